What follows belongs to an exercise in optimizing a design on an open flow for small area; a production flow would make more cautious choices. In this exercise RTL edits were held to simulation tests only and were not proved equivalent to the original. Order is by start time. A run may have started before the one above it ended, and the first run may already hold edits. The series may have gaps, and a smaller design here may also do less where the tests do not look. No activity file was given, so power comes from the tool's default toggle rates.

--- design/flow/config.mk ---
export PLATFORM = sky130hd
export DESIGN_NAME = router_top_module
export DESIGN_NICKNAME = router_top_module
export VERILOG_FILES = /design/flow/design.v
export SDC_FILE = /design/flow/constraint.sdc
export NUM_CORES = 4
export LEC_CHECK = 0
export CAP_MARGIN = 20
export CORE_MARGIN = 2
export CORE_UTILIZATION = 40
export SLEW_MARGIN = 20
--- design/flow/constraint.sdc ---
create_clock -name core_clock -period 5.0 [get_ports {clock}]
set_input_delay 1.0000 -clock core_clock [delete_from_list [all_inputs] [get_ports {clock}]]
set_output_delay 1.0000 -clock core_clock [all_outputs]
set_load 0.01 [all_outputs]
--- design/flow/design.v ---
module router_fifo (
    input clock,
    input resetn,
    input write_en,
    input read_en,
    input soft_reset,
    input [7:0] data_in,
    input lfd_state,
    output reg empty,
    output reg full,
    output reg [7:0] data_out
);
  integer i;
  reg [6:0] count;
  reg [8:0] fifo_memory[0:15];
  reg [4:0] write_ptr, read_ptr;
  reg fifo_full, fifo_empty;
  reg delay_lfd_state;
  always @(*) begin
    fifo_empty = (write_ptr[4:0] == read_ptr[4:0]);
    fifo_full  = (write_ptr[4] != read_ptr[4] && write_ptr[3:0] == read_ptr[3:0]);
  end
  always @(posedge clock) begin
    if (!resetn) delay_lfd_state <= 1'b0;
    else delay_lfd_state <= lfd_state;
  end
  always @(posedge clock) begin
    if (!resetn) begin
      for (i = 0; i < 16; i = i + 1) fifo_memory[i] <= 9'd0;
      count <= 7'd0;
      data_out <= 8'd0;
      empty <= 1'b1;
      full <= 1'b0;
      read_ptr <= 5'd0;
      write_ptr <= 5'd0;
    end else if (soft_reset) begin
      for (i = 0; i < 16; i = i + 1) fifo_memory[i] <= 9'd0;
      data_out <= 8'd0;
      count <= 7'd0;
      write_ptr <= 5'd0;
      read_ptr <= 5'd0;
      empty <= 1'b1;
      full <= 1'b0;
    end else begin
      empty <= fifo_empty;
      full  <= fifo_full;
      if ((write_en) && !(fifo_full)) begin
        fifo_memory[write_ptr[3:0]] <= {delay_lfd_state, data_in};
        write_ptr <= write_ptr + 5'd1;
      end
      if ((read_en) && !(fifo_empty)) begin
        if (fifo_memory[read_ptr[3:0]][8]) begin
          data_out <= fifo_memory[read_ptr[3:0]][7:0];
          count <= fifo_memory[read_ptr[3:0]][7:2] + 7'd1;
          read_ptr <= read_ptr + 5'd1;
        end else begin
          if (count > 0) begin
            data_out <= fifo_memory[read_ptr[3:0]][7:0];
            count <= count - 7'd1;
            read_ptr <= read_ptr + 5'd1;
          end else begin
            data_out <= 8'b0;
          end
        end
      end
    end
  end
endmodule
module router_fsm (
    input            clock,
    input            resetn,
    input            parity_done,
    input      [1:0] data_in,
    input      [2:0] soft_reset,
    input            fifo_full,
    input            packet_valid,
    input            low_packet_valid,
    input            fifo_empty_0,
    input            fifo_empty_1,
    input            fifo_empty_2,
    output reg       busy,
    output reg       detect_add,
    output reg       lfd_state,          
    output reg       ld_state,           
    output reg       laf_state,          
    output reg       full_state,
    output reg       write_enb_reg,
    output reg       rst_int_reg
);
  parameter Decode_address = 3'd0;
  parameter Load_first_data = 3'd1;
  parameter Wait_till_empty = 3'd2;
  parameter Load_data = 3'd3;
  parameter Fifo_full_state = 3'd4;
  parameter Load_parity = 3'd5;
  parameter Load_after_full = 3'd6;
  parameter Check_parity_error = 3'd7;
  reg [2:0] present_state, next_state;
  reg [1:0] dest_addr;
  reg [1:0] next_dest_addr;
  reg soft_reset_active;
  always @(posedge clock) begin
    if (!resetn) begin
      dest_addr <= 2'b11;
      present_state <= Decode_address;
    end else begin
      dest_addr <= next_dest_addr;
      present_state <= next_state;
    end
  end
  always @(*) begin
    case (dest_addr)
      2'b00:   soft_reset_active = soft_reset[0];
      2'b01:   soft_reset_active = soft_reset[1];
      2'b10:   soft_reset_active = soft_reset[2];
      default: soft_reset_active = 1'b0;
    endcase
  end
  always @(*) begin
    next_state = Decode_address;
    next_dest_addr = dest_addr;
    rst_int_reg = 1'b0;
    full_state = 1'b0;
    ld_state = 1'b0;
    detect_add = 1'b0;
    lfd_state = 1'b0;
    laf_state = 1'b0;
    busy = 1'b0;
    write_enb_reg = 1'b0;
    case (present_state)
      Decode_address: begin
        if ((packet_valid) && data_in[1:0] != 2'b11) begin
          next_dest_addr = data_in[1:0];
          detect_add = 1'b1;
          if ((data_in[1:0] == 2'b00 && (fifo_empty_0))
          || (data_in[1:0] == 2'b01 && (fifo_empty_1))
          || (data_in[1:0] == 2'b10 && (fifo_empty_2)))
            next_state = Load_first_data;
          else
            next_state = Wait_till_empty;
        end else begin
          next_dest_addr = dest_addr;
          next_state = Decode_address;
        end
      end
      Wait_till_empty: begin
        if (soft_reset_active) next_state = Decode_address;
        else begin
          busy = 1'b1;
          write_enb_reg = 1'b0;
          if (dest_addr == 2'b11) next_state = Decode_address;
          else if ((fifo_empty_0 && dest_addr == 2'b00) || 
           (fifo_empty_1 &&  dest_addr == 2'b01) || 
           (fifo_empty_2 && dest_addr == 2'b10))
            next_state = Load_first_data;
          else begin
            next_state = Wait_till_empty;
          end
        end
      end
      Load_first_data: begin
        if (soft_reset_active) next_state = Decode_address;
        else begin
          lfd_state = 1'b1;
          busy = 1'b1;
          write_enb_reg = 1'b1;
          next_state = Load_data;
        end
      end
      Load_data: begin
        if (soft_reset_active) next_state = Decode_address;
        else begin
          ld_state = 1'b1;
          busy = 1'b0;
          write_enb_reg = 1'b1;
          if (!fifo_full && !packet_valid) begin
            next_state = Load_parity;
          end else if (fifo_full) next_state = Fifo_full_state;
          else begin
            next_state = Load_data;
          end
        end
      end
      Fifo_full_state: begin
        if (soft_reset_active) next_state = Decode_address;
        else begin
          full_state = 1'b1;
          write_enb_reg = 1'b0;
          busy = 1'b1;
          if (!fifo_full) begin
            next_state = Load_after_full;
          end else begin
            next_state = Fifo_full_state;
          end
        end
      end
      Load_parity: begin
        if (soft_reset_active) next_state = Decode_address;
        else begin
          busy = 1'b1;
          write_enb_reg = 1'b0;
          next_state = Check_parity_error;
        end
      end
      Load_after_full: begin
        if (soft_reset_active) next_state = Decode_address;
        else begin
          laf_state = 1'b1;
          busy = 1'b1;
          write_enb_reg = 1'b1;
          if (!parity_done && low_packet_valid) next_state = Load_parity;
          else if (!parity_done && !low_packet_valid) next_state = Load_data;
          else next_state = Decode_address;
        end
      end
      Check_parity_error: begin
        if (soft_reset_active) next_state = Decode_address;
        else begin
          busy = 1'b1;
          rst_int_reg = 1'b1;
          if (!fifo_full) next_state = Decode_address;
          else next_state = Fifo_full_state;
        end
      end
    endcase
  end
endmodule
module router_register (
    input clock,
    input resetn,
    input packet_valid,
    input fifo_full,
    input rst_int_reg,
    input detect_add,
    input ld_state,
    input laf_state,
    input lfd_state,
    input full_state,
    input [7:0] data_in,
    output reg parity_done,
    output reg low_packet_valid,
    output reg error,
    output reg [7:0] dout
);
  reg [7:0] header_byte_register;
  reg [7:0] fifo_full_state_register;
  reg [7:0] packet_parity_register;
  reg [7:0] internal_parity_register;
  reg parity_check_pending;
  always @(posedge clock) begin
    if (!resetn) begin
      dout <= 8'b0;
      error <= 1'b0;
      parity_done <= 1'b0;
      low_packet_valid <= 1'b0;
      header_byte_register <= 8'd0;
      fifo_full_state_register <= 8'd0;
      packet_parity_register <= 8'b0;
      internal_parity_register <= 8'b0;
      parity_check_pending <= 1'b0;
    end
    else if (rst_int_reg) begin
      low_packet_valid <= 1'b0;
      error <= 1'b0;
    end else begin
      if (packet_valid && detect_add) begin
        header_byte_register <= data_in;
        parity_done <= 1'b0;
        low_packet_valid <= 1'b0;
        internal_parity_register <= data_in;
        fifo_full_state_register <= 8'd0;
      end else if (lfd_state) begin
        dout <= header_byte_register;
      end 
      else if ((ld_state)) begin
        if ((packet_valid) && !(fifo_full)) begin
          dout <= data_in;
          internal_parity_register <= internal_parity_register ^ data_in;
        end else if ((packet_valid) && (fifo_full)) begin
          fifo_full_state_register <= data_in;
        end else if (!(packet_valid) && !(fifo_full)) begin
          dout <= data_in;
          parity_done <= 1'b1;
          low_packet_valid <= 1'b1;
          packet_parity_register <= data_in;
          parity_check_pending <= 1'b1;
        end else if (!(packet_valid) && (fifo_full)) begin
          parity_done <= 1'b0;
          low_packet_valid <= 1'b1;
          packet_parity_register <= data_in;
        end
      end
      else if ((laf_state)) begin
        if ((low_packet_valid) && !(parity_done)) begin
          parity_done <= 1'b1;
          dout <= packet_parity_register;
        end else begin
          internal_parity_register <= internal_parity_register ^ fifo_full_state_register;
          dout <= fifo_full_state_register;
        end
      end 
      else if (parity_check_pending) begin
        error <= (internal_parity_register != packet_parity_register);
        parity_check_pending <= 1'b0;
      end
    end
  end
endmodule
module router_synchronizer (
    input clock,
    input resetn,
    input detect_add,
    input [1:0] data_in,
    input write_enb_reg,
    input [2:0] read_en,
    input empty_0,
    input empty_1,
    input empty_2,
    input full_0,
    input full_1,
    input full_2,
    output reg [2:0] write_enb,
    output reg [2:0] soft_reset,
    output reg fifo_full,
    output reg [2:0] vld_out
);
  integer i;
  parameter MAX_TIME = 30;
  reg [1:0] temp_reg;
  reg [4:0] counter  [2:0];
  always @(posedge clock) begin
    if (!resetn) begin
      temp_reg <= 2'd0;
      for (i = 0; i < 3; i = i + 1) counter[i] <= 5'd1;
      soft_reset <= 3'd0;
      write_enb <= 3'd0;
      vld_out <= 3'd0;
      fifo_full <= 1'b0;
    end else begin
      if (detect_add)
        temp_reg <= data_in; 
      if (write_enb_reg) begin   
        case (temp_reg)
          2'd0: write_enb <= 3'b001;
          2'd1: write_enb <= 3'b010;
          2'd2: write_enb <= 3'b100;
          default: write_enb <= 3'b000;
        endcase
      end else begin
        write_enb <= 3'b000;
      end
      vld_out[0] <= ~empty_0;
      vld_out[1] <= ~empty_1;
      vld_out[2] <= ~empty_2;
      for (i = 0; i < 3; i = i + 1) begin
        if (vld_out[i]) begin
          if (read_en[i]) begin
            counter[i] <= 5'd1;
            soft_reset[i] <= 1'b0;
          end else if (counter[i] != MAX_TIME) begin
            soft_reset[i] <= 1'b0;
            counter[i] <= counter[i] + 5'd1;
          end else begin
            counter[i] <= 5'd1;
            soft_reset[i] <= 1'b1;
          end
        end else begin
          counter[i] <= counter[i] + 5'd1;
          soft_reset[i] <= 1'b0;
        end
      end
      case (temp_reg)
        2'd0: fifo_full <= full_0;   
        2'd1: fifo_full <= full_1;
        2'd2: fifo_full <= full_2;
        default: fifo_full <= 1'b0;
      endcase
    end
  end
endmodule
module router_top_module (
    input clock,
    input resetn,
    input packet_valid,
    input [7:0] data_in,
    input [2:0] read_en,
    output [7:0] data_out_0,
    output [7:0] data_out_1,
    output [7:0] data_out_2,
    output [2:0] valid_out,
    output error,
    output busy
);
  wire lfd_state, ld_state, laf_state, full_state, write_enb_reg, rst_int_reg, detect_add;
  wire parity_done, low_packet_valid;
  wire fifo_full;
  wire [2:0] soft_reset;
  wire [2:0] write_enb;
  wire empty_0, empty_1, empty_2, full_0, full_1, full_2;
  wire [7:0] dout;
  router_fifo FIFO_0 (
      .clock(clock),
      .resetn(resetn),
      .write_en(write_enb[0]),
      .read_en(read_en[0]),
      .soft_reset(soft_reset[0]),
      .data_in(dout),
      .lfd_state(lfd_state),
      .empty(empty_0),
      .full(full_0),
      .data_out(data_out_0)
  );
  router_fifo FIFO_1 (
      .clock(clock),
      .resetn(resetn),
      .write_en(write_enb[1]),
      .read_en(read_en[1]),
      .soft_reset(soft_reset[1]),
      .data_in(dout),
      .lfd_state(lfd_state),
      .empty(empty_1),
      .full(full_1),
      .data_out(data_out_1)
  );
  router_fifo FIFO_2 (
      .clock(clock),
      .resetn(resetn),
      .write_en(write_enb[2]),
      .read_en(read_en[2]),
      .soft_reset(soft_reset[2]),
      .data_in(dout),
      .lfd_state(lfd_state),
      .empty(empty_2),
      .full(full_2),
      .data_out(data_out_2)
  );
  router_synchronizer Synchroniser (
      .clock(clock),
      .resetn(resetn),
      .detect_add(detect_add),
      .data_in(data_in[1:0]),
      .write_enb_reg(write_enb_reg),
      .read_en(read_en),
      .empty_0(empty_0),
      .empty_1(empty_1),
      .empty_2(empty_2),
      .full_0(full_0),
      .full_1(full_1),
      .full_2(full_2),
      .write_enb(write_enb),
      .soft_reset(soft_reset),
      .fifo_full(fifo_full),
      .vld_out(valid_out)
  );
  router_register Register (
      .clock(clock),
      .resetn(resetn),
      .packet_valid(packet_valid),
      .fifo_full(fifo_full),
      .rst_int_reg(rst_int_reg),
      .detect_add(detect_add),
      .ld_state(ld_state),
      .laf_state(laf_state),
      .lfd_state(lfd_state),
      .full_state(full_state),
      .data_in(data_in),
      .parity_done(parity_done),
      .low_packet_valid(low_packet_valid),
      .error(error),
      .dout(dout)
  );
  router_fsm FSM (
      .clock(clock),
      .resetn(resetn),
      .parity_done(parity_done),
      .data_in(data_in[1:0]),
      .soft_reset(soft_reset),
      .fifo_full(fifo_full),
      .packet_valid(packet_valid),
      .low_packet_valid(low_packet_valid),
      .fifo_empty_0(empty_0),
      .fifo_empty_1(empty_1),
      .fifo_empty_2(empty_2),
      .busy(busy),
      .detect_add(detect_add),
      .lfd_state(lfd_state),
      .ld_state(ld_state),
      .laf_state(laf_state),
      .full_state(full_state),
      .write_enb_reg(write_enb_reg),
      .rst_int_reg(rst_int_reg)
  );
endmodule
--- design/flow/run.sh ---
#!/bin/bash
# synth_recipe.tcl (not shown) runs the flow's synth.tcl, then flattens the netlist and writes it again
# the make line also repeats each setting of config.mk as NAME=value (left out here)
make -C /OpenROAD-flow-scripts/flow DESIGN_CONFIG=/design/flow/config.mk WORK_HOME=/design/flow/orfs CLKGATE_MAP_FILE= SYNTH_SCRIPT=/design/flow/synth_recipe.tcl finish
==> results.sh, run 1 <==
export IMPL_crit_buf_inv=0
export IMPL_clock_latency_ns=0.61
export IMPL_ys_flop_type="edfxtp_1"
export IMPL_vias=17341
export IMPL_clkSlewWorstSetupHoldPaths_ns=0.06
export IMPL_multi_input_area_mm2=0.0108
export IMPL_yosysSeqAreaShare=0.589
export IMPL_setup_viol=0
export IMPL_drc_errors=0
export IMPL_finalMaxSlewViolations=0
export IMPL_end_kind="register"
export IMPL_grt_met2_usage=0.321
export IMPL_worstPathMaxFanout=11
export IMPL_final_cell_mix="440 x and2_1, 432 x edfxtp_1, 159 x dfxtp_1, 148 x nor2_1, 122 x mux4_2"
export IMPL_rsz0062_at_grt="no"
export IMPL_grt_use_met3=0.0260
export IMPL_grt_pass1_vias=17412
export IMPL_cp_top_family="simple AND/OR/NAND/NOR gates"
export IMPL_placementRows=96
export IMPL_cts_root_buffer="clkbuf_16"
export IMPL_slowest_stage="nor3_1"
export IMPL_maxCapViolCount=0
export IMPL_top_usage_layer="met2"
export IMPL_synthDistinctLibCells=67
export IMPL_holdBufCountCts=0
export IMPL_path_class="reg -> reg"
export IMPL_die_area_mm2=0.0717
export IMPL_drive_gt1_frac=0.124
export IMPL_synth_seq_cells=602
export IMPL_grt_pass1_wl_mm=107
export IMPL_final_antenna_net_count=0
export IMPL_core_area_mm2=0.0687
export IMPL_die_w_um=268
export IMPL_routed_wl_mm=69.1
export IMPL_yosys_top_cells_area="edfxtp_1 47%, dfxtp_1 12%, and2_1 9.9%"
export IMPL_mostFrequentLayoutCell="and2_1"
export IMPL_synth_top_area_frac=0.466
export IMPL_p_total_mw=11.3
export IMPL_dp_hpwl_mm=46.2
export IMPL_finalSetupTns_ns=0
export IMPL_crit_path_cell_trace="xnor2_1 > and4_1 > a21boi_1 > nand3_1 > nor3_1 > nand2b_1"
export IMPL_cts_resized=0
export IMPL_final_hold_viol_count=0
export IMPL_grt_start_max_net_pins=53
export IMPL_slew_headroom=0.282
export IMPL_drt_iter0_drc=1544
export IMPL_die_h_um=268
export IMPL_ioPinCount=43
export IMPL_post_place_cells=3059
export IMPL_hp_class="reg -> reg"
export IMPL_overflow=0
export IMPL_max_stage_delay_ns=0.90
export IMPL_power_density_mw_per_mm2=360
export IMPL_syn2layout_area_growth_pct=13.0
export IMPL_synth_edf_count=432
export IMPL_cts_sinks=602
export IMPL_port_buffers=42
export IMPL_synth_area_per_cell_um2=12.7
export IMPL_met1_usage=0.272
export IMPL_fin_nets=2242
export IMPL_cp_arrival_ns=4.08
export IMPL_antenna_found_initial=0
export IMPL_finalNonFillerCells=3184
export IMPL_via_per_inst=5.45
export IMPL_worst_pin_slew_ns=1.07
export IMPL_postCtsSetupRepairBufs=0
export IMPL_period_share=0.767
export IMPL_cts_buffer_depth=3
export IMPL_cp_required_ns=5.24
export IMPL_cts_buffers=68
export IMPL_first_pass_iters=6
export IMPL_regArea_mm2=0.0164
export IMPL_place_congestion=0.832
export IMPL_grt_usage=0.195
export IMPL_cellLeakagePower_nw=11.1
export IMPL_start_util=0.405
export IMPL_h_tree_depth=3
export IMPL_cp_start_kind="register"
export IMPL_netlist_instances=2187
export IMPL_max_freq_mhz=261
export IMPL_status="complete, no violations"
export IMPL_reg_top3="FIFO_0.fifo_memory: 144 flops, FIFO_1.fifo_memory: 144 flops, FIFO_2.fifo_memory: 144 flops"
export IMPL_yosysWarnings=5
export IMPL_wl_per_cell_um=21.7
export IMPL_yosysTopAreaCell="edfxtp_1"
export IMPL_fillCellCount=6168
export IMPL_cts_tree="done"
export IMPL_vdd_drop_max_uv=193
export IMPL_fin_crit_ns=3.84
export IMPL_netlist_area_mm2=0.0278
export IMPL_async_reset_ff_frac=0
export IMPL_clock_skew_ns=0.0306
[Yosys cell counts, types with 32 or more instances]
cell,n
a21oi_1,32
nand3_1,65
a22oi_1,47
nand2_1,95
dfxtp_1,170
edfxtp_1,432
a21boi_1,35
clkbuf_1,107
xor2_1,33
mux4_2,122
o21ai_1,69
and2_1,440
nor2_1,148
xnor2_1,34
[logic make-up after synthesis]
family                     count (synthesis)  synth area share
xor gates and xnor gates                  67            0.0211
buffers and inverters                    167            0.0240
muxes                                    151             0.109
adders and majority gates                 30            0.0135
DFF                                      602             0.589
AOI/OAI and AO/OA                        281            0.0683
and+or+nand+nor                          889             0.175
[layout make-up]
cell class              instances  area share
diodes                          2    0.000159
clock buffers                  95      0.0630
clock inverters                28     0.00883
inverters                      30     0.00358
multi-input cells            1418       0.344
flip-flops and latches        602       0.521
well taps                     931      0.0370
repair buffers                 78      0.0222
[stage by stage]
step / instance area, um2 / worst slack [ns] / hold WS, ns / utilization
after floorplan: 27800 / 2.15 / 0.400 / -
after global placement: 29200 / 1.32 / 0.413 / 0.424
after detailed placement: 29200 / 1.20 / 0.425 / 0.425
after CTS: 31400 / 1.28 / 0.443 / 0.458
after global routing: 31400 / 0.836 / 0.460 / 0.458
final: 31500 / 1.16 / 0.441 / 0.458
[power by group]
| part | total, mW | leakage (nW) | switching (mW) | internal [mW] |
|---|---|---|---|---|
| Combinational | 0.658 | 4.15 | 0.445 | 0.212 |
| Clock | 5.03 | 1.11 | 2.04 | 2.99 |
| Sequential | 5.64 | 5.84 | 0.141 | 5.50 |
[final timing paths]
kind	startpoint	slack, ns	end	cells after the start
worst max-delay path	FIFO_2.write_ptr[2]$_SDFFE_PP0N_	1.16	FIFO_2.fifo_memory[1][6]$_SDFFCE_PN0P_	6
worst min-delay path	Synchroniser.counter[0][0]$_SDFF_PN1_	0.44	Synchroniser.counter[0][0]$_SDFF_PN1_	1
worst max register to register	FIFO_2.write_ptr[2]$_SDFFE_PP0N_	1.16	FIFO_2.fifo_memory[1][6]$_SDFFCE_PN0P_	6
worst min register to register	Synchroniser.counter[0][0]$_SDFF_PN1_	0.44	Synchroniser.counter[0][0]$_SDFF_PN1_	1
[per-layer routing]
layer / wire, um / share of wire
met1: 30800 / 0.45
met5: 0 / 0
met2: 33500 / 0.49
met4: 1430 / 0.021
met3: 3320 / 0.048
==> run 2: changes to the inputs <==
==> design/flow/design.v (replaced) <==
module router_fifo (
    input clock,
    input resetn,
    input write_en,
    input read_en,
    input soft_reset,
    input [7:0] data_in,
    input delay_lfd_state,
    output reg empty,
    output reg full,
    output reg [7:0] data_out
);
  integer i;
  reg [7:0] mem[0:15];
  reg [4:0] occ;
  reg [6:0] cnt;   
  reg hdr;
  wire fifo_empty = &occ;
  wire fifo_full = ~occ[4] & (&occ[3:0]);
  wire wr = write_en & ~fifo_full;
  wire rd = read_en & ~fifo_empty;
  wire [7:0] head = mem[occ[3:0]];
  wire take = hdr | ~cnt[6];
  wire pop = rd & take;
  always @(posedge clock) begin
    if (wr) begin
      mem[0] <= data_in;
      for (i = 1; i < 16; i = i + 1) mem[i] <= mem[i-1];
    end
  end
  always @(posedge clock) begin
    if (!resetn || soft_reset) begin
      occ <= 5'h1f;
      cnt <= 7'h7f;
      hdr <= 1'b0;
      data_out <= 8'd0;
      empty <= 1'b1;
      full <= 1'b0;
    end else begin
      empty <= fifo_empty;
      full <= fifo_full;
      occ <= occ + {{4{pop & ~wr}}, pop ^ wr};
      hdr <= (hdr & ~rd) | (wr & delay_lfd_state);
      if (rd) begin
        data_out <= take ? head : 8'd0;
        if (hdr) cnt <= {1'b0, head[7:2]};
        else if (~cnt[6]) cnt <= cnt - 7'd1;
      end
    end
  end
endmodule
module router_fsm (
    input            clock,
    input            resetn,
    input            parity_done,
    input      [1:0] data_in,
    input      [2:0] soft_reset,
    input      [2:0] full,
    input      [2:0] empty,
    input            packet_valid,
    input            low_packet_valid,
    output reg       fifo_full,
    output     [2:0] write_enb,
    output reg       delay_lfd_state,
    output reg       busy,
    output reg       detect_add,
    output reg       lfd_state,
    output reg       ld_state,
    output reg       laf_state,
    output reg       rst_int_reg
);
  localparam Decode_address = 3'd0;
  localparam Load_first_data = 3'd1;
  localparam Wait_till_empty = 3'd2;
  localparam Load_data = 3'd3;
  localparam Fifo_full_state = 3'd4;
  localparam Load_parity = 3'd5;
  localparam Load_after_full = 3'd6;
  localparam Check_parity_error = 3'd7;
  reg [2:0] present_state, next_state;
  reg [2:0] dest;
  reg write_enb_reg, write_enb_d;
  wire [2:0] in_dest = {data_in == 2'd2, data_in == 2'd1, data_in == 2'd0};
  wire soft_reset_active = |(dest & soft_reset);
  wire dest_empty = |(dest & empty);
  assign write_enb = {3{write_enb_d}} & dest;
  always @(posedge clock) begin
    if (!resetn) begin
      dest <= 3'b001;
      present_state <= Decode_address;
      write_enb_d <= 1'b0;
      fifo_full <= 1'b0;
      delay_lfd_state <= 1'b0;
    end else begin
      if (detect_add) dest <= in_dest;
      present_state <= next_state;
      write_enb_d <= write_enb_reg;
      fifo_full <= |(dest & full);
      delay_lfd_state <= lfd_state;
    end
  end
  always @(*) begin
    next_state = Decode_address;
    rst_int_reg = 1'b0;
    ld_state = 1'b0;
    detect_add = 1'b0;
    lfd_state = 1'b0;
    laf_state = 1'b0;
    busy = 1'b0;
    write_enb_reg = 1'b0;
    case (present_state)
      Decode_address: begin
        if (packet_valid && data_in != 2'b11) begin
          detect_add = 1'b1;
          if (|(in_dest & empty)) next_state = Load_first_data;
          else next_state = Wait_till_empty;
        end else next_state = Decode_address;
      end
      Wait_till_empty: begin
        if (!soft_reset_active) begin
          busy = 1'b1;
          if (dest_empty) next_state = Load_first_data;
          else next_state = Wait_till_empty;
        end
      end
      Load_first_data: begin
        if (!soft_reset_active) begin
          lfd_state = 1'b1;
          busy = 1'b1;
          write_enb_reg = 1'b1;
          next_state = Load_data;
        end
      end
      Load_data: begin
        if (!soft_reset_active) begin
          ld_state = 1'b1;
          write_enb_reg = 1'b1;
          if (fifo_full) next_state = Fifo_full_state;
          else if (!packet_valid) next_state = Load_parity;
          else next_state = Load_data;
        end
      end
      Fifo_full_state: begin
        if (!soft_reset_active) begin
          busy = 1'b1;
          if (!fifo_full) next_state = Load_after_full;
          else next_state = Fifo_full_state;
        end
      end
      Load_parity: begin
        if (!soft_reset_active) begin
          busy = 1'b1;
          next_state = Check_parity_error;
        end
      end
      Load_after_full: begin
        if (!soft_reset_active) begin
          laf_state = 1'b1;
          busy = 1'b1;
          write_enb_reg = 1'b1;
          if (!parity_done && low_packet_valid) next_state = Load_parity;
          else if (!parity_done && !low_packet_valid) next_state = Load_data;
          else next_state = Decode_address;
        end
      end
      Check_parity_error: begin
        if (!soft_reset_active) begin
          busy = 1'b1;
          rst_int_reg = 1'b1;
          if (!fifo_full) next_state = Decode_address;
          else next_state = Fifo_full_state;
        end
      end
    endcase
  end
endmodule
module router_register (
    input clock,
    input resetn,
    input packet_valid,
    input fifo_full,
    input rst_int_reg,
    input detect_add,
    input ld_state,
    input laf_state,
    input lfd_state,
    input [7:0] data_in,
    output reg parity_done,
    output reg low_packet_valid,
    output reg error,
    output reg [7:0] dout
);
  reg [7:0] fifo_full_state_register;
  reg [7:0] packet_parity_register;
  reg [7:0] internal_parity_register;
  reg parity_check_pending;
  always @(posedge clock) begin
    if (!resetn) begin
      dout <= 8'b0;
      error <= 1'b0;
      parity_done <= 1'b0;
      low_packet_valid <= 1'b0;
      fifo_full_state_register <= 8'd0;
      packet_parity_register <= 8'b0;
      internal_parity_register <= 8'b0;
      parity_check_pending <= 1'b0;
    end else if (rst_int_reg) begin
      low_packet_valid <= 1'b0;
      error <= 1'b0;
    end else if (detect_add) begin
      parity_done <= 1'b0;
      low_packet_valid <= 1'b0;
      internal_parity_register <= data_in;
      fifo_full_state_register <= 8'd0;
    end else if (lfd_state) begin
      dout <= internal_parity_register;
    end else if (ld_state) begin
      if (packet_valid) begin
        if (fifo_full) fifo_full_state_register <= data_in;
        else begin
          dout <= data_in;
          internal_parity_register <= internal_parity_register ^ data_in;
        end
      end else begin
        if (!fifo_full) begin
          dout <= data_in;
          parity_check_pending <= 1'b1;
        end
        parity_done <= !fifo_full;
        low_packet_valid <= 1'b1;
        packet_parity_register <= data_in;
      end
    end else if (laf_state) begin
      if (low_packet_valid && !parity_done) begin
        parity_done <= 1'b1;
        dout <= packet_parity_register;
      end else begin
        internal_parity_register <= internal_parity_register ^ fifo_full_state_register;
        dout <= fifo_full_state_register;
      end
    end else if (parity_check_pending) begin
      error <= (internal_parity_register != packet_parity_register);
      parity_check_pending <= 1'b0;
    end
  end
endmodule
module router_synchronizer (
    input clock,
    input resetn,
    input [2:0] read_en,
    input empty_0,
    input empty_1,
    input empty_2,
    output reg [2:0] soft_reset,
    output reg [2:0] vld_out
);
  integer i;
  reg [4:0] counter[0:2];
  always @(posedge clock) begin
    if (!resetn) begin
      for (i = 0; i < 3; i = i + 1) counter[i] <= 5'd1;
      soft_reset <= 3'd0;
      vld_out <= 3'd0;
    end else begin
      vld_out <= ~{empty_2, empty_1, empty_0};
      for (i = 0; i < 3; i = i + 1) begin
        if (vld_out[i] && (read_en[i] || counter[i] == 5'd30)) counter[i] <= 5'd1;
        else counter[i] <= counter[i] + 5'd1;
        soft_reset[i] <= vld_out[i] && !read_en[i] && counter[i] == 5'd30;
      end
    end
  end
endmodule
module router_top_module (
    input clock,
    input resetn,
    input packet_valid,
    input [7:0] data_in,
    input [2:0] read_en,
    output [7:0] data_out_0,
    output [7:0] data_out_1,
    output [7:0] data_out_2,
    output [2:0] valid_out,
    output error,
    output busy
);
  wire lfd_state, ld_state, laf_state, rst_int_reg, detect_add, delay_lfd_state;
  wire parity_done, low_packet_valid;
  wire fifo_full;
  wire [2:0] soft_reset;
  wire [2:0] write_enb;
  wire [2:0] empty, full;
  wire [7:0] dout;
  router_fifo FIFO_0 (
      .clock(clock), .resetn(resetn), .write_en(write_enb[0]), .read_en(read_en[0]),
      .soft_reset(soft_reset[0]), .data_in(dout), .delay_lfd_state(delay_lfd_state),
      .empty(empty[0]), .full(full[0]), .data_out(data_out_0)
  );
  router_fifo FIFO_1 (
      .clock(clock), .resetn(resetn), .write_en(write_enb[1]), .read_en(read_en[1]),
      .soft_reset(soft_reset[1]), .data_in(dout), .delay_lfd_state(delay_lfd_state),
      .empty(empty[1]), .full(full[1]), .data_out(data_out_1)
  );
  router_fifo FIFO_2 (
      .clock(clock), .resetn(resetn), .write_en(write_enb[2]), .read_en(read_en[2]),
      .soft_reset(soft_reset[2]), .data_in(dout), .delay_lfd_state(delay_lfd_state),
      .empty(empty[2]), .full(full[2]), .data_out(data_out_2)
  );
  router_synchronizer Synchroniser (
      .clock(clock), .resetn(resetn), .read_en(read_en),
      .empty_0(empty[0]), .empty_1(empty[1]), .empty_2(empty[2]),
      .soft_reset(soft_reset), .vld_out(valid_out)
  );
  router_register Register (
      .clock(clock), .resetn(resetn), .packet_valid(packet_valid), .fifo_full(fifo_full),
      .rst_int_reg(rst_int_reg), .detect_add(detect_add), .ld_state(ld_state),
      .laf_state(laf_state), .lfd_state(lfd_state), .data_in(data_in),
      .parity_done(parity_done), .low_packet_valid(low_packet_valid), .error(error), .dout(dout)
  );
  router_fsm FSM (
      .clock(clock), .resetn(resetn), .parity_done(parity_done), .data_in(data_in[1:0]),
      .soft_reset(soft_reset), .full(full), .empty(empty), .packet_valid(packet_valid),
      .low_packet_valid(low_packet_valid), .fifo_full(fifo_full), .write_enb(write_enb),
      .delay_lfd_state(delay_lfd_state), .busy(busy), .detect_add(detect_add),
      .lfd_state(lfd_state), .ld_state(ld_state), .laf_state(laf_state), .rst_int_reg(rst_int_reg)
  );
endmodule
==> results.sh, run 2 <==
export IMPL_cp_start_kind="register"
export IMPL_path_class="reg -> out"
export IMPL_fin_crit_ns=3.45
export IMPL_rr_worst_depth=12
export IMPL_dpl_cell_area_mm2=0.0229
export IMPL_cts_buffers=53
export IMPL_cts_buffer_depth=3
export IMPL_h_tree_depth=2
export IMPL_yosysTopAreaCell="edfxtp_1"
export IMPL_die_area_mm2=0.0566
export IMPL_hp_class="reg -> reg"
export IMPL_cts_sinks=519
export IMPL_final_hold_viol_count=0
export IMPL_seqPwrFrac=0.485
export IMPL_overflow=0
export IMPL_dp_hpwl_mm=33.4
export IMPL_async_reset_ff_frac=0
export IMPL_routed_wl_mm=52.6
export IMPL_drt_iter0_drc=1457
export IMPL_finalMaxSlewViolations=0
export IMPL_port_buffers=42
export IMPL_start_util=0.406
export IMPL_clock_latency_ns=0.63
export IMPL_pwr_share_clk=0.381
export IMPL_rsz0062_at_grt="no"
export IMPL_setup_viol=0
export IMPL_period_share=0.690
export IMPL_worstPathMaxFanout=11
export IMPL_via_per_inst=5.85
export IMPL_synth_seq_cells=519
export IMPL_grt_pass1_vias=14068
export IMPL_final_cell_mix="384 x edfxtp_1, 133 x dfxtp_1, 122 x nand2_1, 104 x nor2_1, 83 x a21oi_1"
export IMPL_core_area_mm2=0.0539
export IMPL_cts_tree="done"
export IMPL_synth_top_area_frac=0.527
export IMPL_wl_per_cell_um=21.2
export IMPL_yosysSeqAreaShare=0.651
export IMPL_vias=14516
export IMPL_slew_headroom=0.261
export IMPL_fin_nets=1777
export IMPL_final_antenna_net_count=0
export IMPL_grt_usage=0.184
export IMPL_power_density_mw_per_mm2=432
export IMPL_drc_errors=0
export IMPL_mostFrequentLayoutCell="edfxtp_1"
export IMPL_place_congestion=0.842
export IMPL_grt_pass1_wl_mm=82.1
export IMPL_status="complete, no violations"
export IMPL_die_h_um=238
export IMPL_fin_util=0.458
export IMPL_cp_required_ns=4.00
export IMPL_power_frac_comb=0.134
export IMPL_cellLeakagePower_nw=8.42
export IMPL_synth_edf_count=384
export IMPL_synth_commonest_cells="384 x edfxtp_1, 135 x dfxtp_1, 122 x nand2_1, 104 x nor2_1, 83 x a21oi_1"
export IMPL_cts_resized=0
export IMPL_drive_gt1_frac=0.0957
export IMPL_netlist_area_mm2=0.0219
export IMPL_reg_top3="FIFO_0.mem: 128 flops, FIFO_1.mem: 128 flops, FIFO_2.mem: 128 flops"
export IMPL_vdd_drop_max_uv=265
export IMPL_cts_root_buffer="clkbuf_16"
export IMPL_ys_flop_type="edfxtp_1"
export IMPL_synth_area_per_cell_um2=12.7
export IMPL_yosysWarnings=6
export IMPL_netlist_instances=1719
export IMPL_whs_path_depth=1
export IMPL_ioPinCount=43
export IMPL_yosys_top_cells_area="edfxtp_1 53%, dfxtp_1 12%, nand2_1 2.1%"
export IMPL_maxCapViolCount=0
export IMPL_power_switching_mw=2.89
export IMPL_internal_power_mw=7.77
export IMPL_postCtsSetupRepairBufs=0
export IMPL_die_w_um=238
export IMPL_clock_skew_ns=0.0258
export IMPL_antenna_found_initial=0
export IMPL_grt_start_max_net_pins=93
export IMPL_r2r_slack_ns=1.55
export IMPL_clkSlewWorstSetupHoldPaths_ns=0.06
export IMPL_fillCellCount=4775
export IMPL_holdBufCountCts=0
export IMPL_first_pass_iters=5
export IMPL_end_kind="primary output"
export IMPL_finalSetupTns_ns=0
export IMPL_synthDistinctLibCells=83
export IMPL_cp_arrival_ns=2.45
export IMPL_swShare=0.271
export IMPL_syn2layout_area_growth_pct=12.9
export IMPL_yosysMostFrequentCell="edfxtp_1"
export IMPL_worst_pin_slew_ns=1.11
export IMPL_num_antenna_cells=0
export IMPL_placementRows=85
export IMPL_max_freq_mhz=290
export IMPL_fin_area_mm2=0.0247
==> run 2: logic make-up (layout without fill, tap and decap cells) <==
group | count (synthesis) | in the layout | share of synthesized area
AO/OA/AOI/OAI | 471 | 471 | 0.157
buffers and inverters | 160 | 228 | 0.0312
flip-flops | 519 | 519 | 0.651
AND/OR/NAND/NOR | 450 | 450 | 0.103
XOR/XNOR | 32 | 32 | 0.0128
multiplexers | 66 | 66 | 0.0335
adder cells (fa/ha/maj) | 21 | 21 | 0.0124
==> run 2: per-layer routing <==
metal  track usage  share of wire  vias to the layer above
met1         0.266           0.45                     7237
met4        0.0476          0.021                        0
met5             0              0                        -
met2         0.285           0.46                      492
met3        0.0351          0.064                       85
li1              -              -                     6702
==> run 2: path summary, 6_finish.rpt <==
check / endpoint / start
setup / recovery: busy / FSM.dest[0]$_SDFFE_PN1P_
hold / removal: Synchroniser.counter[0][0]$_SDFF_PP1_ / Synchroniser.counter[0][0]$_SDFF_PP1_
setup reg to reg: FIFO_0.occ[4]$_SDFF_PP1_ / FIFO_0.occ[3]$_SDFF_PP1_
hold reg to reg: Synchroniser.counter[0][0]$_SDFF_PP1_ / Synchroniser.counter[0][0]$_SDFF_PP1_
==> run 2: final cells by class <==
class                      instances  area, um2  area share
clock inverter                    24        319      0.0129
sequential                       519      14200       0.577
multi-input combinational       1040       6950       0.282
timing repair buffer              69        627      0.0254
tap                              696        871      0.0353
inverter                          59        229     0.00928
clock buffer                      76       1450      0.0588
==> run 2: power groups by stage <==
stage | Combinational, mW | Clock, mW | Sequential, mW
4_1_cts | 1.41 | 4.13 | 5.17
5_1_grt | 1.56 | 4.31 | 5.20
2_1_floorplan | 1.05 | 0 | 5.15
3_3_place_gp | 1.39 | 0 | 5.25
6_report | 1.43 | 4.06 | 5.17
3_5_place_dp | 1.41 | 0 | 5.26
==> run 2: critical path, stage by stage, from the launching register on <==
cell             delay [ns]
dfxtp_1                0.36
a222oi_1               0.35
buf_4                  0.27
a21boi_0               0.26
clkdlybuf4s50_1        0.59
==> run 2: metrics by stage <==
stage               power (mW)  setup slack (ns)  hold WS [ns]  std cells
floorplan                 6.20              1.35         0.397       1719
global placement          6.64              1.26         0.412       2383
detailed placement        6.66              1.23         0.419       2383
CTS                       10.7              1.48         0.434       2483
global route              11.1              1.28         0.443       2483
finish                    10.7              1.55         0.434       2483
==> run 3: changes to the inputs <==
--- a/design/flow/config.mk
+++ b/design/flow/config.mk
@@ -7,2 +7,3 @@
 export LEC_CHECK = 0
+export ABC_AREA = 1
 export CAP_MARGIN = 20
@@ -10,2 +11,3 @@
 export CORE_UTILIZATION = 40
+export CTS_BUF_LIST = sky130_fd_sc_hd__clkbuf_4
 export SLEW_MARGIN = 20
==> results.sh, run 3 <==
export IMPL_status="complete, no violations"
export IMPL_fin_crit_ns=3.47
export IMPL_slew_headroom=0.300
export IMPL_path_class="reg -> out"
export IMPL_dp_hpwl_mm=34.3
export IMPL_die_area_mm2=0.0553
export IMPL_synth_commonest_cells="680 x nand2_1, 384 x edfxtp_1, 209 x nor2_1, 149 x inv_1, 135 x dfxtp_1"
export IMPL_drt_iter0_drc=1400
export IMPL_die_w_um=235
export IMPL_worst_pin_slew_ns=1.05
export IMPL_setup_viol=0
export IMPL_core_area_mm2=0.0527
export IMPL_hp_class="reg -> reg"
export IMPL_yosysTopAreaCell="edfxtp_1"
export IMPL_yosys_top_cells_area="edfxtp_1 54%, dfxtp_1 13%, nand2_1 12%"
export IMPL_h_tree_depth=4
export IMPL_ys_flop_type="edfxtp_1"
export IMPL_synth_edf_count=384
export IMPL_ioPinCount=43
export IMPL_cts_buffer_depth=3
export IMPL_synth_seq_cells=519
export IMPL_place_ws_ns=1.32
export IMPL_clock_skew_ns=0.0599
export IMPL_worstPathMaxFanout=7
export IMPL_synth_area_per_cell_um2=10.4
export IMPL_grt_pass1_vias=15049
export IMPL_drive_gt1_frac=0.131
export IMPL_reg_top3="FIFO_0.mem: 128 flops, FIFO_1.mem: 128 flops, FIFO_2.mem: 128 flops"
export IMPL_syn2layout_area_growth_pct=14.1
export IMPL_overflow=0
export IMPL_mostFrequentLayoutCell="nand2_1"
export IMPL_port_buffers=42
export IMPL_async_reset_ff_frac=0
export IMPL_max_stage_delay_ns=0.58
export IMPL_cts_resized=0
export IMPL_crit_path_cell_trace="nand2_1 > nand3_4 > a21oi_1 > clkdlybuf4s50_1"
export IMPL_max_freq_mhz=289
export IMPL_power_density_mw_per_mm2=427
export IMPL_cts_root_buffer="clkbuf_4"
export IMPL_grt_pass1_wl_mm=82.9
export IMPL_p_total_mw=10.4
export IMPL_finalSetupTns_ns=0
export IMPL_yosysMostFrequentCell="nand2_1"
export IMPL_cts_buffers=142
export IMPL_netlist_area_mm2=0.0214
export IMPL_finalNonFillerCells=3023
export IMPL_final_cell_mix="680 x nand2_1, 384 x edfxtp_1, 213 x clkbuf_4, 209 x nor2_1, 147 x inv_1"
export IMPL_final_hold_viol_count=0
export IMPL_worst_slack_ns=1.53
export IMPL_first_pass_iters=5
export IMPL_synth_top_area_frac=0.540
export IMPL_fillCellCount=4972
export IMPL_start_util=0.406
export IMPL_yosysWarnings=6
export IMPL_drc_errors=0
export IMPL_clock_latency_ns=0.95
export IMPL_place_congestion=0.863
export IMPL_period_share=0.693
export IMPL_placementRows=84
export IMPL_post_place_cells=2774
export IMPL_fin_hold_ws_ns=0.415
export IMPL_regArea_mm2=0.0142
export IMPL_cp_start_kind="register"
export IMPL_grt_usage=0.193
export IMPL_rsz0062_at_grt="no"
export IMPL_cellLeakagePower_nw=9.34
export IMPL_maxCapViolCount=0
export IMPL_routed_wl_mm=53.0
export IMPL_end_kind="primary output"
export IMPL_antenna_found_initial=2
export IMPL_clkSlewWorstSetupHoldPaths_ns=0.07
export IMPL_netlist_instances=2061
export IMPL_dpl_cell_area_mm2=0.0226
export IMPL_finalMaxSlewViolations=0
export IMPL_cp_required_ns=4.00
export IMPL_cp_arrival_ns=2.47
export IMPL_multi_input_area_mm2=0.00638
export IMPL_fin_area_mm2=0.0244
export IMPL_cts_sinks=519
export IMPL_cts_tree="done"
export IMPL_die_h_um=235
export IMPL_holdBufCountCts=0
export IMPL_yosysSeqAreaShare=0.666
export IMPL_fin_util=0.463
export IMPL_synthDistinctLibCells=53
export IMPL_wl_per_cell_um=17.5
export IMPL_vdd_drop_max_uv=202
export IMPL_final_antenna_net_count=0
export IMPL_fin_nets=2265
export IMPL_via_per_inst=5.05
export IMPL_slowest_stage="clkdlybuf4s50_1"
export IMPL_vias=15260
export IMPL_postCtsSetupRepairBufs=0
export IMPL_grt_start_max_net_pins=89
-- run 3: changes by cell type after synthesis, sizes merged, moves of 31 or more --
cell	before	now
nor2	107	226
a32oi	31	0
buf	65	15
nand4	9	54
a22o	35	0
mux2i	44	0
nand2	123	698
inv	59	157
-- run 3: cell families after synthesis --
family                     synth area share
and+or+nand+nor                       0.220
DFF                                   0.666
adders and majority gates            0.0126
AOI/OAI and AO/OA                    0.0554
xor gates and xnor gates             0.0102
buffers and inverters                0.0358
-- run 3: final timing paths --
path	startpoint	to	slack, ns	cells past startpoint
hold reg to reg	FIFO_0.mem[13][1]$_DFFE_PP_	FIFO_0.mem[14][1]$_DFFE_PP_	0.41	0
hold / removal	FIFO_0.mem[13][1]$_DFFE_PP_	FIFO_0.mem[14][1]$_DFFE_PP_	0.41	0
setup / recovery	FSM.dest[0]$_SDFFE_PN1P_	busy	1.53	4
setup reg to reg	FIFO_2.occ[2]$_SDFF_PP1_	FIFO_2.occ[4]$_SDFF_PP1_	1.79	15
-- run 3: worst max-delay path: cells and delay by family (launching register included) --
kind                   cells  cell delay, ns
DFF                        1            0.37
AOI/OAI and AO/OA          1            0.23
and+or+nand+nor            2            0.34
buffers and inverters      1            0.58
-- run 3: routing by layer --
| layer | part of all wire | global-route usage | wire [um] |
|---|---|---|---|
| met5 | 0 | 0 | 0 |
| met4 | 0.022 | 0.0687 | 1190 |
| met3 | 0.067 | 0.0575 | 3560 |
| met2 | 0.46 | 0.293 | 24200 |
| met1 | 0.45 | 0.262 | 24000 |
-- run 3: power breakdown --
group	internal, mW	total (mW)	switching, mW
Combinational	0.379	1.24	0.859
Sequential	5.06	5.34	0.277
Clock	2.04	3.84	1.80
Total	7.49	10.4	2.93
-- run 3: final cells by class --
class,count,share of cell area
Antenna cell,2,0.000205
Inverter,161,0.0252
Clock buffer,213,0.0656
Sequential cell,519,0.584
Multi-Input combinational cell,1355,0.262
Timing Repair Buffer,51,0.0202
Tap cell,688,0.0353
Clock inverter,34,0.00800
==> run 4: changes to the inputs <==
--- a/design/flow/config.mk
+++ b/design/flow/config.mk
@@ -11,3 +11,5 @@
 export CORE_UTILIZATION = 40
-export CTS_BUF_LIST = sky130_fd_sc_hd__clkbuf_4
+export CTS_BUF_LIST = sky130_fd_sc_hd__clkbuf_16
+export CTS_CLUSTER_DIAMETER = 60
+export CTS_CLUSTER_SIZE = 25
 export SLEW_MARGIN = 20
==> results.sh, run 4 <==
export IMPL_status="complete, no violations"
export IMPL_drc_errors=0
export IMPL_yosysTopAreaCell="edfxtp_1"
export IMPL_synth_top_family_by_area="simple AND/OR/NAND/NOR gates"
export IMPL_holdBufCountCts=0
export IMPL_reg2reg_from="FIFO_2.occ[2]$_SDFF_PP1_"
export IMPL_synth_top_area_frac=0.540
export IMPL_yosysWarnings=6
export IMPL_cts_tree="done"
export IMPL_synth_seq_cells=519
export IMPL_rr_worst_depth=15
export IMPL_final_cell_mix="680 x nand2_1, 384 x edfxtp_1, 209 x nor2_1, 150 x inv_1, 135 x dfxtp_1"
export IMPL_fin_area_mm2=0.0239
export IMPL_synth_mux_area_frac=0
export IMPL_power_density_mw_per_mm2=412
export IMPL_period_share=0.642
export IMPL_synth_fa_ha_area_frac=0.0126
export IMPL_whs_path_depth=0
export IMPL_synth_xor_area_frac=0.0102
export IMPL_vdd_drop_max_uv=235
export IMPL_power_switching_mw=2.83
export IMPL_routed_wl_mm=51.4
export IMPL_rsz0062_at_grt="no"
export IMPL_port_buffers=42
export IMPL_drt_iter0_drc=1498
export IMPL_max_freq_mhz=311
export IMPL_synth_commonest_cells="680 x nand2_1, 384 x edfxtp_1, 209 x nor2_1, 149 x inv_1, 135 x dfxtp_1"
export IMPL_mostFrequentLayoutCell="nand2_1"
export IMPL_first_pass_iters=5
export IMPL_vias=14575
export IMPL_setup_viol=0
export IMPL_overflow=0
export IMPL_drive_gt1_frac=0.0673
export IMPL_hp_start="FIFO_2.mem[12][7]$_DFFE_PP_"
export IMPL_yosys_top_cells_area="edfxtp_1 54%, dfxtp_1 13%, nand2_1 12%"
export IMPL_place_congestion=0.863
export IMPL_cp_arrival_ns=3.73
export IMPL_yosysSeqAreaShare=0.666
export IMPL_synthDistinctLibCells=53
export IMPL_die_w_um=235
export IMPL_grt_start_max_net_pins=89
export IMPL_seqPwrFrac=0.543
export IMPL_place_ws_ns=1.32
export IMPL_cp_required_ns=5.52
export IMPL_start_util=0.406
export IMPL_fin_util=0.453
export IMPL_clkSlewWorstSetupHoldPaths_ns=0.10
export IMPL_fin_crit_ns=3.21
export IMPL_antenna_found_initial=0
export IMPL_fin_nets=2160
export IMPL_dpl_cell_area_mm2=0.0226
export IMPL_synth_edf_count=384
export IMPL_cellLeakagePower_nw=8.89
export IMPL_via_per_inst=5.13
export IMPL_end_kind="register"
export IMPL_grt_pass1_vias=14059
export IMPL_worst_pin_slew_ns=1.04
export IMPL_ys_flop_type="edfxtp_1"
export IMPL_internal_power_mw=7.00
export IMPL_synth_area_per_cell_um2=10.4
export IMPL_pwr_share_clk=0.332
export IMPL_cp_start_kind="register"
export IMPL_reg_top3="FIFO_0.mem: 128 flops, FIFO_1.mem: 128 flops, FIFO_2.mem: 128 flops"
export IMPL_placementRows=84
export IMPL_timing_rr_end="FIFO_2.occ[4]$_SDFF_PP1_"
export IMPL_cts_buffer_depth=3
export IMPL_postCtsSetupRepairBufs=0
export IMPL_num_antenna_cells=0
export IMPL_cts_sinks=519
export IMPL_power_frac_comb=0.126
export IMPL_synth_compound_area_frac=0.0554
export IMPL_grt_pass1_wl_mm=80.2
export IMPL_clock_latency_ns=0.59
export IMPL_async_reset_ff_frac=0
export IMPL_wl_per_cell_um=18.1
export IMPL_r2r_slack_ns=1.79
export IMPL_hp_class="reg -> reg"
export IMPL_netlist_area_mm2=0.0214
export IMPL_finalSetupTns_ns=0
export IMPL_die_h_um=235
export IMPL_finalNonFillerCells=2842
export IMPL_worstPathMaxFanout=12
export IMPL_netlist_instances=2061
export IMPL_post_place_cells=2774
export IMPL_dp_hpwl_mm=34.3
export IMPL_maxCapViolCount=0
export IMPL_syn2layout_area_growth_pct=11.7
export IMPL_cts_resized=0
export IMPL_swShare=0.288
export IMPL_final_hold_viol_count=0
export IMPL_final_antenna_net_count=0
export IMPL_grt_usage=0.184
export IMPL_cts_root_buffer="clkbuf_16"
export IMPL_min_to="FIFO_2.mem[13][7]$_DFFE_PP_"
export IMPL_worst_slack_ns=1.79
export IMPL_yosysMostFrequentCell="nand2_1"
export IMPL_ioPinCount=43
export IMPL_yosys_area_share_simple=0.220
export IMPL_slew_headroom=0.305
export IMPL_h_tree_depth=2
export IMPL_clock_skew_ns=0.0291
export IMPL_finalMaxSlewViolations=0
export IMPL_path_class="reg -> reg"
export IMPL_cts_buffers=37
export IMPL_die_area_mm2=0.0553
export IMPL_core_area_mm2=0.0527
run 4: cell counts after synthesis:
Identical to the previous run, type by type.
run 4: worst max-delay path by stage:
stage	end	cells after the start	startpoint	slack [ns]
floorplan	FIFO_1.mem[0][0]$_DFFE_PP_	5	FIFO_1.occ[1]$_SDFF_PP1_	1.25
global placement	FIFO_1.cnt[1]$_SDFFE_PP1P_	7	resetn	1.38
detailed placement	FIFO_1.cnt[1]$_SDFFE_PP1P_	7	resetn	1.32
CTS	busy	4	FSM.dest[0]$_SDFFE_PN1P_	1.81
global route	FIFO_2.occ[4]$_SDFF_PP1_	15	FIFO_2.occ[2]$_SDFF_PP1_	1.55
finish	FIFO_2.occ[4]$_SDFF_PP1_	15	FIFO_2.occ[2]$_SDFF_PP1_	1.79
run 4: logic make-up after synthesis:
kind of cell / Yosys count
simple gates: 1098
flops: 519
compound gates: 211
buf+inv: 187
xor+xnor: 25
fa+ha+maj: 21
run 4: power groups by stage:
stage | clock network [mW] | registers, mW | logic [mW]
floorplan | 0 | 5.34 | 0.880
global placement | 0 | 5.42 | 1.21
detailed placement | 0 | 5.44 | 1.23
CTS | 3.34 | 5.34 | 1.24
global route | 3.48 | 5.38 | 1.38
finish | 3.26 | 5.33 | 1.23
run 4: cell type report:
cell class	instances	area, um2
Clock inverter	31	359
Inverter	161	616
Clock buffer	37	926
Timing Repair Buffer	51	492
Sequential cell	519	14200
Fill cell	4886	28800
Multi-Input combinational cell	1355	6380
Tap cell	688	861
run 4: critical path, cell delays in order (launching register included):
cell and delay, ns:
dfxtp_1 0.49, nand2_2 0.16, nor2_4 0.50, nand2_1 0.27, nand3_4 0.21, inv_2 0.13, ha_1 0.28, inv_1 0.06
ha_1 0.16, inv_1 0.06, fa_1 0.40, inv_1 0.09, nand3_1 0.09, o21ai_1 0.12, nand2_1 0.06, nand3_1 0.06
run 4: through the flow:
stage                     hold WS (ns)  power, mW
after floorplan                  0.413       6.22
after global placement           0.430       6.63
after detailed placement         0.432       6.67
after CTS                        0.447       9.92
after global routing             0.458       10.3
final                            0.445       9.83
run 4: metal layers:
layer  track usage  wire length [um]
met5             0                 0
met4        0.0520              1330
met3        0.0287              2850
met2         0.289             23600
met1         0.264             23600
==> run 5: changes to the inputs <==
--- a/design/flow/config.mk
+++ b/design/flow/config.mk
@@ -11,5 +11,5 @@
 export CORE_UTILIZATION = 40
-export CTS_BUF_LIST = sky130_fd_sc_hd__clkbuf_16
-export CTS_CLUSTER_DIAMETER = 60
-export CTS_CLUSTER_SIZE = 25
+export CTS_BUF_LIST = sky130_fd_sc_hd__clkbuf_8
+export CTS_CLUSTER_DIAMETER = 50
+export CTS_CLUSTER_SIZE = 18
 export SLEW_MARGIN = 20
==> results.sh, run 5 <==
export IMPL_status="complete, no violations"
export IMPL_fin_hold_ws_ns=0.445
export IMPL_netlist_instances=2061
export IMPL_synth_seq_cells=519
export IMPL_synth_commonest_cells="680 x nand2_1, 384 x edfxtp_1, 209 x nor2_1, 149 x inv_1, 135 x dfxtp_1"
export IMPL_place_congestion=0.863
export IMPL_cp_required_ns=5.61
export IMPL_yosysSeqAreaShare=0.666
export IMPL_vias=14721
export IMPL_synth_top_family_by_area="simple AND/OR/NAND/NOR gates"
export IMPL_p_total_mw=9.52
export IMPL_cellLeakagePower_nw=8.84
export IMPL_ioPinCount=43
export IMPL_drc_errors=0
export IMPL_fin_crit_ns=3.21
export IMPL_reg_top3="FIFO_0.mem: 128 flops, FIFO_1.mem: 128 flops, FIFO_2.mem: 128 flops"
export IMPL_setup_viol=0
export IMPL_postCtsSetupRepairBufs=0
export IMPL_yosys_area_share_simple=0.220
export IMPL_synth_mux_area_frac=0
export IMPL_worst_pin_slew_ns=1.05
export IMPL_cts_sinks=519
export IMPL_holdBufCountCts=0
export IMPL_port_buffers=42
export IMPL_final_cell_mix="680 x nand2_1, 384 x edfxtp_1, 209 x nor2_1, 149 x inv_1, 135 x dfxtp_1"
export IMPL_drive_gt1_frac=0.0772
export IMPL_crit_path_cell_trace="nand2_2 > nor2_4 > nand2_1 > nand3_4 > inv_2 > ha_1 > inv_1 > ha_1 > inv_1 > fa_1 > inv_1 > nand3_1 > o21ai_1 > nand2_1 > nand3_1"
export IMPL_first_pass_iters=6
export IMPL_synth_area_per_cell_um2=10.4
export IMPL_netlist_area_mm2=0.0214
export IMPL_grt_usage=0.184
export IMPL_mostFrequentLayoutCell="nand2_1"
export IMPL_maxCapViolCount=0
export IMPL_wl_per_cell_um=18.0
export IMPL_slew_headroom=0.297
export IMPL_hp_class="reg -> reg"
export IMPL_power_density_mw_per_mm2=401
export IMPL_slowest_stage="dfxtp_1"
export IMPL_cts_tree="done"
export IMPL_finalMaxSlewViolations=0
export IMPL_yosys_top_cells_area="edfxtp_1 54%, dfxtp_1 13%, nand2_1 12%"
export IMPL_finalSetupTns_ns=0
export IMPL_die_w_um=235
export IMPL_cp_start_kind="register"
export IMPL_h_tree_depth=2
export IMPL_clock_latency_ns=0.67
export IMPL_cts_buffer_depth=3
export IMPL_core_area_mm2=0.0527
export IMPL_fin_util=0.451
export IMPL_clock_skew_ns=0.0249
export IMPL_die_area_mm2=0.0553
export IMPL_cts_root_buffer="clkbuf_8"
export IMPL_synth_xor_area_frac=0.0102
export IMPL_vdd_drop_max_uv=222
export IMPL_grt_pass1_vias=14159
export IMPL_overflow=0
export IMPL_end_kind="register"
export IMPL_fillCellCount=4928
export IMPL_die_h_um=235
export IMPL_ys_flop_type="edfxtp_1"
export IMPL_yosysTopAreaCell="edfxtp_1"
export IMPL_synth_fa_ha_area_frac=0.0126
export IMPL_regArea_mm2=0.0142
export IMPL_path_class="reg -> reg"
export IMPL_synth_edf_count=384
export IMPL_async_reset_ff_frac=0
export IMPL_yosysWarnings=6
export IMPL_start_util=0.406
export IMPL_synth_compound_area_frac=0.0554
export IMPL_synthDistinctLibCells=53
export IMPL_syn2layout_area_growth_pct=11.1
export IMPL_placementRows=84
export IMPL_grt_start_max_net_pins=89
export IMPL_max_freq_mhz=311
export IMPL_multi_input_area_mm2=0.00638
export IMPL_drt_iter0_drc=1573
export IMPL_final_hold_viol_count=0
export IMPL_rsz0062_at_grt="no"
export IMPL_fin_nets=2173
export IMPL_synth_top_area_frac=0.540
export IMPL_cts_buffers=50
export IMPL_final_antenna_net_count=0
export IMPL_clkSlewWorstSetupHoldPaths_ns=0.11
export IMPL_cp_top_family="simple AND/OR/NAND/NOR gates"
export IMPL_routed_wl_mm=51.7
export IMPL_worstPathMaxFanout=12
export IMPL_grt_pass1_wl_mm=80.5
export IMPL_dp_hpwl_mm=34.3
export IMPL_period_share=0.643
export IMPL_max_stage_delay_ns=0.50
export IMPL_crit_buf_inv=4
export IMPL_cts_resized=0
export IMPL_cp_common_cell="inv_1"
export IMPL_via_per_inst=5.14
export IMPL_cp_arrival_ns=3.82
export IMPL_yosysMostFrequentCell="nand2_1"
export IMPL_antenna_found_initial=1
[run 5: cell types whose count changed in the layout (fill, tap and decap cells not counted), sizes merged]
cell | before | now
diode | 0 | 1
clkinv | 13 | 17
clkbuf | 37 | 51
clkinvlp | 3 | 4
bufinv | 2 | 3
inv | 174 | 177
[run 5: final timing paths]
| check | cells past startpoint | endpoint | slack [ns] | startpoint |
|---|---|---|---|---|
| setup / recovery | 15 | FIFO_2.occ[4]$_SDFF_PP1_ | 1.79 | FIFO_2.occ[2]$_SDFF_PP1_ |
| setup reg to reg | 15 | FIFO_2.occ[4]$_SDFF_PP1_ | 1.79 | FIFO_2.occ[2]$_SDFF_PP1_ |
| hold reg to reg | 0 | FIFO_2.mem[5][3]$_DFFE_PP_ | 0.44 | FIFO_2.mem[4][3]$_DFFE_PP_ |
| hold / removal | 0 | FIFO_2.mem[5][3]$_DFFE_PP_ | 0.44 | FIFO_2.mem[4][3]$_DFFE_PP_ |
[run 5: cell families after synthesis]
| family | after synthesis |
|---|---|
| AOI/OAI and AO/OA | 211 |
| DFF | 519 |
| xor gates and xnor gates | 25 |
| buffers and inverters | 187 |
| and+or+nand+nor | 1098 |
| adders and majority gates | 21 |
[run 5: area by class of cell]
type | instances | area share
inverter | 161 | 0.0259
tap | 688 | 0.0363
timing repair buffer | 51 | 0.0207
clock buffer | 51 | 0.0296
multi-input combinational | 1355 | 0.269
sequential | 519 | 0.600
antenna | 1 | 0.000105
clock inverter | 40 | 0.0187
[run 5: through the flow]
stage               area, um2  setup WS [ns]  std cells
floorplan               21400           1.25       2061
finish                  23700           1.79       2866
global placement        22600           1.38       2774
global route            23700           1.55       2866
CTS                     23700           1.68       2865
detailed placement      22600           1.32       2774
[run 5: metal layers]
metal  global-route usage  vias up  share of wire
li1                     -     7108              -
met1                0.264     7115           0.46
met2                0.291      406           0.46
met3               0.0290       92          0.058
met4               0.0526        0          0.027
met5                    0        -              0
[run 5: power by group]
| group | internal, mW | switching, mW | total, mW |
|---|---|---|---|
| clock network | 1.23 | 1.72 | 2.95 |
| logic | 0.378 | 0.854 | 1.23 |
| registers | 5.06 | 0.275 | 5.33 |
| total | 6.67 | 2.85 | 9.52 |
==> run 6: changes to the inputs <==
--- a/design/flow/design.v
+++ b/design/flow/design.v
@@ -21,3 +21,8 @@
   wire rd = read_en & ~fifo_empty;
-  wire [7:0] head = mem[occ[3:0]];
+  wire [7:0] l0, l1, l2, l3, head;
+  router_mux4 m0 (.a(mem[0]), .b(mem[1]), .c(mem[2]), .d(mem[3]), .s(occ[1:0]), .y(l0));
+  router_mux4 m1 (.a(mem[4]), .b(mem[5]), .c(mem[6]), .d(mem[7]), .s(occ[1:0]), .y(l1));
+  router_mux4 m2 (.a(mem[8]), .b(mem[9]), .c(mem[10]), .d(mem[11]), .s(occ[1:0]), .y(l2));
+  router_mux4 m3 (.a(mem[12]), .b(mem[13]), .c(mem[14]), .d(mem[15]), .s(occ[1:0]), .y(l3));
+  router_mux4 m4 (.a(l0), .b(l1), .c(l2), .d(l3), .s(occ[3:2]), .y(head));
   wire take = hdr | ~cnt[6];
@@ -51,2 +56,12 @@
 endmodule
+module router_mux4 (
+    input [7:0] a,
+    input [7:0] b,
+    input [7:0] c,
+    input [7:0] d,
+    input [1:0] s,
+    output [7:0] y
+);
+  assign y = s[1] ? (s[0] ? d : c) : (s[0] ? b : a);
+endmodule
 module router_fsm (
--- a/design/flow/config.mk
+++ b/design/flow/config.mk
@@ -7,3 +7,2 @@
 export LEC_CHECK = 0
-export ABC_AREA = 1
 export CAP_MARGIN = 20
@@ -15 +14,2 @@
 export SLEW_MARGIN = 20
+export SYNTH_HIERARCHICAL = 1
==> results.sh, run 6 <==
export IMPL_via_per_inst=5.47
export IMPL_vdd_drop_max_uv=213
export IMPL_setup_viol=0
export IMPL_yosys_top_cells_area="edfxtp_1 54%, dfxtp_1 13%, mux4_2 13%"
export IMPL_cts_buffers=47
export IMPL_grt_usage=0.150
export IMPL_cts_buffer_depth=3
export IMPL_vias=11320
export IMPL_hp_class="reg -> reg"
export IMPL_core_area_mm2=0.0529
export IMPL_seqPwrFrac=0.554
export IMPL_top_layer="met5"
export IMPL_worst_slack_ns=1.53
export IMPL_yosysMostFrequentCell="edfxtp_1"
export IMPL_fin_nets=1385
export IMPL_drive_gt1_frac=0.199
export IMPL_synth_area_per_cell_um2=16.4
export IMPL_synth_seq_cells=519
export IMPL_grt_pass1_wl_mm=66.4
export IMPL_hp_start="FIFO_1.mem[11][5]$_DFFE_PP_"
export IMPL_drc_errors=0
export IMPL_postCtsSetupRepairBufs=0
export IMPL_antenna_found_initial=8
export IMPL_ioPinCount=43
export IMPL_swShare=0.284
export IMPL_period_share=0.694
export IMPL_clock_latency_ns=0.65
export IMPL_status="complete, no violations"
export IMPL_whs_path_depth=0
export IMPL_fin_util=0.446
export IMPL_place_ws_ns=1.14
export IMPL_overflow=0
export IMPL_pwr_share_clk=0.294
export IMPL_cts_sinks=519
export IMPL_synth_top_area_frac=0.537
export IMPL_mostFrequentLayoutCell="edfxtp_1"
export IMPL_drt_met1_wl_mm=18.7
export IMPL_final_hold_viol_count=0
export IMPL_syn2layout_area_growth_pct=9.66
export IMPL_worst_pin_slew_ns=0.971
export IMPL_final_antenna_net_count=0
export IMPL_fin_crit_ns=3.47
export IMPL_r2r_slack_ns=1.55
export IMPL_power_density_mw_per_mm2=421
export IMPL_cp_required_ns=4.00
export IMPL_max_freq_mhz=288
export IMPL_start_util=0.406
export IMPL_die_area_mm2=0.0556
export IMPL_synthDistinctLibCells=79
export IMPL_place_congestion=0.798
export IMPL_async_reset_ff_frac=0
export IMPL_yosysTopAreaCell="edfxtp_1"
export IMPL_ys_flop_type="edfxtp_1"
export IMPL_internal_power_mw=7.11
export IMPL_wl_met3_mm=2.11
export IMPL_die_h_um=236
export IMPL_cts_root_buffer="clkbuf_8"
export IMPL_netlist_area_mm2=0.0215
export IMPL_met2_length_mm=19.3
export IMPL_maxCapViolCount=0
export IMPL_cts_resized=0
export IMPL_grt_start_max_net_pins=90
export IMPL_fin_hold_ws_ns=0.432
export IMPL_die_w_um=236
export IMPL_placementRows=84
export IMPL_final_cell_mix="384 x edfxtp_1, 132 x dfxtp_1, 120 x mux4_2, 70 x nor2_1, 62 x nand2_1"
export IMPL_port_buffers=42
export IMPL_end_kind="primary output"
export IMPL_first_pass_iters=5
export IMPL_power_switching_mw=2.82
export IMPL_post_place_cells=1983
export IMPL_worstPathMaxFanout=5
export IMPL_dp_hpwl_mm=25.4
export IMPL_finalSetupTns_ns=0
export IMPL_finalMaxSlewViolations=0
export IMPL_netlist_instances=1311
export IMPL_power_frac_comb=0.151
export IMPL_h_tree_depth=2
export IMPL_reg_top3="FIFO_0.mem: 128 flops, FIFO_1.mem: 128 flops, FIFO_2.mem: 128 flops"
export IMPL_slew_headroom=0.347
export IMPL_clkSlewWorstSetupHoldPaths_ns=0.11
export IMPL_yosysWarnings=13
export IMPL_cts_tree="done"
export IMPL_yosysSeqAreaShare=0.663
export IMPL_path_class="reg -> out"
export IMPL_finalNonFillerCells=2071
export IMPL_drt_iter0_drc=840
export IMPL_cp_start_kind="register"
export IMPL_holdBufCountCts=0
export IMPL_rr_worst_depth=8
export IMPL_synth_commonest_cells="384 x edfxtp_1, 135 x dfxtp_1, 120 x mux4_2, 71 x nor2_1, 62 x nand2_1"
export IMPL_reg2reg_from="Synchroniser.soft_reset[1]$_SDFF_PN0_"
export IMPL_cp_arrival_ns=2.47
export IMPL_grt_pass1_vias=11464
export IMPL_rsz0062_at_grt="no"
export IMPL_min_to="FIFO_1.mem[12][5]$_DFFE_PP_"
export IMPL_clock_skew_ns=0.0304
export IMPL_wl_per_cell_um=19.8
export IMPL_timing_rr_end="Register.internal_parity_register[2]$_SDFFE_PN0P_"
export IMPL_routed_wl_mm=41.1
export IMPL_synth_edf_count=384
export IMPL_cellLeakagePower_nw=7.82
## run 6: cell types whose count changed after synthesis, moves of 15 or more
| cell | delta |
|---|---|
| inv_1 | -120 |
| or2_2 | -16 |
| nand4_1 | -48 |
| mux4_2 | +120 |
| nor2b_1 | +15 |
| nand2b_1 | +23 |
| mux2i_1 | +16 |
| nor2_1 | -138 |
| nor3_1 | +17 |
| nand2_1 | -618 |
| o21ai_0 | -52 |
| buf_6 | +18 |
| a21oi_1 | -26 |
| nand3_1 | -32 |
## run 6: worst max-delay path by stage
stage                                                      from                                                end  slack [ns]
after global routing      Synchroniser.soft_reset[0]$_SDFF_PN0_  Register.internal_parity_register[2]$_SDFFE_PN0P_        1.34
after CTS                 Synchroniser.soft_reset[1]$_SDFF_PN0_                                               busy        1.44
after detailed placement                           packet_valid  Register.internal_parity_register[2]$_SDFFE_PN0P_        1.14
after floorplan                        FIFO_0.occ[0]$_SDFF_PP1_                         FIFO_0.mem[0][0]$_DFFE_PP_        1.39
final                     Synchroniser.soft_reset[1]$_SDFF_PN0_                                               busy        1.53
after global placement                             packet_valid  Register.internal_parity_register[1]$_SDFFE_PN0P_        1.37
## run 6: cells by family after synthesis
kind of cell | share of synthesized area
DFF | 0.663
buffers and inverters | 0.0296
adders and majority gates | 0.0168
AOI/OAI and AO/OA | 0.0718
and+or+nand+nor | 0.0733
muxes | 0.134
xor gates and xnor gates | 0.0122
## run 6: through the flow
step | total power, mW | cell area (um2)
after global routing | 10.4 | 23600
after detailed placement | 7.12 | 22400
final | 9.93 | 23600
after CTS | 10.1 | 23500
after global placement | 7.08 | 22400
after floorplan | 6.69 | 21500
## run 6: per-module statistics from Yosys (local to each module, per instance), a selection
module | flops+latches | times used | cells | area (um2)
router_register | 36 | 1 | 233 | 2090
router_fifo | 151 | 3 | 259 | 5010
router_mux4 | 0 | 15 | 10 | 196
router_synchronizer | 21 | 1 | 81 | 860
router_fsm | 9 | 1 | 70 | 564
## run 6: area by class of cell
type	count	area (um2)
antenna	2	5.00
clock buffer	48	661
timing repair buffer	55	533
sequential	519	14200
clock inverter	38	482
multi-input combinational	684	6630
fill	4541	29300
inverter	37	149
tap	688	861
## run 6: critical path: stages (launching register included)
cell and delay [ns]:
dfxtp_1 0.38, a222oi_1 0.30, buf_4 0.20, a21boi_0 0.33
clkdlybuf4s50_1 0.61
## run 6: power by group through the flow
stage                     Combinational, mW  Sequential [mW]  Clock [mW]
after floorplan                        1.28             5.41           0
after global placement                 1.48             5.60           0
after detailed placement               1.51             5.61           0
after CTS                              1.51             5.52        3.03
after global routing                   1.65             5.57        3.19
final                                  1.50             5.50        2.92
## run 6: per-layer routing
metal	vias up	global-route usage
met3	66	0.0335
li1	5239	-
met4	12	0.0490
met1	5786	0.210
met2	217	0.232
met5	-	0
==> run 7: changes to the inputs <==
--- a/design/flow/config.mk
+++ b/design/flow/config.mk
@@ -11,4 +11,4 @@
 export CTS_BUF_LIST = sky130_fd_sc_hd__clkbuf_8
-export CTS_CLUSTER_DIAMETER = 50
-export CTS_CLUSTER_SIZE = 18
+export CTS_CLUSTER_DIAMETER = 40
+export CTS_CLUSTER_SIZE = 22
 export SLEW_MARGIN = 20
==> results.sh, run 7 <==
export IMPL_final_cell_mix="384 x edfxtp_1, 132 x dfxtp_1, 120 x mux4_2, 74 x clkbuf_8, 70 x nor2_1"
export IMPL_cts_tree="done"
export IMPL_h_tree_depth=3
export IMPL_rsz0062_at_grt="no"
export IMPL_yosysSeqAreaShare=0.663
export IMPL_synth_edf_count=384
export IMPL_cp_arrival_ns=2.47
export IMPL_holdBufCountCts=0
export IMPL_grt_start_max_net_pins=90
export IMPL_period_share=0.695
export IMPL_final_hold_viol_count=0
export IMPL_mostFrequentLayoutCell="edfxtp_1"
export IMPL_rr_worst_depth=8
export IMPL_hp_start="FIFO_0.mem[10][3]$_DFFE_PP_"
export IMPL_power_density_mw_per_mm2=438
export IMPL_ioPinCount=43
export IMPL_grt_usage=0.152
export IMPL_synthDistinctLibCells=79
export IMPL_maxCapViolCount=0
export IMPL_cp_start_kind="register"
export IMPL_top_usage_layer="met2"
export IMPL_slew_headroom=0.345
export IMPL_die_area_mm2=0.0556
export IMPL_routed_wl_mm=41.6
export IMPL_finalSetupTns_ns=0
export IMPL_fillCellCount=4500
export IMPL_power_switching_mw=3.01
export IMPL_synth_compound_area_frac=0.0718
export IMPL_yosys_area_share_simple=0.0733
export IMPL_fin_nets=1408
export IMPL_cts_sinks=519
export IMPL_yosys_top_cells_area="edfxtp_1 54%, dfxtp_1 13%, mux4_2 13%"
export IMPL_power_frac_comb=0.143
export IMPL_netlist_area_mm2=0.0215
export IMPL_vdd_drop_max_uv=222
export IMPL_cts_root_buffer="clkbuf_8"
export IMPL_setup_viol=0
export IMPL_worst_pin_slew_ns=0.975
export IMPL_first_pass_iters=5
export IMPL_timing_rr_end="Register.internal_parity_register[6]$_SDFFE_PN0P_"
export IMPL_ys_flop_type="edfxtp_1"
export IMPL_synth_top_area_frac=0.537
export IMPL_synth_area_per_cell_um2=16.4
export IMPL_reg2reg_from="Synchroniser.soft_reset[1]$_SDFF_PN0_"
export IMPL_grt_met2_usage=0.231
export IMPL_path_class="reg -> out"
export IMPL_status="complete, no violations"
export IMPL_whs_path_depth=0
export IMPL_synth_mux_area_frac=0.134
export IMPL_r2r_slack_ns=1.55
export IMPL_post_place_cells=1983
export IMPL_core_area_mm2=0.0529
export IMPL_clock_skew_ns=0.0416
export IMPL_grt_pass1_wl_mm=66.9
export IMPL_reg_top3="FIFO_0.mem: 128 flops, FIFO_1.mem: 128 flops, FIFO_2.mem: 128 flops"
export IMPL_drt_iter0_drc=867
export IMPL_drc_errors=0
export IMPL_synth_top_family_by_area="multiplexers"
export IMPL_place_congestion=0.798
export IMPL_pwr_share_clk=0.333
export IMPL_cts_resized=0
export IMPL_grt_use_met3=0.0383
export IMPL_synth_commonest_cells="384 x edfxtp_1, 135 x dfxtp_1, 120 x mux4_2, 71 x nor2_1, 62 x nand2_1"
export IMPL_antenna_found_initial=8
export IMPL_yosysTopAreaCell="edfxtp_1"
export IMPL_met1_usage=0.211
export IMPL_cp_required_ns=4.00
export IMPL_overflow=0
export IMPL_finalMaxSlewViolations=0
export IMPL_hp_class="reg -> reg"
export IMPL_async_reset_ff_frac=0
export IMPL_vias=11494
export IMPL_die_h_um=236
export IMPL_fin_hold_ws_ns=0.420
export IMPL_p_total_mw=10.5
export IMPL_synth_seq_cells=519
export IMPL_swShare=0.286
export IMPL_start_util=0.406
export IMPL_postCtsSetupRepairBufs=0
export IMPL_seqPwrFrac=0.524
export IMPL_final_antenna_net_count=0
export IMPL_clock_latency_ns=0.65
export IMPL_netlist_instances=1311
export IMPL_port_buffers=42
export IMPL_max_freq_mhz=288
export IMPL_fin_crit_ns=3.47
export IMPL_internal_power_mw=7.49
export IMPL_clkSlewWorstSetupHoldPaths_ns=0.08
export IMPL_syn2layout_area_growth_pct=11.5
export IMPL_cellLeakagePower_nw=8.04
export IMPL_dp_hpwl_mm=25.4
export IMPL_grt_pass1_vias=11662
export IMPL_end_kind="primary output"
export IMPL_min_to="FIFO_0.mem[11][3]$_DFFE_PP_"
export IMPL_yosysWarnings=13
export IMPL_placementRows=84
export IMPL_yosysMostFrequentCell="edfxtp_1"
export IMPL_via_per_inst=5.44
export IMPL_die_w_um=236
export IMPL_cts_buffer_depth=3
export IMPL_worstPathMaxFanout=5
export IMPL_synth_xor_area_frac=0.0122
export IMPL_finalNonFillerCells=2114
export IMPL_wl_per_cell_um=19.7
export IMPL_drive_gt1_frac=0.220
export IMPL_synth_fa_ha_area_frac=0.0168
export IMPL_cts_buffers=70
## run 7: cell types whose count changed in the layout (fill, tap and decap cells not counted), sizes merged
cell	delta
clkbuf	+26
clkinv	+8
inv	+7
clkinvlp	+4
bufinv	-2
## run 7: routing by layer
metal	wire length (um)	share of wire
met5	71	0.0017
met4	930	0.022
met3	2390	0.057
met2	19300	0.46
met1	19000	0.46
## run 7: worst max-delay path, cell delays in order (launching register included)
cell and delay [ns]:
dfxtp_1 0.38, a222oi_1 0.31, buf_4 0.20, a21boi_0 0.33
clkdlybuf4s50_1 0.61
## run 7: power groups by stage
| stage | Clock (mW) | Sequential [mW] | Combinational, mW |
|---|---|---|---|
| detailed placement | 0 | 5.61 | 1.51 |
| floorplan | 0 | 5.41 | 1.28 |
| global route | 3.78 | 5.57 | 1.65 |
| global placement | 0 | 5.60 | 1.48 |
| CTS | 3.61 | 5.52 | 1.51 |
| finish | 3.50 | 5.50 | 1.51 |
## run 7: Yosys stat by module (local to each module, per instance), a selection
module / flip-flops and latches / cells inside / cell area [um2] / copies in the design
router_fsm: 9 / 70 / 564 / 1
router_mux4: 0 / 10 / 196 / 15
router_synchronizer: 21 / 81 / 860 / 1
router_fifo: 151 / 259 / 5010 / 3
router_register: 36 / 233 / 2090 / 1
## run 7: how the worst max path moves through the flow
stage | start | slack (ns) | cells past startpoint | endpoint
2_1_floorplan | FIFO_0.occ[0]$_SDFF_PP1_ | 1.39 | 3 | FIFO_0.mem[0][0]$_DFFE_PP_
3_3_place_gp | packet_valid | 1.37 | 7 | Register.internal_parity_register[1]$_SDFFE_PN0P_
3_5_place_dp | packet_valid | 1.14 | 7 | Register.internal_parity_register[2]$_SDFFE_PN0P_
4_1_cts | Synchroniser.soft_reset[1]$_SDFF_PN0_ | 1.46 | 4 | busy
5_1_grt | Synchroniser.soft_reset[0]$_SDFF_PN0_ | 1.33 | 8 | Register.internal_parity_register[6]$_SDFFE_PN0P_
6_report | Synchroniser.soft_reset[1]$_SDFF_PN0_ | 1.53 | 4 | busy
## run 7: final cells by class
cell class / count / area, um2 / share of cell area
clock inverters: 55 / 522 / 0.0218
diodes: 2 / 5.00 / 0.000209
repair buffers: 55 / 533 / 0.0222
multi-input cells: 684 / 6630 / 0.277
clock buffers: 74 / 1020 / 0.0425
flip-flops and latches: 519 / 14200 / 0.594
inverters: 37 / 149 / 0.00621
well taps: 688 / 861 / 0.0359
## run 7: through the flow
step,setup slack [ns],util,instance area (um2)
global placement,1.37,0.423,22400
detailed placement,1.14,0.424,22400
global route,1.33,0.453,24000
CTS,1.46,0.453,23900
finish,1.53,0.453,24000
floorplan,1.39,-,21500
## run 7: cell families (layout without fill, tap and decap cells)
group | count (synthesis) | in the layout
mux | 137 | 137
simple gates | 287 | 287
compound gates | 203 | 203
fa+ha+maj | 27 | 27
flops | 519 | 519
xor+xnor | 30 | 30
other cells | 0 | 2
buf+inv | 108 | 221
==> run 8: changes to the inputs <==
==> design/flow/flow/run.sh (new file) <==
#!/bin/bash
# Layout: the standard flow, with clock tree synthesis told not to add
# dummy loads and to build the tree from clkbuf_8 cells.
set -euo pipefail
export CTS_ARGS="-sink_clustering_enable -repair_clock_nets -dont_use_dummy_load -buf_list sky130_fd_sc_hd__clkbuf_8 -sink_clustering_size 18 -sink_clustering_max_diameter 50"
bash standard.sh finish > flow_standard.log 2>&1
==> design/flow/standard.sh (new file) <==
#!/bin/bash
# synth_recipe.tcl (not shown) runs the flow's synth.tcl, then flattens the netlist and writes it again
# the make line also repeats each setting of config.mk as NAME=value (left out here)
make -C /OpenROAD-flow-scripts/flow DESIGN_CONFIG=/design/flow/config.mk WORK_HOME=/design/flow/orfs CLKGATE_MAP_FILE= SYNTH_SCRIPT=/design/flow/synth_recipe.tcl "${@:-finish}"
--- a/design/flow/config.mk
+++ b/design/flow/config.mk
@@ -10,5 +10,2 @@
 export CORE_UTILIZATION = 40
-export CTS_BUF_LIST = sky130_fd_sc_hd__clkbuf_8
-export CTS_CLUSTER_DIAMETER = 40
-export CTS_CLUSTER_SIZE = 22
 export SLEW_MARGIN = 20
removed: design/flow/run.sh
==> results.sh, run 8 <==
export IMPL_yosysTopAreaCell="edfxtp_1"
export IMPL_end_kind="primary output"
export IMPL_fillCellCount=4580
export IMPL_die_h_um=236
export IMPL_power_frac_comb=0.164
export IMPL_finalSetupTns_ns=0
export IMPL_grt_start_max_net_pins=90
export IMPL_drc_errors=0
export IMPL_power_switching_mw=2.51
export IMPL_die_w_um=236
export IMPL_dp_hpwl_mm=25.4
export IMPL_antenna_found_initial=8
export IMPL_cts_buffer_depth=3
export IMPL_clkSlewWorstSetupHoldPaths_ns=0.11
export IMPL_cts_buffers=47
export IMPL_internal_power_mw=6.64
export IMPL_start_util=0.406
export IMPL_hp_class="reg -> reg"
export IMPL_place_congestion=0.798
export IMPL_ys_flop_type="edfxtp_1"
export IMPL_yosys_top_cells_area="edfxtp_1 54%, dfxtp_1 13%, mux4_2 13%"
export IMPL_synth_area_per_cell_um2=16.4
export IMPL_final_hold_viol_count=0
export IMPL_mostFrequentLayoutCell="edfxtp_1"
export IMPL_drt_iter0_drc=847
export IMPL_regArea_mm2=0.0142
export IMPL_final_antenna_net_count=0
export IMPL_final_cell_mix="384 x edfxtp_1, 132 x dfxtp_1, 120 x mux4_2, 70 x nor2_1, 62 x nand2_1"
export IMPL_cts_tree="done"
export IMPL_synth_commonest_cells="384 x edfxtp_1, 135 x dfxtp_1, 120 x mux4_2, 71 x nor2_1, 62 x nand2_1"
export IMPL_holdBufCountCts=0
export IMPL_reg2reg_from="Synchroniser.soft_reset[1]$_SDFF_PN0_"
export IMPL_vdd_drop_max_uv=202
export IMPL_place_ws_ns=1.14
export IMPL_slew_headroom=0.324
export IMPL_netlist_instances=1311
export IMPL_yosysMostFrequentCell="edfxtp_1"
export IMPL_die_area_mm2=0.0556
export IMPL_fin_area_mm2=0.0231
export IMPL_drt_met1_wl_mm=18.5
export IMPL_vias=11246
export IMPL_worst_pin_slew_ns=1.01
export IMPL_swShare=0.274
export IMPL_wl_per_cell_um=20.1
export IMPL_period_share=0.695
export IMPL_cp_arrival_ns=2.47
export IMPL_netlist_area_mm2=0.0215
export IMPL_rsz0062_at_grt="no"
export IMPL_grt_pass1_vias=11422
export IMPL_seqPwrFrac=0.602
export IMPL_power_density_mw_per_mm2=397
export IMPL_yosysWarnings=13
export IMPL_cts_sinks=519
export IMPL_synthDistinctLibCells=79
export IMPL_crit_start="Synchroniser.soft_reset[1]$_SDFF_PN0_"
export IMPL_max_stage_delay_ns=0.61
export IMPL_yosysSeqAreaShare=0.663
export IMPL_synth_edf_count=384
export IMPL_routed_wl_mm=40.8
export IMPL_crit_path_cell_trace="a222oi_1 > buf_4 > a21boi_0 > clkdlybuf4s50_1"
export IMPL_cp_start_kind="register"
export IMPL_overflow=0
export IMPL_top_layer="met5"
export IMPL_syn2layout_area_growth_pct=7.36
export IMPL_maxCapViolCount=0
export IMPL_grt_usage=0.148
export IMPL_async_reset_ff_frac=0
export IMPL_synth_seq_cells=519
export IMPL_worst_slack_ns=1.53
export IMPL_cp_required_ns=4.00
export IMPL_dpl_cell_area_mm2=0.0224
export IMPL_hp_start="FIFO_1.mem[7][7]$_DFFE_PP_"
export IMPL_port_buffers=42
export IMPL_worstPathMaxFanout=5
export IMPL_wl_met3_mm=2.07
export IMPL_h_tree_depth=2
export IMPL_grt_pass1_wl_mm=65.9
export IMPL_clock_latency_ns=0.65
export IMPL_placementRows=84
export IMPL_crit_buf_inv=2
export IMPL_fin_nets=1385
export IMPL_met2_length_mm=19.1
export IMPL_slowest_stage="clkdlybuf4s50_1"
export IMPL_reg_top3="FIFO_0.mem: 128 flops, FIFO_1.mem: 128 flops, FIFO_2.mem: 128 flops"
export IMPL_path_class="reg -> out"
export IMPL_cellLeakagePower_nw=7.59
export IMPL_clock_skew_ns=0.0634
export IMPL_first_pass_iters=4
export IMPL_cts_root_buffer="clkbuf_8"
export IMPL_cp_top_family="buffers and inverters"
export IMPL_cts_resized=0
export IMPL_ioPinCount=43
export IMPL_pwr_share_clk=0.234
export IMPL_via_per_inst=5.53
export IMPL_finalMaxSlewViolations=0
export IMPL_status="complete, no violations"
export IMPL_postCtsSetupRepairBufs=0
export IMPL_setup_viol=0
export IMPL_synth_top_area_frac=0.537
export IMPL_core_area_mm2=0.0529
export IMPL_max_freq_mhz=288
export IMPL_drive_gt1_frac=0.179
export IMPL_fin_crit_ns=3.47
export IMPL_multi_input_area_mm2=0.00663
[run 8: logic make-up (layout without fill, tap and decap cells)]
logic type | count (synthesis) | after routing | share of synthesized area
and+or+nand+nor | 287 | 287 | 0.0733
muxes | 137 | 137 | 0.134
xor gates and xnor gates | 30 | 30 | 0.0122
adders and majority gates | 27 | 27 | 0.0168
DFF | 519 | 519 | 0.663
AOI/OAI and AO/OA | 203 | 203 | 0.0718
other | 0 | 2 | 0
buffers and inverters | 108 | 139 | 0.0296
[run 8: through the flow]
| step | total power [mW] | hold slack, ns | util | instances |
|---|---|---|---|---|
| floorplan | 6.69 | 0.400 | - | 1311 |
| detailed placement | 7.12 | 0.420 | 0.424 | 1983 |
| global placement | 7.08 | 0.414 | 0.423 | 1982 |
| CTS | 9.28 | 0.399 | 0.436 | 2030 |
| global route | 9.60 | 0.407 | 0.436 | 2031 |
| finish | 9.15 | 0.393 | 0.436 | 2032 |
[run 8: path summary, 6_finish.rpt]
| check | to | slack (ns) | cells past startpoint |
|---|---|---|---|
| worst max-delay path | busy | 1.53 | 4 |
| worst min-delay path | FIFO_1.mem[8][7]$_DFFE_PP_ | 0.39 | 0 |
| worst max register to register | Register.internal_parity_register[6]$_SDFFE_PN0P_ | 1.55 | 8 |
| worst min register to register | FIFO_1.mem[8][7]$_DFFE_PP_ | 0.39 | 0 |
[run 8: layer usage]
| metal | up-vias | global-route usage |
|---|---|---|
| li1 | 5185 | - |
| met1 | 5768 | 0.207 |
| met2 | 217 | 0.229 |
| met3 | 64 | 0.0339 |
| met4 | 12 | 0.0521 |
| met5 | - | 0 |
[run 8: power groups by stage]
stage	Clock, mW	Sequential, mW	Combinational [mW]
after floorplan	0	5.41	1.28
after CTS	2.26	5.52	1.51
after detailed placement	0	5.61	1.51
after global placement	0	5.60	1.48
after global routing	2.39	5.57	1.65
final	2.14	5.50	1.50
[run 8: layout make-up]
| cell class | instances | share of cell area |
|---|---|---|
| multi-input combinational | 684 | 0.288 |
| inverter | 37 | 0.00646 |
| timing repair buffer | 55 | 0.0231 |
| antenna | 2 | 0.000217 |
| sequential | 519 | 0.617 |
| tap | 688 | 0.0373 |
| clock buffer | 47 | 0.0280 |
[run 8: modules after synthesis (local to each module, per instance), excerpt]
module,cell area [um2],times used
router_mux4,196,15
router_register,2090,1
router_fsm,564,1
router_fifo,5010,3
router_synchronizer,860,1
==> run 9: changes to the inputs <==
--- a/design/flow/config.mk
+++ b/design/flow/config.mk
@@ -11,2 +11 @@
 export SLEW_MARGIN = 20
-export SYNTH_HIERARCHICAL = 1
==> results.sh, run 9 <==
export IMPL_mostFrequentLayoutCell="edfxtp_1"
export IMPL_routed_wl_mm=42.3
export IMPL_yosysSeqAreaShare=0.674
export IMPL_cp_arrival_ns=2.58
export IMPL_grt_usage=0.158
export IMPL_synth_seq_cells=519
export IMPL_cts_buffer_depth=3
export IMPL_final_antenna_net_count=0
export IMPL_first_pass_iters=6
export IMPL_drt_iter0_drc=926
export IMPL_period_share=0.716
export IMPL_overflow=0
export IMPL_cts_root_buffer="clkbuf_8"
export IMPL_fin_crit_ns=3.58
export IMPL_setup_viol=0
export IMPL_reg_top3="FIFO_0.mem: 128 flops, FIFO_1.mem: 128 flops, FIFO_2.mem: 128 flops"
export IMPL_holdBufCountCts=0
export IMPL_grt_pass1_vias=11618
export IMPL_netlist_instances=1375
export IMPL_vdd_drop_max_uv=187
export IMPL_max_freq_mhz=279
export IMPL_p_total_mw=8.83
export IMPL_clkSlewWorstSetupHoldPaths_ns=0.10
export IMPL_fin_area_mm2=0.0229
export IMPL_die_h_um=234
export IMPL_synthDistinctLibCells=70
export IMPL_slew_headroom=0.336
export IMPL_regArea_mm2=0.0142
export IMPL_h_tree_depth=2
export IMPL_internal_power_mw=6.42
export IMPL_port_buffers=42
export IMPL_netlist_area_mm2=0.0211
export IMPL_status="complete, no violations"
export IMPL_rsz0062_at_grt="no"
export IMPL_max_stage_delay_ns=0.57
export IMPL_ioPinCount=43
export IMPL_yosysTopAreaCell="edfxtp_1"
export IMPL_cellLeakagePower_nw=7.96
export IMPL_power_frac_comb=0.155
export IMPL_synth_area_per_cell_um2=15.4
export IMPL_synth_top_area_frac=0.546
export IMPL_crit_path_cell_trace="a222oi_1 > buf_4 > inv_1 > a31oi_1 > clkdlybuf4s50_1"
export IMPL_final_cell_mix="384 x edfxtp_1, 132 x dfxtp_1, 89 x mux2i_1, 82 x nand2_1, 77 x mux4_2"
export IMPL_worst_slack_ns=1.42
export IMPL_synth_commonest_cells="384 x edfxtp_1, 135 x dfxtp_1, 89 x mux2i_1, 82 x nand2_1, 77 x mux4_2"
export IMPL_async_reset_ff_frac=0
export IMPL_placementRows=84
export IMPL_clock_latency_ns=0.65
export IMPL_cts_sinks=519
export IMPL_clock_skew_ns=0.0527
export IMPL_cts_tree="done"
export IMPL_worst_pin_slew_ns=0.996
export IMPL_cts_buffers=48
export IMPL_antenna_found_initial=2
export IMPL_grt_start_max_net_pins=98
export IMPL_ys_flop_type="edfxtp_1"
export IMPL_maxCapViolCount=0
export IMPL_finalMaxSlewViolations=0
export IMPL_place_congestion=0.836
export IMPL_fillCellCount=4653
export IMPL_seqPwrFrac=0.597
export IMPL_multi_input_area_mm2=0.00639
export IMPL_hp_class="reg -> reg"
export IMPL_cp_required_ns=4.00
export IMPL_end_kind="primary output"
export IMPL_crit_buf_inv=3
export IMPL_worstPathMaxFanout=14
export IMPL_power_density_mw_per_mm2=385
export IMPL_yosysWarnings=7
export IMPL_power_switching_mw=2.41
export IMPL_path_class="reg -> out"
export IMPL_pwr_share_clk=0.248
export IMPL_finalSetupTns_ns=0
export IMPL_wl_per_cell_um=20.0
export IMPL_cp_top_family="buffers and inverters"
export IMPL_die_w_um=234
export IMPL_start_util=0.403
export IMPL_via_per_inst=5.54
export IMPL_core_area_mm2=0.0523
export IMPL_yosys_top_cells_area="edfxtp_1 55%, dfxtp_1 13%, mux4_2 8.2%"
export IMPL_cts_resized=0
export IMPL_postCtsSetupRepairBufs=0
export IMPL_grt_pass1_wl_mm=67.4
export IMPL_die_area_mm2=0.0546
export IMPL_dp_hpwl_mm=26.0
export IMPL_fin_nets=1465
export IMPL_drive_gt1_frac=0.124
export IMPL_yosysMostFrequentCell="edfxtp_1"
export IMPL_syn2layout_area_growth_pct=8.63
export IMPL_vias=11703
export IMPL_swShare=0.273
export IMPL_cp_start_kind="register"
export IMPL_dpl_cell_area_mm2=0.0222
export IMPL_place_ws_ns=0.993
export IMPL_synth_edf_count=384
export IMPL_drc_errors=0
export IMPL_slowest_stage="clkdlybuf4s50_1"
export IMPL_final_hold_viol_count=0
==> run 9: worst reg2reg max path: cells and delay by family, from the launching register on <==
family | cells | cell delay [ns]
and+or+nand+nor | 2 | 0.39
adders and majority gates | 3 | 0.91
DFF | 1 | 0.32
xor gates and xnor gates | 1 | 0.15
AOI/OAI and AO/OA | 4 | 0.94
buffers and inverters | 4 | 0.58
==> run 9: final timing paths <==
| kind | to | start | slack, ns | depth (start not counted) |
|---|---|---|---|---|
| worst min-delay path | FIFO_2.mem[12][1]$_DFFE_PP_ | FIFO_2.mem[11][1]$_DFFE_PP_ | 0.40 | 0 |
| worst max-delay path | busy | FSM.dest[1]$_SDFFE_PN0P_ | 1.42 | 5 |
| worst min register to register | FIFO_2.mem[12][1]$_DFFE_PP_ | FIFO_2.mem[11][1]$_DFFE_PP_ | 0.40 | 0 |
| worst max register to register | FIFO_0.occ[4]$_SDFF_PP1_ | FIFO_0.occ[1]$_SDFF_PP1_ | 1.63 | 14 |
==> run 9: kinds of logic (layout without fill, tap and decap cells) <==
logic type               count (synthesis)  after routing  share of synthesized area
AO/OA/AOI/OAI                          256            256                     0.0857
XOR/XNOR                                30             30                     0.0124
adder cells (fa/ha/maj)                 27             27                     0.0171
buffers and inverters                  108            155                     0.0235
flip-flops                             519            519                      0.674
multiplexers                           172            172                      0.128
other                                    0              1                          0
AND/OR/NAND/NOR                        263            263                     0.0596
==> run 9: power groups by stage <==
stage	logic [mW]	clock network, mW	registers [mW]
after global routing	1.53	2.42	5.32
after CTS	1.38	2.29	5.28
after detailed placement	1.38	0	5.37
final	1.37	2.19	5.27
after floorplan	1.06	0	5.24
after global placement	1.36	0	5.36
==> run 9: layer usage <==
layer | up-vias | share of wire | track usage
li1 | 5440 | - | -
met1 | 5888 | 0.47 | 0.229
met2 | 284 | 0.45 | 0.237
met3 | 85 | 0.049 | 0.0288
met4 | 6 | 0.031 | 0.0597
met5 | - | 0.00080 | 0
==> run 9: layout make-up <==
class,count,area share
multi-input combinational,748,0.279
antenna,1,0.000109
timing repair buffer,66,0.0271
clock buffer,48,0.0288
tap,688,0.0375
inverter,41,0.00715
sequential,519,0.621
==> run 9: stage by stage <==
step / hold slack [ns] / util / instances
2_1_floorplan: 0.398 / - / 1375
3_3_place_gp: 0.410 / 0.425 / 2060
3_5_place_dp: 0.416 / 0.425 / 2060
4_1_cts: 0.396 / 0.437 / 2108
5_1_grt: 0.403 / 0.438 / 2110
6_report: 0.398 / 0.438 / 2111
==> run 10: changes to the inputs <==
==> design/flow/flow/run.sh (replaced) <==
#!/bin/bash
# Layout: the standard flow, with clock tree synthesis told not to add
# dummy loads and to build the tree from clkbuf_8 cells; synthesis buffers
# removed at floorplan, ports buffered with buf_1, and gates off the critical
# paths downsized after global routing.
set -euo pipefail
export CTS_ARGS="-sink_clustering_enable -repair_clock_nets -dont_use_dummy_load -buf_list sky130_fd_sc_hd__clkbuf_8 -sink_clustering_size 18 -sink_clustering_max_diameter 50"
export REMOVE_ABC_BUFFERS=1
export BUFFER_PORTS_ARGS="-buffer_cell sky130_fd_sc_hd__buf_1"
export RECOVER_POWER=100
bash standard.sh finish > flow_standard.log 2>&1
==> results.sh, run 10 <==
export IMPL_status="complete, but fails checks"
export IMPL_violations="capacitance limit, slew limit"
export IMPL_setup_viol=0
export IMPL_via_per_inst=5.52
export IMPL_clkSlewWorstSetupHoldPaths_ns=0.11
export IMPL_regArea_mm2=0.0142
export IMPL_cts_tree="done"
export IMPL_netlist_area_mm2=0.0211
export IMPL_cts_buffer_depth=3
export IMPL_reg2reg_from="FIFO_1.occ[2]$_SDFF_PP1_"
export IMPL_synth_area_per_cell_um2=15.4
export IMPL_max_stage_delay_ns=0.76
export IMPL_final_cell_mix="384 x edfxtp_1, 135 x dfxtp_1, 89 x mux2i_1, 82 x nand2_1, 77 x mux4_2"
export IMPL_worst_pin_slew_ns=2.20
export IMPL_yosysMostFrequentCell="edfxtp_1"
export IMPL_hp_class="reg -> reg"
export IMPL_yosysSeqAreaShare=0.674
export IMPL_dp_hpwl_mm=25.7
export IMPL_crit_start="FIFO_1.occ[2]$_SDFF_PP1_"
export IMPL_synth_commonest_cells="384 x edfxtp_1, 135 x dfxtp_1, 89 x mux2i_1, 82 x nand2_1, 77 x mux4_2"
export IMPL_max_freq_mhz=266
export IMPL_cp_start_kind="register"
export IMPL_overflow=0
export IMPL_wl_per_cell_um=19.7
export IMPL_die_w_um=234
export IMPL_async_reset_ff_frac=0
export IMPL_cts_root_buffer="clkbuf_8"
export IMPL_ioPinCount=43
export IMPL_clock_latency_ns=0.66
export IMPL_worstPathMaxFanout=13
export IMPL_final_hold_viol_count=0
export IMPL_cts_sinks=519
export IMPL_routed_wl_mm=41.5
export IMPL_end_kind="register"
export IMPL_synth_seq_cells=519
export IMPL_place_congestion=0.827
export IMPL_reg_top3="FIFO_0.mem: 128 flops, FIFO_1.mem: 128 flops, FIFO_2.mem: 128 flops"
export IMPL_placementRows=84
export IMPL_antenna_found_initial=2
export IMPL_finalMaxSlewViolations=145
export IMPL_drt_iter0_drc=854
export IMPL_post_place_cells=2055
export IMPL_yosysWarnings=7
export IMPL_multi_input_area_mm2=0.00636
export IMPL_start_util=0.403
export IMPL_drive_gt1_frac=0.106
export IMPL_crit_path_cell_trace="and4_1 > a21boi_0 > o21ai_0 > inv_1 > ha_1 > inv_1 > ha_1 > fa_1 > a21o_1 > a21oi_1 > xnor2_1 > nand2_1"
export IMPL_vdd_drop_max_uv=242
export IMPL_die_h_um=234
export IMPL_final_antenna_net_count=0
export IMPL_r2r_slack_ns=1.24
export IMPL_port_buffers=42
export IMPL_synthDistinctLibCells=70
export IMPL_grt_usage=0.154
export IMPL_hp_start="FIFO_1.mem[2][6]$_DFFE_PP_"
export IMPL_fillCellCount=4717
export IMPL_fin_nets=1456
export IMPL_h_tree_depth=2
export IMPL_num_antenna_cells=0
export IMPL_path_class="reg -> reg"
export IMPL_cp_arrival_ns=4.23
export IMPL_netlist_instances=1375
export IMPL_cellLeakagePower_nw=7.78
export IMPL_cts_buffers=46
export IMPL_power_density_mw_per_mm2=389
export IMPL_grt_pass1_wl_mm=65.8
export IMPL_core_area_mm2=0.0523
export IMPL_vias=11603
export IMPL_yosys_top_cells_area="edfxtp_1 55%, dfxtp_1 13%, mux4_2 8.2%"
export IMPL_die_area_mm2=0.0546
export IMPL_synth_edf_count=384
export IMPL_yosysTopAreaCell="edfxtp_1"
export IMPL_cts_resized=0
export IMPL_maxCapViolCount=4
export IMPL_ys_flop_type="edfxtp_1"
export IMPL_synth_top_area_frac=0.546
export IMPL_period_share=0.752
export IMPL_slew_headroom=-0.478
export IMPL_rsz0062_at_grt="no"
export IMPL_finalNonFillerCells=2101
export IMPL_grt_pass1_vias=11528
export IMPL_drc_errors=0
export IMPL_first_pass_iters=5
export IMPL_mostFrequentLayoutCell="edfxtp_1"
export IMPL_grt_start_max_net_pins=92
export IMPL_slowest_stage="a21boi_0"
export IMPL_syn2layout_area_growth_pct=6.61
export IMPL_cp_required_ns=5.47
export IMPL_fin_crit_ns=3.76
export IMPL_finalSetupTns_ns=0
export IMPL_postCtsSetupRepairBufs=0
export IMPL_holdBufCountCts=0
export IMPL_clock_skew_ns=0.0985
run 10: cell counts after synthesis:
Identical to the previous run, type by type.
run 10: where the power goes:
part           switching (mW)  internal (mW)
Sequential              0.264           5.01
Clock                    1.31          0.821
Combinational           0.803          0.540
Total                    2.38           6.37
run 10: final cells by class:
cell class,instances,share of cell area
clock buffer,46,0.0281
inverter,41,0.00728
multi-input combinational,748,0.283
sequential,519,0.632
tap,688,0.0382
timing repair buffer,59,0.0112
run 10: worst paths after layout:
path	endpoint	cells past startpoint
worst max-delay path	FIFO_1.occ[4]$_SDFF_PP1_	12
worst min register to register	FIFO_1.mem[3][6]$_DFFE_PP_	0
worst max register to register	FIFO_1.occ[4]$_SDFF_PP1_	12
worst min-delay path	FIFO_1.mem[3][6]$_DFFE_PP_	0
run 10: critical path, delay by kind of cell (launching register included):
family	cells	cell delay, ns
compound gates	4	1.50
fa+ha+maj	3	0.80
flops	1	0.53
simple gates	2	0.40
buf+inv	2	0.21
xor+xnor	1	0.14
run 10: cell families (layout without fill, tap and decap cells):
| family | count (synthesis) | after routing | synth area share |
|---|---|---|---|
| AO/OA/AOI/OAI | 256 | 256 | 0.0857 |
| XOR/XNOR | 30 | 30 | 0.0124 |
| buffers and inverters | 108 | 146 | 0.0235 |
| AND/OR/NAND/NOR | 263 | 263 | 0.0596 |
| multiplexers | 172 | 172 | 0.128 |
| adder cells (fa/ha/maj) | 27 | 27 | 0.0171 |
| flip-flops | 519 | 519 | 0.674 |
run 10: layer usage:
layer	GRT usage	part of all wire
met1	0.222	0.47
met2	0.236	0.46
met3	0.0289	0.046
met4	0.0461	0.025
met5	0	0.00027
run 10: per-stage QoR:
step	setup WS, ns	area, um2	hold WS [ns]	total power [mW]	utilization
after detailed placement	1.28	21900	0.430	6.73	0.419
after CTS	1.64	22600	0.368	8.86	0.431
final	1.24	22500	0.380	8.75	0.430
after global placement	1.50	21900	0.414	6.70	0.419
after floorplan	0.292	20800	0.398	6.25	-
after global routing	0.948	22500	0.375	9.16	0.430
==> run 11: changes to the inputs <==
==> design/flow/flow/run.sh (replaced) <==
#!/bin/bash
# Layout: the standard flow, with synthesis buffers removed at floorplan,
# ports buffered with buf_1, and clock tree synthesis told not to add dummy
# loads and to build the tree from clkbuf_16 cells.
set -euo pipefail
export CTS_ARGS="-sink_clustering_enable -repair_clock_nets -dont_use_dummy_load -buf_list sky130_fd_sc_hd__clkbuf_16 -sink_clustering_size 30 -sink_clustering_max_diameter 60"
export REMOVE_ABC_BUFFERS=1
export BUFFER_PORTS_ARGS="-buffer_cell sky130_fd_sc_hd__buf_1"
bash standard.sh finish > flow_standard.log 2>&1
==> results.sh, run 11 <==
export IMPL_final_cell_mix="384 x edfxtp_1, 132 x dfxtp_1, 89 x mux2i_1, 82 x nand2_1, 77 x mux4_2"
export IMPL_cts_tree="done"
export IMPL_yosysWarnings=7
export IMPL_crit_buf_inv=3
export IMPL_yosys_top_cells_area="edfxtp_1 55%, dfxtp_1 13%, mux4_2 8.2%"
export IMPL_netlist_area_mm2=0.0211
export IMPL_yosysSeqAreaShare=0.674
export IMPL_cp_start_kind="register"
export IMPL_place_ws_ns=1.28
export IMPL_grt_pass1_wl_mm=65.4
export IMPL_cellLeakagePower_nw=7.91
export IMPL_worstPathMaxFanout=28
export IMPL_async_reset_ff_frac=0
export IMPL_vias=11566
export IMPL_postCtsSetupRepairBufs=0
export IMPL_maxCapViolCount=0
export IMPL_port_buffers=42
export IMPL_antenna_found_initial=2
export IMPL_hp_class="reg -> reg"
export IMPL_netlist_instances=1375
export IMPL_path_class="reg -> reg"
export IMPL_slew_headroom=0.295
export IMPL_max_freq_mhz=296
export IMPL_cts_resized=0
export IMPL_h_tree_depth=2
export IMPL_final_hold_viol_count=0
export IMPL_core_area_mm2=0.0523
export IMPL_yosysTopAreaCell="edfxtp_1"
export IMPL_setup_viol=0
export IMPL_ioPinCount=43
export IMPL_status="complete, no violations"
export IMPL_drive_gt1_frac=0.113
export IMPL_power_density_mw_per_mm2=405
export IMPL_die_w_um=234
export IMPL_via_per_inst=5.53
export IMPL_dp_hpwl_mm=25.7
export IMPL_syn2layout_area_growth_pct=8.20
export IMPL_cts_buffer_depth=3
export IMPL_drt_iter0_drc=898
export IMPL_die_h_um=234
export IMPL_cts_root_buffer="clkbuf_16"
export IMPL_period_share=0.676
export IMPL_worst_pin_slew_ns=1.06
export IMPL_fin_area_mm2=0.0228
export IMPL_seqPwrFrac=0.570
export IMPL_finalNonFillerCells=2091
export IMPL_place_congestion=0.827
export IMPL_grt_start_max_net_pins=92
export IMPL_swShare=0.262
export IMPL_fin_crit_ns=3.38
export IMPL_grt_usage=0.153
export IMPL_overflow=0
export IMPL_vdd_drop_max_uv=304
export IMPL_die_area_mm2=0.0546
export IMPL_yosysMostFrequentCell="edfxtp_1"
export IMPL_reg_top3="FIFO_0.mem: 128 flops, FIFO_1.mem: 128 flops, FIFO_2.mem: 128 flops"
export IMPL_cp_top_family="compound AO/OA/AOI/OAI gates"
export IMPL_placementRows=84
export IMPL_worst_slack_ns=1.62
export IMPL_synth_top_area_frac=0.546
export IMPL_final_antenna_net_count=0
export IMPL_max_stage_delay_ns=0.50
export IMPL_power_switching_mw=2.43
export IMPL_fin_nets=1446
export IMPL_crit_path_cell_trace="buf_4 > and4_1 > a21boi_0 > o21ai_0 > inv_1 > ha_1 > inv_1 > ha_1 > fa_1 > a21o_1 > a21oi_1 > xnor2_1 > nand2_1"
export IMPL_synthDistinctLibCells=70
export IMPL_clock_latency_ns=0.58
export IMPL_fillCellCount=4652
export IMPL_clkSlewWorstSetupHoldPaths_ns=0.10
export IMPL_power_frac_comb=0.146
export IMPL_synth_commonest_cells="384 x edfxtp_1, 135 x dfxtp_1, 89 x mux2i_1, 82 x nand2_1, 77 x mux4_2"
export IMPL_synth_seq_cells=519
export IMPL_synth_edf_count=384
export IMPL_drc_errors=0
export IMPL_synth_area_per_cell_um2=15.4
export IMPL_mostFrequentLayoutCell="edfxtp_1"
export IMPL_end_kind="register"
export IMPL_dpl_cell_area_mm2=0.0219
export IMPL_wl_per_cell_um=19.8
export IMPL_finalMaxSlewViolations=0
export IMPL_slowest_stage="a21boi_0"
export IMPL_cts_buffers=36
export IMPL_internal_power_mw=6.83
export IMPL_grt_pass1_vias=11406
export IMPL_cp_required_ns=5.41
export IMPL_start_util=0.403
export IMPL_ys_flop_type="edfxtp_1"
export IMPL_num_antenna_cells=0
export IMPL_holdBufCountCts=0
export IMPL_rsz0062_at_grt="no"
export IMPL_cts_sinks=519
export IMPL_pwr_share_clk=0.284
export IMPL_cp_arrival_ns=3.79
export IMPL_post_place_cells=2055
export IMPL_routed_wl_mm=41.5
export IMPL_clock_skew_ns=0.0577
export IMPL_first_pass_iters=5
export IMPL_finalSetupTns_ns=0
## run 11: area by class of cell
type / count / area, um2 / area share
inverter: 41 / 164 / 0.00717
multi-input combinational: 748 / 6400 / 0.280
timing repair buffer: 59 / 285 / 0.0125
tap: 688 / 861 / 0.0377
clock buffer: 36 / 901 / 0.0394
sequential: 519 / 14200 / 0.623
## run 11: kinds of logic after synthesis
group | Yosys count | share of synthesized area
and+or+nand+nor | 263 | 0.0596
AOI/OAI and AO/OA | 256 | 0.0857
xor gates and xnor gates | 30 | 0.0124
DFF | 519 | 0.674
muxes | 172 | 0.128
adders and majority gates | 27 | 0.0171
buffers and inverters | 108 | 0.0235
## run 11: worst paths after layout
path | start | to | slack [ns] | cells past startpoint
hold / removal | FIFO_1.mem[6][2]$_DFFE_PP_ | FIFO_1.mem[7][2]$_DFFE_PP_ | 0.41 | 0
setup / recovery | FIFO_2.occ[1]$_SDFF_PP1_ | FIFO_2.occ[4]$_SDFF_PP1_ | 1.62 | 13
hold reg to reg | FIFO_1.mem[6][2]$_DFFE_PP_ | FIFO_1.mem[7][2]$_DFFE_PP_ | 0.41 | 0
setup reg to reg | FIFO_2.occ[1]$_SDFF_PP1_ | FIFO_2.occ[4]$_SDFF_PP1_ | 1.62 | 13
## run 11: worst reg2reg max path, stage by stage (launching register included)
cell	delay (ns)
dfxtp_1	0.31
buf_4	0.25
and4_1	0.23
a21boi_0	0.50
o21ai_0	0.36
inv_1	0.17
ha_1	0.15
inv_1	0.04
ha_1	0.22
fa_1	0.43
a21o_1	0.17
a21oi_1	0.18
xnor2_1	0.14
nand2_1	0.07
## run 11: power groups by stage
stage	sequential (mW)	clock, mW	combinational [mW]
5_1_grt	5.31	2.86	1.49
6_report	5.27	2.63	1.35
2_1_floorplan	5.33	0	0.921
3_3_place_gp	5.36	0	1.34
3_5_place_dp	5.37	0	1.36
4_1_cts	5.28	2.73	1.36
## run 11: metrics by stage
stage,utilization,power [mW],hold slack [ns]
5_1_grt,0.436,9.66,0.420
2_1_floorplan,-,6.25,0.398
3_3_place_gp,0.419,6.70,0.414
4_1_cts,0.436,9.37,0.415
6_report,0.436,9.25,0.410
3_5_place_dp,0.419,6.73,0.430
## run 11: layer usage
| layer | global-route usage | routed length, um | vias up |
|---|---|---|---|
| met5 | 0 | 11 | - |
| met4 | 0.0520 | 1010 | 2 |
| met3 | 0.0243 | 1770 | 61 |
| met2 | 0.237 | 19000 | 237 |
| met1 | 0.221 | 19700 | 5857 |
| li1 | - | - | 5409 |
==> run 12: changes to the inputs <==
==> design/flow/flow/run.sh (replaced) <==
#!/bin/bash
# Layout: the standard flow, with synthesis buffers removed at floorplan,
# ports buffered with buf_1, and clock tree synthesis told not to add dummy
# loads and to build the tree from clkbuf_8 cells.
set -euo pipefail
export CTS_ARGS="-sink_clustering_enable -repair_clock_nets -dont_use_dummy_load -buf_list sky130_fd_sc_hd__clkbuf_8 -sink_clustering_size 24 -sink_clustering_max_diameter 40"
export REMOVE_ABC_BUFFERS=1
export BUFFER_PORTS_ARGS="-buffer_cell sky130_fd_sc_hd__buf_1"
bash standard.sh finish > flow_standard.log 2>&1
==> results.sh, run 12 <==
export IMPL_reg_top3="FIFO_0.mem: 128 flops, FIFO_1.mem: 128 flops, FIFO_2.mem: 128 flops"
export IMPL_async_reset_ff_frac=0
export IMPL_clock_latency_ns=0.68
export IMPL_synth_top_area_frac=0.546
export IMPL_synthDistinctLibCells=70
export IMPL_vdd_drop_max_uv=279
export IMPL_die_h_um=234
export IMPL_slew_headroom=0.296
export IMPL_power_density_mw_per_mm2=397
export IMPL_vias=11687
export IMPL_yosysWarnings=7
export IMPL_cts_root_buffer="clkbuf_8"
export IMPL_cts_tree="done"
export IMPL_end_kind="register"
export IMPL_synth_edf_count=384
export IMPL_cp_start_kind="register"
export IMPL_placementRows=84
export IMPL_maxCapViolCount=0
export IMPL_clock_skew_ns=0.0757
export IMPL_finalMaxSlewViolations=0
export IMPL_rsz0062_at_grt="no"
export IMPL_cts_sinks=519
export IMPL_fillCellCount=4682
export IMPL_via_per_inst=5.53
export IMPL_num_antenna_cells=0
export IMPL_h_tree_depth=2
export IMPL_cts_buffer_depth=3
export IMPL_place_congestion=0.827
export IMPL_yosysSeqAreaShare=0.674
export IMPL_fin_area_mm2=0.0228
export IMPL_dp_hpwl_mm=25.7
export IMPL_worstPathMaxFanout=29
export IMPL_drc_errors=0
export IMPL_mostFrequentLayoutCell="edfxtp_1"
export IMPL_clkSlewWorstSetupHoldPaths_ns=0.08
export IMPL_cellLeakagePower_nw=7.90
export IMPL_ioPinCount=43
export IMPL_overflow=0
export IMPL_grt_start_max_net_pins=92
export IMPL_cts_resized=0
export IMPL_netlist_instances=1375
export IMPL_antenna_found_initial=2
export IMPL_cp_required_ns=5.55
export IMPL_wl_per_cell_um=19.7
export IMPL_yosys_top_cells_area="edfxtp_1 55%, dfxtp_1 13%, mux4_2 8.2%"
export IMPL_period_share=0.672
export IMPL_die_w_um=234
export IMPL_grt_usage=0.154
export IMPL_port_buffers=42
export IMPL_status="complete, no violations"
export IMPL_multi_input_area_mm2=0.00640
export IMPL_fin_crit_ns=3.36
export IMPL_cts_buffers=60
export IMPL_final_hold_viol_count=0
export IMPL_path_class="reg -> reg"
export IMPL_max_freq_mhz=298
export IMPL_worst_pin_slew_ns=1.06
export IMPL_core_area_mm2=0.0523
export IMPL_dpl_cell_area_mm2=0.0219
export IMPL_cp_arrival_ns=3.91
export IMPL_synth_area_per_cell_um2=15.4
export IMPL_holdBufCountCts=0
export IMPL_drt_iter0_drc=903
export IMPL_syn2layout_area_growth_pct=7.85
export IMPL_netlist_area_mm2=0.0211
export IMPL_final_cell_mix="384 x edfxtp_1, 132 x dfxtp_1, 89 x mux2i_1, 82 x nand2_1, 77 x mux4_2"
export IMPL_yosysTopAreaCell="edfxtp_1"
export IMPL_first_pass_iters=5
export IMPL_drive_gt1_frac=0.128
export IMPL_fin_nets=1470
export IMPL_regArea_mm2=0.0142
export IMPL_grt_pass1_wl_mm=66.0
export IMPL_start_util=0.403
export IMPL_yosysMostFrequentCell="edfxtp_1"
export IMPL_die_area_mm2=0.0546
export IMPL_ys_flop_type="edfxtp_1"
export IMPL_final_antenna_net_count=0
export IMPL_finalSetupTns_ns=0
export IMPL_postCtsSetupRepairBufs=0
export IMPL_setup_viol=0
export IMPL_synth_seq_cells=519
export IMPL_synth_commonest_cells="384 x edfxtp_1, 135 x dfxtp_1, 89 x mux2i_1, 82 x nand2_1, 77 x mux4_2"
export IMPL_grt_pass1_vias=11617
export IMPL_hp_class="reg -> reg"
export IMPL_routed_wl_mm=41.7
run 12: cell counts after synthesis:
Identical to the previous run, type by type.
run 12: final timing paths:
check                              from  cells after the start                    endpoint  slack, ns
max            FIFO_0.occ[1]$_SDFF_PP1_                     14    FIFO_0.occ[4]$_SDFF_PP1_       1.64
min          FIFO_0.mem[5][2]$_DFFE_PP_                      0  FIFO_0.mem[6][2]$_DFFE_PP_       0.41
max reg2reg    FIFO_0.occ[1]$_SDFF_PP1_                     14    FIFO_0.occ[4]$_SDFF_PP1_       1.64
min reg2reg  FIFO_0.mem[5][2]$_DFFE_PP_                      0  FIFO_0.mem[6][2]$_DFFE_PP_       0.41
run 12: cells by family (layout without fill, tap and decap cells):
kind of cell,Yosys count,count (layout),share of synthesized area
multiplexers,172,172,0.128
AND/OR/NAND/NOR,263,263,0.0596
AO/OA/AOI/OAI,256,256,0.0857
buffers and inverters,108,160,0.0235
adder cells (fa/ha/maj),27,27,0.0171
flip-flops,519,519,0.674
XOR/XNOR,30,30,0.0124
run 12: per-layer routing:
metal  vias up  wire (um)  GRT usage
li1       5444          -          -
met1      5885      19600      0.221
met2       278      19100      0.239
met3        78       2030     0.0304
met4         2        985     0.0457
met5         -         11          0
run 12: power breakdown:
part	internal, mW	switching, mW	total (mW)
Sequential	5.01	0.263	5.27
Combinational	0.543	0.807	1.35
Clock	1.06	1.36	2.42
run 12: final cells by class:
cell class,count,share of cell area
Sequential cell,519,0.625
Timing Repair Buffer,59,0.0125
Multi-Input combinational cell,748,0.281
Tap cell,688,0.0378
Clock buffer,60,0.0363
Inverter,41,0.00720
run 12: critical path, stage by stage (launching register included):
cell	delay (ns)
dfxtp_1	0.31
buf_4	0.39
nand4_1	0.27
o21ai_0	0.57
a21oi_1	0.20
ha_1	0.33
inv_1	0.05
ha_1	0.17
inv_1	0.07
fa_1	0.42
inv_1	0.07
a21o_1	0.11
a21oi_1	0.07
xnor2_1	0.15
nand2_1	0.06
run 12: stage by stage:
stage | util | setup WS (ns) | hold slack, ns | power, mW | std cells
after global placement | 0.419 | 1.50 | 0.414 | 6.70 | 2055
final | 0.435 | 1.64 | 0.409 | 9.04 | 2115
after global routing | 0.435 | 1.38 | 0.416 | 9.46 | 2115
after detailed placement | 0.419 | 1.28 | 0.430 | 6.73 | 2055
after CTS | 0.435 | 1.68 | 0.412 | 9.16 | 2115
after floorplan | - | 0.292 | 0.398 | 6.25 | 1308

## separate check: timing with driven ports
The flow's constraints put no driver on any port. The routed layouts listed below were extracted and timed again, unchanged, in two steps. Step 1 (the two cells are an assumption about what drives the block):
set clk [get_ports {clock}]
set_driving_cell -lib_cell sky130_fd_sc_hd__clkbuf_16 $clk
set_driving_cell -lib_cell sky130_fd_sc_hd__buf_2 [delete_from_list [all_inputs] $clk]
Step 2 moves the port delays by t, midway between the first and last clock arrival at a register: inputs arrive t later, outputs are due t later. That takes back most of the time a late clock gives input paths. a / b / c = no drivers / after step 1 / after step 2; a / b = the first two.
| run | shift t [ns] | slack for setup (ns) | worst setup path after step 2 |
|---|---|---|---|
| run 1 | 0.651 | 1.163 / 1.163 / 1.137 | input to register |
| run 2 | 0.667 | 1.551 / 1.499 / 1.195 | input to register |
| run 3 | 0.980 | 1.534 / 1.481 / 1.377 | input to register |
| run 4 | 0.628 | 1.789 / 1.789 / 1.360 | input to register |
| run 5 | 0.720 | 1.787 / 1.737 / 1.317 | input to register |
| run 6 | 0.688 | 1.528 / 1.476 / 1.076 | input to register |
| run 7 | 0.685 | 1.527 / 1.475 / 1.046 | input to register |
| run 8 | 0.667 | 1.526 / 1.473 / 1.079 | input to register |
| run 9 | 0.677 | 1.421 / 1.370 / 0.977 | input to register |
| run 10 | 0.661 | 1.239 / 1.239 / 0.849 | input to register |
| run 11 | 0.604 | 1.621 / 1.621 / 1.217 | input to register |
| run 12 | 0.693 | 1.642 / 1.642 / 1.226 | input to register |
The setup slack of run 7, which loses most, moves by -0.052 ns with the drivers and by -0.481 ns with both steps.
